What follows belongs to an exercise in optimizing a design on an open flow for small area; a production flow would make more cautious choices.
Function was checked by simulation only, so behaviour that the tests miss may differ from the original.
Order is by start time. A run may have started before the one above it ended, and the first run may already hold edits.
Some runs may be left out. An edit can pass the tests and still lose a function that they never use.
Power figures rest on the tool's default switching activity, not on a simulated workload.

$ cat design.v
`timescale 1ns / 1ps
package WivDefines;
typedef struct packed {
    bit valid;
    bit [63:0] PC;
    bit [31:0] instruction;
} IF_ID_t;
typedef struct packed {
    bit        valid;
    bit [63:0] PC;
    bit [6:0]  opcode;
    bit [2:0]  funct3;
    bit [6:0]  funct7;
    bit [63:0] dat_a;
    bit [63:0] dat_b;
    bit [4:0]  rd;
    bit [11:0] csr;
    bit        we;
    bit        ld;
    bit        st;
    bit        jmp;
    bit        invalidate_icache;
    bit        invalidate_dcache;
    bit        csr_st;
    bit        amo;
    bit        trap;
} ID_EX_t;
typedef struct packed {
    bit        valid;
    bit [63:0] PC;
    bit [2:0]  funct3;
    bit [4:0]  funct5;
    bit [63:0] data;
    bit [63:0] addr;
    bit [4:0]  rd;
    bit [11:0] csr;
    bit [63:0] csr_data;
    bit        we;
    bit        ld;
    bit        st;
    bit        csr_st;
    bit        amo;
} EX_MEM_t;
typedef struct packed {
    bit        valid;
    bit [63:0] PC;
    bit [63:0] data;
    bit [4:0]  rd;
    bit        we;
} MEM_WB_t;
typedef enum bit [6:0] {
    LOAD      = 7'h3,
    LOAD_FP   = 7'h7,
    CUSTOM_0  = 7'hB,
    MISC_MEM  = 7'hF,
    OP_IMM    = 7'h13,
    AUIPC     = 7'h17,
    OP_IMM_32 = 7'h1B,
    RESERVED0 = 7'h1F,
    STORE     = 7'h23,
    STORE_FP  = 7'h27,
    CUSTOM_1  = 7'h2B,
    AMO       = 7'h2F,
    OP        = 7'h33,
    LUI       = 7'h37,
    OP_32     = 7'h3B,
    RESERVED1 = 7'h3F,
    MADD      = 7'h43,
    MSUB      = 7'h47,
    NMSUB     = 7'h4B,
    NMADD     = 7'h4F,
    OP_FP     = 7'h53,
    RESERVED2 = 7'h57,
    CUSTOM_2  = 7'h5B,
    RESERVED3 = 7'h5F,
    BRANCH    = 7'h63,
    JALR      = 7'h67,
    RESERVED4 = 7'h6B,
    JAL       = 7'h6F,
    SYSTEM    = 7'h73,
    RESERVED5 = 7'h77,
    CUSTOM_3  = 7'h7B,
    RESERVED6 = 7'h7F
} opcode_type_t;
typedef enum bit [1:0] {
    C0        = 2'h0,
    C1        = 2'h1,
    C2        = 2'h2
} cop_type_t;
typedef enum bit [2:0] {
    C_ADDI4SPN= 3'h0,
    C_FLD     = 3'h1,
    C_LW      = 3'h2,
    C_LD      = 3'h3,
    C_RESERVED= 3'h4,
    C_FSD     = 3'h5,
    C_SW      = 3'h6,
    C_SD      = 3'h7
} cfunct3_c0_type_t;
typedef enum bit [2:0] {
    C_ADDI    = 3'h0,
    C_ADDIW   = 3'h1,
    C_LI      = 3'h2,
    C_LUI     = 3'h3,
    C_ALU     = 3'h4,
    C_J       = 3'h5,
    C_BEQZ    = 3'h6,
    C_BNEZ    = 3'h7
} cfunct3_c1_type_t;
typedef enum bit [2:0] {
    C_SLLI    = 3'h0,
    C_FLDSP   = 3'h1,
    C_LWSP    = 3'h2,
    C_LDSP    = 3'h3,
    C_SPECIAL = 3'h4,
    C_FSDSP   = 3'h5,
    C_SWSP    = 3'h6,
    C_SDSP    = 3'h7
} cfunct3_c2_type_t;
typedef enum bit [2:0] {
    ADDI      = 3'h0,
    SLLI      = 3'h1,
    SLTI      = 3'h2,
    SLTIU     = 3'h3,
    XORI      = 3'h4,
    SRLI_SRAI = 3'h5,
    ORI       = 3'h6,
    ANDI      = 3'h7
} funct3_type_t;
typedef enum bit [2:0] {
    LB_SB     = 3'h0,
    LH_SH     = 3'h1,
    LW_SW     = 3'h2,
    LD_SD     = 3'h3,
    LBU       = 3'h4,
    LHU       = 3'h5,
    LWU       = 3'h6
} funct3_ld_type_t;
typedef enum bit [2:0] {
    FENCE     = 3'h0,
    FENCE_I   = 3'h1
} funct3_misc_mem_type_t;
typedef enum bit [2:0] {
    PRIV      = 3'h0,
    CSRRW     = 3'h1,
    CSRRS     = 3'h2,
    CSRRC     = 3'h3,
    CSRRWI    = 3'h5,
    CSRRSI    = 3'h6,
    CSRRCI    = 3'h7
} funct3_system_type_t;
typedef enum bit [11:0] {
    ECALL      = 12'h000,
    EBREAK     = 12'h001,
    MRET       = 12'h302,
    WFI        = 12'h105
} funct12_system_type_t;
typedef enum bit [4:0] {
    AMOADD     = 5'h00,
    AMOSWAP    = 5'h01,
    LR         = 5'h02,
    SC         = 5'h03,
    AMOXOR     = 5'h04,
    AMOOR      = 5'h08,
    AMOAND     = 5'h0C,
    AMOMIN     = 5'h10,
    AMOMAX     = 5'h14,
    AMOMINU    = 5'h18,
    AMOMAXU    = 5'h1C
} funct5_amo_type_t;
typedef enum bit [1:0] {
    PMP_MODE_OFF    = 2'h0,
    PMP_MODE_TOR    = 2'h1,
    PMP_MODE_NA4    = 2'h2,
    PMP_MODE_NAPOT  = 2'h3
} pmp_cfg_mode_t;
typedef struct packed {
    bit             lock;
    pmp_cfg_mode_t  mode;
    bit             exec;
    bit             write;
    bit             read;
} pmp_cfg_t;
typedef enum bit [1:0] {
    PMP_REQ_EXEC    = 2'h0,
    PMP_REQ_READ    = 2'h1,
    PMP_REQ_WRITE   = 2'h2
} pmp_req_type_t;
endpackage: WivDefines
`timescale 1ns / 1ps
import WivDefines::*;
module core_ex(
    input i_clk,
    input i_reset,
    input  WivDefines::ID_EX_t  i_ID_EX,
    output WivDefines::EX_MEM_t o_EX_MEM,
    input  i_stall,
    input  i_flush,
    output o_dependency
);
WivDefines::EX_MEM_t EX_MEM;
assign o_EX_MEM = EX_MEM;
wire [6:0] opcode = i_ID_EX.opcode;
wire is_compressed = opcode[1:0] != 2'b11;
wire [63:0] dat_a = i_ID_EX.dat_a;
wire [63:0] dat_b = i_ID_EX.dat_b;
wire op_32bit = opcode == OP_32 || opcode == OP_IMM_32;
assign o_dependency = 1'b0;
always @(posedge i_clk) begin
    if(i_reset) begin
        EX_MEM.valid <= 1'b0;
        EX_MEM.PC <= 64'h0;
        EX_MEM.funct3 <= 3'h0;
        EX_MEM.funct5 <= 5'h0;
        EX_MEM.data <= 64'h0;
        EX_MEM.addr <= 64'h0;
        EX_MEM.rd <= 5'h0;
        EX_MEM.we <= 1'b0;
        EX_MEM.ld <= 1'b0;
        EX_MEM.st <= 1'b0;
        EX_MEM.csr <= 12'h0;
        EX_MEM.csr_data <= 64'h0;
        EX_MEM.csr_st <= 1'b0;
        EX_MEM.amo <= 1'b0;
    end
    else if(i_flush) begin
        EX_MEM.valid <= 1'b0;
        EX_MEM.PC <= 64'h0;
        EX_MEM.funct3 <= 3'h0;
        EX_MEM.funct5 <= 5'h0;
        EX_MEM.data <= 64'h0;
        EX_MEM.addr <= 64'h0;
        EX_MEM.rd <= 5'h0;
        EX_MEM.we <= 1'b0;
        EX_MEM.ld <= 1'b0;
        EX_MEM.st <= 1'b0;
        EX_MEM.csr <= 12'h0;
        EX_MEM.csr_data <= 64'h0;
        EX_MEM.csr_st <= 1'b0;
        EX_MEM.amo <= 1'b0;
    end
    else begin
        if(!i_stall) begin
            EX_MEM.valid <= i_ID_EX.valid && !i_stall;
            EX_MEM.rd <= 5'h0;
            EX_MEM.we <= 1'b0;
            EX_MEM.funct3 <= 3'h0;
            EX_MEM.funct5 <= 5'h0;
            EX_MEM.data <= 64'h0;
            EX_MEM.addr <= 64'h0;
            EX_MEM.ld <= 1'b0;
            EX_MEM.st <= 1'b0;
            EX_MEM.csr <= 12'h0;
            EX_MEM.csr_data <= 64'h0;
            EX_MEM.csr_st <= 1'b0;
            EX_MEM.amo <= 1'b0;
            if(i_ID_EX.valid) begin
                if(opcode == OP_IMM || opcode == OP || opcode == OP_IMM_32 || opcode == OP_32) begin
                    case(i_ID_EX.funct3)
                        ADDI: begin
                            if(!op_32bit)
                                if(opcode == OP && i_ID_EX.funct7[5:5])
                                    EX_MEM.data <= dat_a - dat_b;
                                else
                                    EX_MEM.data <= dat_a + dat_b;
                            else  
                                if(opcode == OP_32 && i_ID_EX.funct7[5:5])
                                    EX_MEM.data <= 64'($signed(dat_a[31:0] - dat_b[31:0]));
                                else
                                    EX_MEM.data <= 64'($signed(dat_a[31:0] + dat_b[31:0]));
                        end
                        SLTI:   EX_MEM.data <= ($signed(dat_a) < $signed(dat_b)) ? 64'h1 : 64'h0;
                        SLTIU:  EX_MEM.data <= (dat_a < dat_b) ? 64'h1 : 64'h0;
                        ANDI:   EX_MEM.data <= dat_a & dat_b;
                        ORI:    EX_MEM.data <= dat_a | dat_b;
                        XORI:   EX_MEM.data <= dat_a ^ dat_b;
                        SLLI: begin
                            if(!op_32bit)
                                EX_MEM.data <= dat_a << dat_b[5:0];
                            else begin
                                EX_MEM.data <= 64'($signed(32'(dat_a[31:0] << dat_b[4:0])));
                            end
                        end
                        SRLI_SRAI: begin
                            if(!op_32bit)  
                                if(i_ID_EX.funct7[5:5])
                                    EX_MEM.data <= $signed(dat_a) >>> dat_b[5:0];
                                else
                                    EX_MEM.data <= dat_a >> dat_b[5:0];
                            else
                                if(i_ID_EX.funct7[5:5])  
                                    EX_MEM.data <= 64'($signed($signed(dat_a[31:0]) >>> dat_b[4:0]));
                                else
                                    EX_MEM.data <= 64'($signed(dat_a[31:0] >> dat_b[4:0]));
                        end
                        default: begin
                            EX_MEM.valid <= 1'b0;
                        end
                    endcase
                end else if(opcode == SYSTEM) begin
                    EX_MEM.data <= dat_b;
                    case(i_ID_EX.funct3)
                        CSRRW, CSRRWI: begin
                            EX_MEM.csr_data <= dat_a;
                        end
                        CSRRC, CSRRCI: begin
                            EX_MEM.csr_data <= dat_b & ~dat_a;
                        end
                        CSRRS, CSRRSI: begin
                            EX_MEM.csr_data <= dat_b | dat_a;
                        end
                        default: begin
                            EX_MEM.csr_data <= dat_a + dat_b;
                        end
                    endcase
                end else if(is_compressed) begin
                    EX_MEM.data <= dat_a;
                    case(opcode[1:0])
                        C0: begin
                            if(i_ID_EX.funct3 == C_ADDI4SPN)
                                EX_MEM.data <= dat_a + dat_b;
                            else
                                EX_MEM.data <= dat_a;
                        end
                        C1: begin
                            if(i_ID_EX.funct3 == C_ADDIW)
                                EX_MEM.data <= 64'($signed(dat_a[31:0] + dat_b[31:0]));
                            else if(i_ID_EX.funct3 == C_ALU) begin
                                if(i_ID_EX.funct7[1:0] != 2'b11) begin
                                    case(i_ID_EX.funct7[1:0])
                                        2'b00: EX_MEM.data <= dat_a >> dat_b[5:0];
                                        2'b01: EX_MEM.data <= $signed(dat_a) >>> dat_b[5:0];
                                        2'b10: EX_MEM.data <= dat_a & 64'($signed(dat_b[5:0]));
                                        default: EX_MEM.data <= 64'h0;
                                    endcase
                                end else begin
                                    case(i_ID_EX.funct7[4:2])
                                        3'b000: EX_MEM.data <= dat_a - dat_b;
                                        3'b001: EX_MEM.data <= dat_a ^ dat_b;
                                        3'b010: EX_MEM.data <= dat_a | dat_b;
                                        3'b011: EX_MEM.data <= dat_a & dat_b;
                                        3'b100: EX_MEM.data <= 64'($signed(dat_a[31:0] - dat_b[31:0]));
                                        3'b101: EX_MEM.data <= 64'($signed(dat_a[31:0] + dat_b[31:0]));
                                        default: EX_MEM.data <= 64'h0;
                                    endcase
                                end
                            end
                            else
                                EX_MEM.data <= dat_a + dat_b;
                        end
                        C2: begin
                            case(i_ID_EX.funct3)
                                C_SLLI: begin
                                    EX_MEM.data <= dat_a << dat_b[5:0];
                                end
                                default: begin
                                    EX_MEM.data <= dat_a;
                                end
                            endcase
                        end
                        default: begin end
                    endcase
                end else if(opcode != STORE && opcode != LOAD && opcode != JALR && opcode != JAL && opcode != AMO) begin
                    EX_MEM.data <= dat_a + dat_b;
                end else begin
                    EX_MEM.data <= dat_a;
                end
                EX_MEM.funct3 <= i_ID_EX.funct3;
                EX_MEM.funct5 <= i_ID_EX.funct7[6:2];
                if(is_compressed && (i_ID_EX.ld || i_ID_EX.st)) begin
                    case(i_ID_EX.funct3)
                        C_SWSP,
                        C_LWSP: EX_MEM.funct3 <= LW_SW;
                        C_SDSP,
                        C_LDSP: EX_MEM.funct3 <= LD_SD;
                        default: begin end
                    endcase
                end
                EX_MEM.addr <= i_ID_EX.dat_b;
                EX_MEM.rd <= i_ID_EX.rd;
                EX_MEM.we <= i_ID_EX.we;
                EX_MEM.ld <= i_ID_EX.ld;
                EX_MEM.st <= i_ID_EX.st;
                EX_MEM.csr <= i_ID_EX.csr;
                EX_MEM.csr_st <= i_ID_EX.csr_st;
                EX_MEM.amo <= i_ID_EX.amo;
                EX_MEM.PC <= i_ID_EX.PC;
            end
        end
    end
end
endmodule
module wiv_ex(
    input         clk,
    input         rst,
    input         stall,
    input         flush,
    input         id_valid,
    input  [63:0] id_pc,
    input  [6:0]  id_opcode,
    input  [2:0]  id_funct3,
    input  [6:0]  id_funct7,
    input  [63:0] id_dat_a,
    input  [63:0] id_dat_b,
    input  [4:0]  id_rd,
    input  [11:0] id_csr,
    input         id_we,
    input         id_ld,
    input         id_st,
    input         id_csr_st,
    input         id_amo,
    output        ex_valid,
    output [63:0] ex_pc,
    output [2:0]  ex_funct3,
    output [4:0]  ex_funct5,
    output [63:0] ex_data,
    output [63:0] ex_addr,
    output [4:0]  ex_rd,
    output [11:0] ex_csr,
    output [63:0] ex_csr_data,
    output        ex_we,
    output        ex_ld,
    output        ex_st,
    output        ex_csr_st,
    output        ex_amo
);
WivDefines::ID_EX_t  id;
WivDefines::EX_MEM_t ex;
always_comb begin
    id = '0;
    id.valid    = id_valid;
    id.PC       = id_pc;
    id.opcode   = id_opcode;
    id.funct3   = id_funct3;
    id.funct7   = id_funct7;
    id.dat_a    = id_dat_a;
    id.dat_b    = id_dat_b;
    id.rd       = id_rd;
    id.csr      = id_csr;
    id.we       = id_we;
    id.ld       = id_ld;
    id.st       = id_st;
    id.csr_st   = id_csr_st;
    id.amo      = id_amo;
end
core_ex u_ex(
    .i_clk(clk),
    .i_reset(rst),
    .i_ID_EX(id),
    .o_EX_MEM(ex),
    .i_stall(stall),
    .i_flush(flush),
    .o_dependency()
);
assign ex_valid    = ex.valid;
assign ex_pc       = ex.PC;
assign ex_funct3   = ex.funct3;
assign ex_funct5   = ex.funct5;
assign ex_data     = ex.data;
assign ex_addr     = ex.addr;
assign ex_rd       = ex.rd;
assign ex_csr      = ex.csr;
assign ex_csr_data = ex.csr_data;
assign ex_we       = ex.we;
assign ex_ld       = ex.ld;
assign ex_st       = ex.st;
assign ex_csr_st   = ex.csr_st;
assign ex_amo      = ex.amo;
endmodule
$ cat run.sh
#!/bin/bash
# synth_recipe.tcl (not shown) runs the flow's synth.tcl, then flattens the netlist and writes it again
# the make line also repeats each setting of config.mk as NAME=value (left out here)
make -C /OpenROAD-flow-scripts/flow DESIGN_CONFIG=/design/flow/config.mk WORK_HOME=/design/flow/orfs CLKGATE_MAP_FILE= SYNTH_SCRIPT=/design/flow/synth_recipe.tcl finish
$ cat config.mk
export PLATFORM = sky130hd
export DESIGN_NAME = wiv_ex
export DESIGN_NICKNAME = wiv_ex
export VERILOG_FILES = /design/flow/design.v
export SDC_FILE = /design/flow/constraint.sdc
export NUM_CORES = 4
export LEC_CHECK = 0
export ABC_AREA = 1
export CAP_MARGIN = 20
export CORE_MARGIN = 2
export CORE_UTILIZATION = 25
export PLACE_DENSITY = 0.45
export SLEW_MARGIN = 20
$ cat constraint.sdc
create_clock -name core_clock -period 7.0 [get_ports {clk}]
set_input_delay 1.4000 -clock core_clock [delete_from_list [all_inputs] [get_ports {clk}]]
set_output_delay 1.4000 -clock core_clock [all_outputs]
set_load 0.01 [all_outputs]
==> results of run 1 <==
==> metrics by stage <==
stage	util [%]	std cells	instance area, µm²	setup WS, ps	total power [mW]
floorplan	-	8916	46800	2500	4.04
global placement	30.6	11820	56800	458	6.65
detailed placement	30.6	11820	56800	534	6.61
CTS	31.4	11895	58200	1240	8.95
global route	31.4	11900	58200	816	9.42
finish	31.4	11921	58300	800	9.27
==> final cells by class <==
| cell class | instances | area [µm²] | area share, % |
|---|---|---|---|
| multi-input combinational | 7230 | 35500 | 61.0 |
| antenna | 26 | 65.1 | 0.112 |
| inverter | 787 | 2990 | 5.12 |
| clock inverter | 13 | 186 | 0.320 |
| sequential | 287 | 5750 | 9.86 |
| clock buffer | 62 | 1210 | 2.08 |
| tap | 2480 | 3100 | 5.32 |
| timing repair buffer | 1036 | 9460 | 16.2 |
==> synthesized netlist by cell type, types with 48 or more instances <==
| cell type | number |
|---|---|
| o211ai_1 | 161 |
| buf_1 | 106 |
| o21ai_0 | 552 |
| o22ai_1 | 58 |
| nor2_1 | 649 |
| o21ai_1 | 205 |
| buf_2 | 150 |
| ha_1 | 260 |
| nor3_1 | 52 |
| o221ai_1 | 64 |
| inv_1 | 741 |
| nand2_1 | 3066 |
| a21oi_1 | 903 |
| clkbuf_1 | 313 |
| dfxtp_1 | 287 |
| nand3_1 | 822 |
| xor2_1 | 48 |
| nand4_1 | 57 |
==> path summary, 6_finish.rpt <==
path,from,endpoint,slack (ps),cells past startpoint
min,u_ex.EX_MEM[90],u_ex.EX_MEM[90],460,2
max,id_dat_a[18],u_ex.EX_MEM[198],800,19
min reg2reg,u_ex.EX_MEM[90],u_ex.EX_MEM[90],460,2
max reg2reg,u_ex.EX_MEM[174],u_ex.EX_MEM[174],5950,3
==> per-layer routing <==
| metal | part of all wire [%] | up-vias | GRT usage (%) |
|---|---|---|---|
| li1 | - | 30411 | - |
| met1 | 40 | 35489 | 61.3 |
| met2 | 38 | 5645 | 64.7 |
| met3 | 15 | 1070 | 22.1 |
| met4 | 7.9 | 28 | 31.8 |
| met5 | 0.039 | - | 0 |
==> worst reg2reg max path, cell delays in order, from the launching register on <==
cell and delay [ps]:
dfxtp_1 560, nand2_1 90, a21boi_0 150, a21oi_1 170
==> power breakdown <==
part | switching [mW] | internal, mW | total (mW)
clock network | 1.03 | 1.29 | 2.32
registers | 0.0323 | 1.67 | 1.70
logic | 3.95 | 1.30 | 5.25
==> cell families after synthesis <==
logic type	count (synthesis)	share of synthesized area, %
AND/OR/NAND/NOR	4713	40.9
AO/OA/AOI/OAI	2189	26.4
buffers and inverters	1399	12.1
flip-flops	287	12.3
adder cells (fa/ha/maj)	262	7.04
XOR/XNOR	51	0.970
multiplexers	15	0.321
==> results by group, run 1 <==
Yosys
  – Post-synth top area share: 24.6%
  – Syn. warnings: 2
  – Netlist cell types: 67
  – Sequential share of the synthesized area: 12.3%
  – Number of synthesized register bits: 287
  – Main synth FF type: dfxtp_1
  – Post-synth EDFFs: 0
  – Post-Syn Nets: 9,414
  – Post-synth ARST share: 0%
  – Synth area leader: nand2_1
  – Top cells by area, synth: nand2_1 25%, dfxtp_1 12%, a21oi_1 9.7%
  – Mapped Area: 46,800 µm²
  – Syn Inst Count: 8,916
  – Syn avg cell area: 5.25 µm²

STA
  – Clk_skew: 0 ps
  – Pins Over Slew Limit: 0
  – RSZ-0062 raised after global routing: false
  – Min Tclk post-route: 6200 ps
  – Tcrit/Tclk final: 88.6%
  – Setup tns final: 0 ps
  – Final setup viols: 0
  – Hold_ws: 460 ps
  – Relative slew slack: 17.1%
  – Worst-margin pin slew: 1230 ps
  – Final Hold Vio Count: 0
  – Highest Clock Rate: 0.161 GHz

Floorplan
  – Total core area: 186,000 µm²
  – Die area: 191,000 µm²
  – Chip width: 437 µm
  – Starting Density: 25.2%
  – Die height: 437 µm
  – # IOs: 523
  – Row cnt: 158

Global route
  – GRT Overall Usage: 48.4%
  – First-pass GRT wire length: 623,000 µm
  – Initial antenna violation count: 64
  – Vias in the first global route: 65,692
  – Largest net degree at the start of global routing: 138
  – Overflow after GRT: 0

Layout
  – Layout fillers: 21,753
  – Largest register FFs: 287
  – Layout cells sized above 1: 7.49%
  – Register name with the most flops: u_ex.EX_MEM
  – Nets@finish: 9,881
  – Layout area overhead: 24.6%
  – Commonest non-fill, non-tap cell in the layout: nand2_1
  – Most frequent cells in the layout: 3,065 x nand2_1, 903 x a21oi_1, 820 x nand3_1

Hold path
  – HP Class: reg -> reg

CTS
  – TritonCTS clock tree: built
  – Hold buffers post-CTS: 0
  – Setup Buffers After CTS: 0
  – Worst-path clk slew: 70 ps
  – Clk sink count: 287
  – Clk buf depth: 3
  – Post-CTS sizing: 0
  – H-tree Lvls: 2
  – Number of buffers created by CTS: 41
  – Root Driver: clkbuf_16
  – Clock Latency Late Sink: 670 ps

Place
  – RePlAce Congestion: 1.10
  – Dpl hpwl: 385,000 µm
  – PortBufs: 522

Route
  – Vias: 72,643
  – Routed WL: 485,000 µm
  – # DRC: 0
  – DRT iter0 DRCs: 13,139
  – 1st-pass router iterations: 8
  – Routed vias/inst: 6.09
  – Wire per inst: 40.7 µm
  – Post-route ant nets: 0

Worst setup path
  – Crit path largest cell delay: 1000 ps
  – WP buf/inv: 5
  – Cell mode on critical path: nand2_1
  – CP Capture Type: register
  – Max FO, Critical Path: 19
  – CP required: 7590 ps
  – Top cell family by delay on the critical path: buffers and inverters
  – CP cell instances: clkdlybuf4s50_1 > inv_1 > ha_1 > a21oi_1 > nand2_1 > nand2_1 > nand2_1 > a21oi_2 > nand2_1 > nand2_1 > nand2_1 > inv_2 > o21ai_4 > inv_2 > a21oi_1 > o21ai_1 > nand2_1 > buf_12 > a21oi_1
  – CP max-delay cell: clkdlybuf4s50_1
  – Arrival @ worst endpoint: 6790 ps
  – WS Path Type: in -> reg
  – Startpoint Class: input pin

Power
  – Lkg Pwr: 26.4 nW
  – VDD IR max: 159 µV
  – Total power per unit cell area: 159 nW/µm²

Status
  – Status: no timing/DRC/antenna violations

Job
  – MaxCap Viol Count: 0
==> inputs of run 2 (changes only) <==
==> design.v (replaced) <==
package WivDefines;
localparam bit [2:0] CL_SUM   = 3'd0;   
localparam bit [2:0] CL_SH    = 3'd1;   
localparam bit [2:0] CL_CMP   = 3'd2;   
localparam bit [2:0] CL_LOGIC = 3'd3;   
localparam bit [2:0] CL_B     = 3'd4;   
localparam bit [2:0] CL_A     = 3'd5;   
localparam bit [2:0] CL_ANDSX = 3'd6;   
endpackage : WivDefines
module ex_add64(
    input  [63:0] a,
    input  [63:0] b,
    input         cin,
    output [63:0] s,
    output        co
);
    wire [63:0] p = a ^ b;
    wire [63:0] g0 = a & b;
    wire [63:0] G [0:6];
    wire [63:0] P [0:6];
    assign G[0] = {g0[63:1], g0[0] | (p[0] & cin)};
    assign P[0] = p;
    genvar l, i;
    generate
        for (l = 1; l <= 6; l = l + 1) begin : up
            for (i = 0; i < 64; i = i + 1) begin : b_
                if ((i % (1 << l)) == (1 << l) - 1) begin : n
                    assign G[l][i] = G[l-1][i] | (P[l-1][i] & G[l-1][i - (1 << (l-1))]);
                    assign P[l][i] = P[l-1][i] & P[l-1][i - (1 << (l-1))];
                end else begin : c
                    assign G[l][i] = G[l-1][i];
                    assign P[l][i] = P[l-1][i];
                end
            end
        end
    endgenerate
    wire [63:0] D [1:6];
    assign D[6] = G[6];
    generate
        for (l = 5; l >= 1; l = l - 1) begin : dn
            for (i = 0; i < 64; i = i + 1) begin : b_
                if ((i % (1 << l)) == (1 << (l-1)) - 1 && i >= (1 << l)) begin : n
                    assign D[l][i] = D[l+1][i] | (P[l-1][i] & D[l+1][i - (1 << (l-1))]);
                end else begin : c
                    assign D[l][i] = D[l+1][i];
                end
            end
        end
    endgenerate
    wire [64:0] c = {D[1], cin};
    assign s = p ^ c[63:0];
    assign co = c[64];
endmodule
module ex_shift64(
    input  [63:0] a,
    input  [5:0]  amt,
    input         left,
    input         word,
    input         arith,
    output [63:0] y
);
    wire fill = arith & (word ? a[31] : a[63]);
    wire [63:0] x;
    genvar i, l;
    generate
        for (i = 0; i < 64; i = i + 1) begin : inp
            if (i < 32) begin : lo
                assign x[i] = left ? a[63-i] : a[i];
            end else begin : hi
                assign x[i] = left ? a[63-i] : (word ? fill : a[i]);
            end
        end
    endgenerate
    wire [63:0] z [0:6];
    assign z[0] = x;
    generate
        for (l = 0; l < 6; l = l + 1) begin : lv
            for (i = 0; i < 64; i = i + 1) begin : b_
                if (i + (1 << l) < 64) begin : n
                    assign z[l+1][i] = amt[l] ? z[l][i + (1 << l)] : z[l][i];
                end else begin : f
                    assign z[l+1][i] = amt[l] ? fill : z[l][i];
                end
            end
        end
    endgenerate
    generate
        for (i = 0; i < 64; i = i + 1) begin : outp
            assign y[i] = left ? z[6][63-i] : z[6][i];
        end
    endgenerate
endmodule
module core_ex(
    input             clk,
    input             rst,
    input             stall,
    input             flush,
    input             id_valid,
    input      [63:0] id_pc,
    input      [6:0]  id_opcode,
    input      [2:0]  id_funct3,
    input      [6:0]  id_funct7,
    input      [63:0] id_dat_a,
    input      [63:0] id_dat_b,
    input      [4:0]  id_rd,
    input      [11:0] id_csr,
    input             id_we,
    input             id_ld,
    input             id_st,
    input             id_csr_st,
    input             id_amo,
    output reg        ex_valid,
    output reg [63:0] ex_pc,
    output reg [2:0]  ex_funct3,
    output reg [4:0]  ex_funct5,
    output     [63:0] ex_data,
    output reg [63:0] ex_addr,
    output reg [4:0]  ex_rd,
    output reg [11:0] ex_csr,
    output     [63:0] ex_csr_data,
    output reg        ex_we,
    output reg        ex_ld,
    output reg        ex_st,
    output reg        ex_csr_st,
    output reg        ex_amo
);
    wire [6:0] opc = id_opcode;
    wire [2:0] f3  = id_funct3;
    wire [6:0] f7  = id_funct7;
    wire is_alu = opc == 7'h13 || opc == 7'h33 || opc == 7'h1B || opc == 7'h3B;
    wire is_w   = opc == 7'h1B || opc == 7'h3B;
    wire is_reg = opc == 7'h33 || opc == 7'h3B;
    wire is_sys = opc == 7'h73;
    wire is_pass = opc == 7'h23 || opc == 7'h03 || opc == 7'h67 || opc == 7'h6F || opc == 7'h2F;
    reg [2:0] d_cl;
    reg [2:0] d_m;    
    always_comb begin
        d_cl = WivDefines::CL_SUM;
        d_m  = 3'b000;
        if (is_alu) begin
            case (f3)
                3'd0: begin d_cl = WivDefines::CL_SUM;   d_m = {1'b0, is_w, is_reg & f7[5]}; end
                3'd1: begin d_cl = WivDefines::CL_SH;    d_m = {1'b0, is_w, 1'b1}; end
                3'd2: begin d_cl = WivDefines::CL_CMP;   d_m = 3'b001; end
                3'd3: begin d_cl = WivDefines::CL_CMP;   d_m = 3'b000; end
                3'd4: begin d_cl = WivDefines::CL_LOGIC; d_m = 3'b001; end
                3'd5: begin d_cl = WivDefines::CL_SH;    d_m = {f7[5], is_w, 1'b0}; end
                3'd6: begin d_cl = WivDefines::CL_LOGIC; d_m = 3'b011; end
                default: begin d_cl = WivDefines::CL_LOGIC; d_m = 3'b010; end
            endcase
        end else if (is_sys) begin
            d_cl = WivDefines::CL_B;
        end else if (opc[1:0] == 2'b00) begin
            d_cl = (f3 == 3'd0) ? WivDefines::CL_SUM : WivDefines::CL_A;
        end else if (opc[1:0] == 2'b01) begin
            if (f3 == 3'd1) begin
                d_cl = WivDefines::CL_SUM; d_m = 3'b010;
            end else if (f3 == 3'd4) begin
                case (f7[1:0])
                    2'b00: begin d_cl = WivDefines::CL_SH; d_m = 3'b000; end
                    2'b01: begin d_cl = WivDefines::CL_SH; d_m = 3'b100; end
                    2'b10: begin d_cl = WivDefines::CL_ANDSX; end
                    default: begin
                        case (f7[4:2])
                            3'd0: begin d_cl = WivDefines::CL_SUM;   d_m = 3'b001; end
                            3'd1: begin d_cl = WivDefines::CL_LOGIC; d_m = 3'b001; end
                            3'd2: begin d_cl = WivDefines::CL_LOGIC; d_m = 3'b011; end
                            3'd3: begin d_cl = WivDefines::CL_LOGIC; d_m = 3'b010; end
                            3'd4: begin d_cl = WivDefines::CL_SUM;   d_m = 3'b011; end
                            3'd5: begin d_cl = WivDefines::CL_SUM;   d_m = 3'b010; end
                            default: begin d_cl = WivDefines::CL_LOGIC; d_m = 3'b000; end
                        endcase
                    end
                endcase
            end
        end else if (opc[1:0] == 2'b10) begin
            if (f3 == 3'd0) begin d_cl = WivDefines::CL_SH; d_m = 3'b001; end
            else d_cl = WivDefines::CL_A;
        end else if (is_pass) begin
            d_cl = WivDefines::CL_A;
        end
    end
    wire [2:0] d_f3 = (opc[1:0] != 2'b11 && (id_ld || id_st) && f3[1]) ? {1'b0, f3[1:0]} : f3;
    wire clr  = rst | flush;
    wire take = !clr && !stall && id_valid;
    wire keep = !clr && stall;
    reg [63:0] a_q;
    reg [2:0]  cl_q;
    reg [2:0]  m_q;
    always @(posedge clk) begin
        if (clr) begin
            ex_pc <= 64'h0;
        end else if (!stall && id_valid) begin
            ex_pc <= id_pc;
        end
        if (!keep) begin
            cl_q <= d_cl;
            m_q  <= d_m;
        end
        if (!keep) begin
            if (take) begin
                ex_valid  <= 1'b1;
                a_q       <= id_dat_a;
                ex_addr   <= id_dat_b;
                ex_funct3 <= d_f3;
                ex_funct5 <= f7[6:2];
                ex_rd     <= id_rd;
                ex_csr    <= id_csr;
                ex_we     <= id_we;
                ex_ld     <= id_ld;
                ex_st     <= id_st;
                ex_csr_st <= id_csr_st;
                ex_amo    <= id_amo;
            end else begin
                ex_valid  <= 1'b0;
                a_q       <= 64'h0;
                ex_addr   <= 64'h0;
                ex_funct3 <= 3'h0;
                ex_funct5 <= 5'h0;
                ex_rd     <= 5'h0;
                ex_csr    <= 12'h0;
                ex_we     <= 1'b0;
                ex_ld     <= 1'b0;
                ex_st     <= 1'b0;
                ex_csr_st <= 1'b0;
                ex_amo    <= 1'b0;
            end
        end
    end
    wire [63:0] a = a_q;
    wire [63:0] b = ex_addr;
    wire c_sum   = cl_q == WivDefines::CL_SUM;
    wire c_sh    = cl_q == WivDefines::CL_SH;
    wire c_cmp   = cl_q == WivDefines::CL_CMP;
    wire c_logic = cl_q == WivDefines::CL_LOGIC;
    wire c_b     = cl_q == WivDefines::CL_B;
    wire c_a     = cl_q == WivDefines::CL_A;
    wire c_andsx = cl_q == WivDefines::CL_ANDSX;
    wire sub  = (c_sum & m_q[0]) | c_cmp;
    wire word = (c_sum | c_sh) & m_q[1];
    wire [63:0] sum;
    wire        co;
    ex_add64 u_add(.a(a), .b(b ^ {64{sub}}), .cin(sub), .s(sum), .co(co));
    wire [63:0] sh;
    ex_shift64 u_sh(.a(a), .amt({b[5] & ~word, b[4:0]}), .left(m_q[0]), .word(word),
                    .arith(m_q[2]), .y(sh));
    wire [63:0] ar  = c_sum ? sum : (c_sh ? sh : 64'h0);
    wire [63:0] arw = word ? {{32{ar[31]}}, ar[31:0]} : ar;
    wire lt = c_cmp & ((a[63] ^ b[63]) ? (m_q[0] & a[63]) | (~m_q[0] & b[63]) : ~co);
    wire lx = c_logic & m_q[0];
    wire la = c_logic & m_q[1];
    wire [63:0] sxb = {{58{b[5]}}, b[5:0]};
    assign ex_data = arw
                   | ({64{lx}} & (a ^ b))
                   | ({64{la}} & a & b)
                   | ({64{c_andsx}} & a & sxb)
                   | ({64{c_a}} & a)
                   | ({64{c_b}} & b)
                   | {63'h0, lt};
    wire [2:0] cf = ex_funct3;
    assign ex_csr_data = {64{c_b}} & (
                           ({64{cf[1:0] == 2'b01}} & a)
                         | ({64{cf[1:0] == 2'b11}} & b & ~a)
                         | ({64{cf[1:0] == 2'b10}} & (b | a))
                         | ({64{cf[1:0] == 2'b00}} & sum));
endmodule
module wiv_ex(
    input         clk,
    input         rst,
    input         stall,
    input         flush,
    input         id_valid,
    input  [63:0] id_pc,
    input  [6:0]  id_opcode,
    input  [2:0]  id_funct3,
    input  [6:0]  id_funct7,
    input  [63:0] id_dat_a,
    input  [63:0] id_dat_b,
    input  [4:0]  id_rd,
    input  [11:0] id_csr,
    input         id_we,
    input         id_ld,
    input         id_st,
    input         id_csr_st,
    input         id_amo,
    output        ex_valid,
    output [63:0] ex_pc,
    output [2:0]  ex_funct3,
    output [4:0]  ex_funct5,
    output [63:0] ex_data,
    output [63:0] ex_addr,
    output [4:0]  ex_rd,
    output [11:0] ex_csr,
    output [63:0] ex_csr_data,
    output        ex_we,
    output        ex_ld,
    output        ex_st,
    output        ex_csr_st,
    output        ex_amo
);
core_ex u_ex(
    .clk(clk),
    .rst(rst),
    .stall(stall),
    .flush(flush),
    .id_valid(id_valid),
    .id_pc(id_pc),
    .id_opcode(id_opcode),
    .id_funct3(id_funct3),
    .id_funct7(id_funct7),
    .id_dat_a(id_dat_a),
    .id_dat_b(id_dat_b),
    .id_rd(id_rd),
    .id_csr(id_csr),
    .id_we(id_we),
    .id_ld(id_ld),
    .id_st(id_st),
    .id_csr_st(id_csr_st),
    .id_amo(id_amo),
    .ex_valid(ex_valid),
    .ex_pc(ex_pc),
    .ex_funct3(ex_funct3),
    .ex_funct5(ex_funct5),
    .ex_data(ex_data),
    .ex_addr(ex_addr),
    .ex_rd(ex_rd),
    .ex_csr(ex_csr),
    .ex_csr_data(ex_csr_data),
    .ex_we(ex_we),
    .ex_ld(ex_ld),
    .ex_st(ex_st),
    .ex_csr_st(ex_csr_st),
    .ex_amo(ex_amo)
);
endmodule
==> run 2 against run 1 <==
Area after synthesis down 50%. Non-clock buffer count down 408. Power down 42%. Register-to-register slack better by 400 ps. Sequential share of layout area up 10 points. Highest routed layer unchanged.
==> results by group, run 2 <==
STA
  – Min Tclk post-route: 6820 ps
  – Final setup viols: 0
  – Final setup margin: 177 ps
  – Pins Over Slew Limit: 0
  – Setup tns final: 0 ps
  – Tcrit/Tclk final: 97.5%
  – Relative slew slack: 26.7%
  – Clk_skew: 0 ps
  – Worst-margin pin slew: 1100 ps
  – Highest Clock Rate: 0.147 GHz
  – Final Hold Vio Count: 0

Layout
  – Layout cells sized above 1: 6.80%
  – Layout area overhead: 34.6%
  – Nets@finish: 4,327
  – Commonest non-fill, non-tap cell in the layout: nand2_1
  – Multi-input gate area: 14,700 µm²
  – Most frequent cells in the layout: 716 x nand2_1, 630 x nand3_1, 477 x clkdlybuf4s50_1
  – Final Core Density: 34.0%
  – Layout fillers: 10,161
  – FF+latch area: 6240 µm²

Yosys
  – Netlist cell types: 53
  – Synth Area in XOR/XNOR: 3.54%
  – Main synth FF type: edfxtp_1
  – Mapped Area: 23,200 µm²
  – Simple-Gate Fraction of Synth Area: 34.1%
  – Top cells by area, synth: edfxtp_1 21%, nand3_1 14%, nand2_1 12%
  – Sequential share of the synthesized area: 26.8%
  – Syn Inst Count: 3,510
  – Post-synthesis compound-gate area fraction: 15.1%
  – Syn. warnings: 3
  – Synth area leader: edfxtp_1
  – Post-Syn Nets: 3,904
  – Leading cell types by count after synthesis: 725 x nand2_1, 630 x nand3_1, 392 x inv_1, 376 x nor2_1, 189 x a21oi_1
  – Post-synth ARST share: 0%
  – Number of synthesized register bits: 229
  – Post-synth top area share: 21.3%
  – Count leader, synth: nand2_1
  – Main combinational cell family by area after synthesis: simple AND/OR/NAND/NOR gates
  – Post-synth EDFFs: 165
  – Post-Synth Adder-Cell Area: 9.54%
  – Syn avg cell area: 6.62 µm²
  – Post-synthesis mux area share: 0.129%

Power
  – VDD IR max: 153 µV
  – Lkg Pwr: 14.4 nW
  – Tot Pwr: 5.42 mW
  – Total power per unit cell area: 173 nW/µm²

Route
  – Vias: 26,951
  – Wire per inst: 23.9 µm
  – # DRC: 0
  – Post-route ant nets: 0
  – Routed WL: 124,000 µm
  – Routed vias/inst: 5.18
  – DRT iter0 DRCs: 2,484
  – 1st-pass router iterations: 8

Global route
  – Largest net degree at the start of global routing: 164
  – First-pass GRT wire length: 178,000 µm
  – Initial antenna violation count: 5
  – GRT Overall Usage: 25.2%
  – Overflow after GRT: 0
  – Vias in the first global route: 25,670

Place
  – PortBufs: 522
  – Pre-CTS setup slack: 356 ps
  – RePlAce Congestion: 0.986
  – Dpl hpwl: 95,500 µm

Floorplan
  – Chip width: 309 µm
  – Row cnt: 111
  – Starting Density: 25.3%
  – # IOs: 523
  – Die height: 309 µm
  – Total core area: 91,900 µm²
  – Die area: 95,400 µm²

Status
  – Status: no timing/DRC/antenna violations

CTS
  – Clock Latency Late Sink: 590 ps
  – Worst-path clk slew: 60 ps
  – TritonCTS clock tree: built
  – Number of buffers created by CTS: 30
  – Clk sink count: 229
  – Clk buf depth: 3
  – Root Driver: clkbuf_16
  – H-tree Lvls: 1

Worst setup path
  – CP required: 5600 ps
  – Max FO, Critical Path: 8
  – Arrival @ worst endpoint: 5420 ps
  – R2R Setup Slk: 6350 ps
  – WS Path Type: reg -> out
  – Startpoint Class: register
  – CP Capture Type: output pin

Job
  – MaxCap Viol Count: 0

Hold path
  – HP Class: reg -> reg
## run 2: cell type report
class / count / area share, %
diodes: 2 / 0.0160
flip-flops and latches: 229 / 19.9
repair buffers: 628 / 20.0
clock inverters: 6 / 0.160
clock buffers: 50 / 2.94
inverters: 401 / 4.83
well taps: 1243 / 4.97
multi-input cells: 2643 / 47.1
## run 2: through the flow
| stage | area, µm² | hold slack (ps) | std cells |
|---|---|---|---|
| finish | 31300 | 511 | 5202 |
| global route | 31300 | 534 | 5200 |
| floorplan | 23200 | 549 | 3510 |
| CTS | 30900 | 518 | 5188 |
| detailed placement | 29900 | 500 | 5131 |
| global placement | 29900 | 491 | 5131 |
## run 2: logic make-up (layout without fill, tap and decap cells)
logic type,after synthesis,after routing
AO/OA/AOI/OAI,571,571
XOR/XNOR,94,94
adder cells (fa/ha/maj),158,158
buffers and inverters,638,1085
flip-flops,229,229
multiplexers,3,3
other,0,2
AND/OR/NAND/NOR,1817,1817
## run 2: critical path, cell delays in order, from the launching register on
cell and delay, ps:
edfxtp_1 420, nor2_2 150, nand2_1 110, o21ai_4 180, buf_12 170, xor2_1 200, ha_1 300, a21o_1 230
a221oi_2 270, nand2_2 110, nand3_1 100, nand2_2 90, buf_12 150, buf_4 140, a21oi_2 130, nor2_1 50
nor2_1 140, buf_4 130, buf_4 100, fa_1 430, o22ai_1 180, inv_1 60, a31oi_1 340, clkdlybuf4s50_1 630
## run 2: layer usage
layer / up-vias / part of all wire (%) / wire length [µm] / track usage (%)
li1: 12683 / - / - / -
met1: 12925 / 41 / 51400 / 32.5
met2: 1174 / 46 / 57500 / 41.2
met3: 159 / 8.8 / 11000 / 5.91
met4: 10 / 3.6 / 4440 / 8.42
met5: - / 0.050 / 62 / 0
## run 2: final timing paths
| path | depth (start not counted) | startpoint | to |
|---|---|---|---|
| max reg2reg | 2 | u_ex.ex_pc[29] | u_ex.ex_pc[29] |
| max | 23 | u_ex.cl_q[1] | ex_csr_data[28] |
| min reg2reg | 2 | u_ex.ex_pc[56] | u_ex.ex_pc[56] |
| min | 2 | u_ex.ex_pc[56] | u_ex.ex_pc[56] |
## run 2: repair_timing
| action | 4_1_cts | 5_1_grt |
|---|---|---|
| pin swaps | 3 | 10 |
| hold buffers | 0 | 0 |
| setup endpoints to repair | 51 | 60 |
| resized for setup | 14 | 70 |
| setup buffers | 1 | 12 |
## run 2: where the power goes
part	switching [mW]	total, mW	internal [mW]
sequential	0.0989	1.62	1.52
combinational	1.39	2.25	0.858
clock	0.658	1.55	0.893
total	2.15	5.42	3.27
==> inputs of run 3 (changes only) <==
--- a/design.v
+++ b/design.v
@@ -13,8 +13,10 @@
     input         cin,
     output [63:0] s,
-    output        co
+    output        co,
+    output [63:0] p,
+    output [63:0] g0
 );
-    wire [63:0] p = a ^ b;
-    wire [63:0] g0 = a & b;
+    assign p  = a ^ b;
+    assign g0 = a & b;
     wire [63:0] G [0:6];
     wire [63:0] P [0:6];
@@ -60,35 +62,106 @@
     output [63:0] y
 );
-    wire fill = arith & (word ? a[31] : a[63]);
+    wire fill  = arith & (word ? a[31] : a[63]);
+    wire right = ~left;
+    wire wfill = ~left & word & fill;
+    wire rfull = ~left & ~word;
     wire [63:0] x;
-    genvar i, l;
+    genvar i, k;
     generate
         for (i = 0; i < 64; i = i + 1) begin : inp
             if (i < 32) begin : lo
-                assign x[i] = left ? a[63-i] : a[i];
+                assign x[i] = (left & a[63-i]) | (right & a[i]);
             end else begin : hi
-                assign x[i] = left ? a[63-i] : (word ? fill : a[i]);
+                assign x[i] = (left & a[63-i]) | (rfull & a[i]) | wfill;
             end
         end
     endgenerate
-    wire [63:0] z [0:6];
-    assign z[0] = x;
+    wire [3:0] d0 = 4'b1 << amt[1:0];
+    wire [3:0] d1 = 4'b1 << amt[3:2];
+    wire [3:0] d2 = 4'b1 << amt[5:4];
+    wire [3:0] n0 = ~d0, n1 = ~d1, n2 = ~d2;
+    wire [63:0] z1, z2, z3;
     generate
-        for (l = 0; l < 6; l = l + 1) begin : lv
-            for (i = 0; i < 64; i = i + 1) begin : b_
-                if (i + (1 << l) < 64) begin : n
-                    assign z[l+1][i] = amt[l] ? z[l][i + (1 << l)] : z[l][i];
-                end else begin : f
-                    assign z[l+1][i] = amt[l] ? fill : z[l][i];
-                end
+        for (i = 0; i < 64; i = i + 1) begin : st
+            wire [3:0] t1, t2, t3;
+            for (k = 0; k < 4; k = k + 1) begin : tk
+                assign t1[k] = n0[k] | ((i + k      < 64) ? x[(i + k) % 64]       : fill);
+                assign t2[k] = n1[k] | ((i + 4*k    < 64) ? z1[(i + 4*k) % 64]    : fill);
+                assign t3[k] = n2[k] | ((i + 16*k   < 64) ? z2[(i + 16*k) % 64]   : fill);
             end
+            assign z1[i] = &t1;
+            assign z2[i] = &t2;
+            assign z3[i] = &t3;
         end
     endgenerate
+    assign y = z3;
+endmodule
+module ex_sel #(parameter integer W = 1) (
+    input          k,
+    input          t,
+    input  [W-1:0] q,
+    input  [W-1:0] d,
+    output [W-1:0] y
+);
+    assign y = ({W{k}} & q) | ({W{t}} & d);
+endmodule
+module ex_res(
+    input  [63:0] sum,
+    input  [63:0] z,
+    input  [63:0] a,
+    input  [63:0] b,
+    input  [63:0] p,
+    input  [63:0] g,
+    input         s_sum,
+    input         s_shr,
+    input         s_shl,
+    input         word,
+    input         s_p,
+    input         s_g,
+    input         s_a,
+    input         s_b,
+    input         s_andsx,
+    input         lt,
+    output [63:0] y
+);
+    wire ar31 = (s_sum & sum[31]) | (s_shr & z[31]) | (s_shl & z[32]);
+    wire ext  = word & ar31;
+    wire h_sum = s_sum & ~word;
+    wire h_shr = s_shr & ~word;
+    wire h_shl = s_shl & ~word;
+    wire g_lo  = s_g | s_andsx;
+    wire a_hi  = s_a | (s_andsx & b[5]);
+    genvar i;
     generate
-        for (i = 0; i < 64; i = i + 1) begin : outp
-            assign y[i] = left ? z[6][63-i] : z[6][i];
+        for (i = 0; i < 64; i = i + 1) begin : bt
+            if (i < 6) begin : lo6
+                assign y[i] = (s_sum & sum[i]) | (s_shr & z[i]) | (s_shl & z[63-i])
+                            | (s_p & p[i]) | (g_lo & g[i]) | (s_a & a[i]) | (s_b & b[i])
+                            | ((i == 0) ? lt : 1'b0);
+            end else if (i < 32) begin : lo
+                assign y[i] = (s_sum & sum[i]) | (s_shr & z[i]) | (s_shl & z[63-i])
+                            | (s_p & p[i]) | (s_g & g[i]) | (a_hi & a[i]) | (s_b & b[i]);
+            end else begin : hi
+                assign y[i] = (h_sum & sum[i]) | (h_shr & z[i]) | (h_shl & z[63-i]) | ext
+                            | (s_p & p[i]) | (s_g & g[i]) | (a_hi & a[i]) | (s_b & b[i]);
+            end
         end
     endgenerate
 endmodule
+module ex_csr(
+    input  [63:0] a,
+    input  [63:0] b,
+    input  [63:0] p,
+    input  [63:0] g,
+    input  [63:0] sum,
+    input         s_a,
+    input         s_bna,
+    input         s_or,
+    input         s_sum,
+    output [63:0] y
+);
+    assign y = ({64{s_a}} & a) | ({64{s_bna}} & p & b) | ({64{s_or}} & (p | g))
+             | ({64{s_sum}} & sum);
+endmodule
 module core_ex(
     input             clk,
@@ -188,42 +261,22 @@
     reg [2:0]  cl_q;
     reg [2:0]  m_q;
+    reg        sub_q;    
+    wire [63:0] n_pc;
+    ex_sel #(.W(64)) u_npc(.k(!clr && (stall || !id_valid)), .t(take), .q(ex_pc), .d(id_pc), .y(n_pc));
+    localparam integer NR = 1 + 64 + 64 + 3 + 5 + 5 + 12 + 5;
+    wire [NR-1:0] r_q = {ex_valid, a_q, ex_addr, ex_funct3, ex_funct5, ex_rd, ex_csr,
+                         ex_we, ex_ld, ex_st, ex_csr_st, ex_amo};
+    wire [NR-1:0] r_in = {1'b1, id_dat_a, id_dat_b, d_f3, f7[6:2], id_rd, id_csr,
+                          id_we, id_ld, id_st, id_csr_st, id_amo};
+    wire [NR-1:0] n_r;
+    ex_sel #(.W(NR)) u_nr(.k(keep), .t(take), .q(r_q), .d(r_in), .y(n_r));
     always @(posedge clk) begin
-        if (clr) begin
-            ex_pc <= 64'h0;
-        end else if (!stall && id_valid) begin
-            ex_pc <= id_pc;
-        end
-        if (!keep) begin
-            cl_q <= d_cl;
-            m_q  <= d_m;
-        end
+        ex_pc <= n_pc;
+        {ex_valid, a_q, ex_addr, ex_funct3, ex_funct5, ex_rd, ex_csr,
+         ex_we, ex_ld, ex_st, ex_csr_st, ex_amo} <= n_r;
         if (!keep) begin
-            if (take) begin
-                ex_valid  <= 1'b1;
-                a_q       <= id_dat_a;
-                ex_addr   <= id_dat_b;
-                ex_funct3 <= d_f3;
-                ex_funct5 <= f7[6:2];
-                ex_rd     <= id_rd;
-                ex_csr    <= id_csr;
-                ex_we     <= id_we;
-                ex_ld     <= id_ld;
-                ex_st     <= id_st;
-                ex_csr_st <= id_csr_st;
-                ex_amo    <= id_amo;
-            end else begin
-                ex_valid  <= 1'b0;
-                a_q       <= 64'h0;
-                ex_addr   <= 64'h0;
-                ex_funct3 <= 3'h0;
-                ex_funct5 <= 5'h0;
-                ex_rd     <= 5'h0;
-                ex_csr    <= 12'h0;
-                ex_we     <= 1'b0;
-                ex_ld     <= 1'b0;
-                ex_st     <= 1'b0;
-                ex_csr_st <= 1'b0;
-                ex_amo    <= 1'b0;
-            end
+            cl_q  <= d_cl;
+            m_q   <= d_m;
+            sub_q <= (d_cl == WivDefines::CL_SUM && d_m[0]) || d_cl == WivDefines::CL_CMP;
         end
     end
@@ -237,31 +290,23 @@
     wire c_a     = cl_q == WivDefines::CL_A;
     wire c_andsx = cl_q == WivDefines::CL_ANDSX;
-    wire sub  = (c_sum & m_q[0]) | c_cmp;
+    wire sub  = sub_q;
     wire word = (c_sum | c_sh) & m_q[1];
-    wire [63:0] sum;
+    wire [63:0] sum, p, g;
     wire        co;
-    ex_add64 u_add(.a(a), .b(b ^ {64{sub}}), .cin(sub), .s(sum), .co(co));
+    ex_add64 u_add(.a(a), .b(b ^ {64{sub}}), .cin(sub), .s(sum), .co(co), .p(p), .g0(g));
     wire [63:0] sh;
     ex_shift64 u_sh(.a(a), .amt({b[5] & ~word, b[4:0]}), .left(m_q[0]), .word(word),
                     .arith(m_q[2]), .y(sh));
-    wire [63:0] ar  = c_sum ? sum : (c_sh ? sh : 64'h0);
-    wire [63:0] arw = word ? {{32{ar[31]}}, ar[31:0]} : ar;
     wire lt = c_cmp & ((a[63] ^ b[63]) ? (m_q[0] & a[63]) | (~m_q[0] & b[63]) : ~co);
-    wire lx = c_logic & m_q[0];
-    wire la = c_logic & m_q[1];
-    wire [63:0] sxb = {{58{b[5]}}, b[5:0]};
-    assign ex_data = arw
-                   | ({64{lx}} & (a ^ b))
-                   | ({64{la}} & a & b)
-                   | ({64{c_andsx}} & a & sxb)
-                   | ({64{c_a}} & a)
-                   | ({64{c_b}} & b)
-                   | {63'h0, lt};
+    ex_res u_res(
+        .sum(sum), .z(sh), .a(a), .b(b), .p(p), .g(g),
+        .s_sum(c_sum), .s_shr(c_sh & ~m_q[0]), .s_shl(c_sh & m_q[0]), .word(word),
+        .s_p(c_logic & m_q[0]), .s_g(c_logic & m_q[1]), .s_a(c_a), .s_b(c_b),
+        .s_andsx(c_andsx), .lt(lt), .y(ex_data));
     wire [2:0] cf = ex_funct3;
-    assign ex_csr_data = {64{c_b}} & (
-                           ({64{cf[1:0] == 2'b01}} & a)
-                         | ({64{cf[1:0] == 2'b11}} & b & ~a)
-                         | ({64{cf[1:0] == 2'b10}} & (b | a))
-                         | ({64{cf[1:0] == 2'b00}} & sum));
+    ex_csr u_csr(.a(a), .b(b), .p(p), .g(g), .sum(sum),
+                 .s_a(c_b & cf[1:0] == 2'b01), .s_bna(c_b & cf[1:0] == 2'b11),
+                 .s_or(c_b & cf[1:0] == 2'b10), .s_sum(c_b & cf[1:0] == 2'b00),
+                 .y(ex_csr_data));
 endmodule
 module wiv_ex(
==> flow/run.sh (new file) <==
#!/bin/bash
# Own layout flow: the standard flow (standard.sh) with two changes:
#  - synthesis (flow/synth.tcl, the standard script with the abc call wrapped) maps
#    the adder module with the standard ABC script and every other module with an
#    area-oriented one (flow/abc_small.script); registers are mapped before ABC,
#    exactly as in the standard synthesis;
#  - the port buffers that placement inserts are sky130_fd_sc_hd__buf_1.
set -euo pipefail
WORK=$(cd "$(dirname "$0")/.." && pwd)
export MY_ABC_AREA="$WORK/flow/abc_small.script"
export MY_ABC_FAST_MODULES="ex_add64"
export BUFFER_PORTS_ARGS="-buffer_cell sky130_fd_sc_hd__buf_1"
sed "s#SYNTH_SCRIPT=[^ ]*#SYNTH_SCRIPT=$WORK/flow/synth.tcl#" "$WORK/standard.sh" > "$WORK/own_standard.sh"
bash "$WORK/own_standard.sh" > "$WORK/own_flow.log" 2>&1
==> flow/abc_small.script (new file) <==
strash
dch
amap -F 4 -A 10
topo
==> flow/synth.tcl (new file) <==
proc synth {args} { yosys synth -nofsm -noshare {*}$args }
proc abc {args} {
  set i [lsearch -exact $args -script]
  if {$i >= 0 && [info exists ::env(MY_ABC_AREA)] && $::env(MY_ABC_AREA) ne ""} {
    set small $args
    lset small [expr {$i + 1}] $::env(MY_ABC_AREA)
    set fast [list]
    foreach m $::env(MY_ABC_FAST_MODULES) {
      lappend fast "=$m"
      if {[llength $fast] > 1} { lappend fast %u }
    }
    if {[llength $fast] > 0} {
      yosys abc {*}$args {*}$fast
      yosys abc {*}$small {*}$fast %n
    } else {
      yosys abc {*}$small
    }
  } else {
    yosys abc {*}$args
  }
}
source $::env(SCRIPTS_DIR)/synth.tcl
# left out here: clear keep_hierarchy, flatten, clean up, hide names made inside functions, write 1_2_yosys.v
==> standard.sh (new file) <==
#!/bin/bash
# synth_recipe.tcl (not shown) runs the flow's synth.tcl, then flattens the netlist and writes it again
# the make line also repeats each setting of config.mk as NAME=value (left out here)
make -C /OpenROAD-flow-scripts/flow DESIGN_CONFIG=/design/flow/config.mk WORK_HOME=/design/flow/orfs CLKGATE_MAP_FILE= SYNTH_SCRIPT=/design/flow/synth_recipe.tcl "${@:-finish}"
--- a/config.mk
+++ b/config.mk
@@ -9,5 +9,7 @@
 export CAP_MARGIN = 20
 export CORE_MARGIN = 2
-export CORE_UTILIZATION = 25
-export PLACE_DENSITY = 0.45
+export CORE_UTILIZATION = 50
+export PLACE_DENSITY = 0.65
 export SLEW_MARGIN = 20
+export SYNTH_HIERARCHICAL = 1
+export SYNTH_MINIMUM_KEEP_SIZE = 0
removed: run.sh
==> run 3 against run 2 <==
Setup slack better by 17 ps. Via count is 11% lower. Utilization is 29 points higher. Largest cell class unchanged.
==> results by group, run 3 <==
Status
  – Status: no timing/DRC/antenna violations

CTS
  – Clock Latency Late Sink: 550 ps
  – Clk buf depth: 3
  – Hold buffers post-CTS: 0
  – Clk sink count: 230
  – Number of buffers created by CTS: 25
  – TritonCTS clock tree: built
  – H-tree Lvls: 1
  – Root Driver: clkbuf_16
  – Worst-path clk slew: 60 ps

Global route
  – Largest net degree at the start of global routing: 149
  – Overflow after GRT: 0
  – First-pass GRT wire length: 130,000 µm
  – GRT Overall Usage: 44.7%
  – Initial antenna violation count: 7
  – Vias in the first global route: 21,778

Yosys
  – Main synth FF type: dfxtp_1
  – Mapped Area: 17,900 µm²
  – Netlist cell types: 51
  – Post-synth top area share: 25.0%
  – Post-Syn Nets: 2,530
  – Number of synthesized register bits: 230
  – Leading cell types by count after synthesis: 223 x a22o_1, 223 x dfxtp_1, 207 x clkinv_1, 194 x nor2_1, 165 x o22ai_1
  – Sequential share of the synthesized area: 26.2%
  – Syn avg cell area: 8.13 µm²
  – Synth area leader: dfxtp_1
  – Top cells by area, synth: dfxtp_1 25%, a22o_1 11%, a222oi_1 7.6%
  – Syn. warnings: 436
  – Post-synth ARST share: 0%
  – Post-synth EDFFs: 7
  – Syn Inst Count: 2,197

STA
  – Worst-margin pin slew: 1250 ps
  – Highest Clock Rate: 0.147 GHz
  – Tcrit/Tclk final: 97.2%
  – RSZ-0062 raised after global routing: false
  – Setup tns final: 0 ps
  – Pins Over Slew Limit: 0
  – Clk_skew: 0 ps
  – Relative slew slack: 16.5%
  – Final setup margin: 194 ps
  – Final setup viols: 0
  – Min Tclk post-route: 6810 ps
  – Final Hold Vio Count: 0
  – Hold_ws: 468 ps

Place
  – Dpl hpwl: 63,400 µm
  – RePlAce Congestion: 1.11
  – Pre-CTS setup slack: 484 ps
  – PortBufs: 522

Route
  – Post-route ant nets: 0
  – 1st-pass router iterations: 13
  – DRT iter0 DRCs: 4,298
  – # DRC: 0
  – Wire per inst: 26.7 µm
  – Vias: 23,854
  – Routed WL: 88,300 µm
  – Routed vias/inst: 7.20

Layout
  – Layout cells sized above 1: 5.97%
  – Final Core Density: 62.6%
  – Layout area overhead: 23.9%
  – Most frequent cells in the layout: 522 x buf_1, 223 x a22o_1, 223 x dfxtp_1
  – Nets@finish: 3,160
  – Commonest non-fill, non-tap cell in the layout: buf_1
  – Layout fillers: 3,183

Floorplan
  – Die height: 193 µm
  – Row cnt: 69
  – Die area: 37,300 µm²
  – # IOs: 523
  – Starting Density: 50.5%
  – Total core area: 35,400 µm²
  – Chip width: 193 µm

Power
  – Tot Pwr: 3.79 mW
  – VDD IR max: 224 µV
  – Total power per unit cell area: 171 nW/µm²
  – Lkg Pwr: 8.36 nW

Worst setup path
  – RR Startpoint: u_ex.a_q[31]
  – Startpoint Class: register
  – WS Path Type: reg -> out
  – CP Capture Type: output pin
  – CP required: 5600 ps
  – Max FO, Critical Path: 16
  – Crit. Startpoint: u_ex.cl_q[1]
  – Arrival @ worst endpoint: 5410 ps

Job
  – MaxCap Viol Count: 0

Hold path
  – Hold wc startpoint: u_ex.ex_csr[1]
  – HP Class: reg -> reg
[run 3: cell types whose count changed after synthesis, moves of 136 or more]
cell / previous run / this run
inv_1: 392 / 64
clkbuf_1: 144 / 0
nor2_1: 376 / 194
nand3_1: 630 / 90
a222oi_1: 0 / 136
edfxtp_1: 165 / 7
nand2_1: 725 / 146
clkinv_1: 6 / 207
a22o_1: 0 / 223
o22ai_1: 13 / 165
dfxtp_1: 64 / 223
[run 3: cell type report]
type / instances / area [µm²] / share of cell area (%)
antenna: 5 / 12.5 / 0.0565
clock buffer: 37 / 751 / 3.39
clock inverter: 9 / 110 / 0.497
inverter: 271 / 1020 / 4.62
multi-input combinational: 1697 / 12300 / 55.7
sequential: 230 / 4670 / 21.1
tap: 461 / 577 / 2.60
timing repair buffer: 602 / 2660 / 12.0
[run 3: cell families (layout without fill, tap and decap cells)]
logic type | after synthesis | in the layout | synth area share (%)
flip-flops | 230 | 230 | 26.2
AO/OA/AOI/OAI | 1048 | 1048 | 45.7
buffers and inverters | 271 | 919 | 5.69
AND/OR/NAND/NOR | 519 | 520 | 12.7
other | 1 | 6 | 0.0210
XOR/XNOR | 31 | 31 | 1.52
adder cells (fa/ha/maj) | 97 | 97 | 8.18
[run 3: power breakdown]
| group | total (mW) | switching, mW | internal (mW) |
|---|---|---|---|
| Sequential | 1.39 | 0.0430 | 1.35 |
| Combinational | 1.01 | 0.689 | 0.322 |
| Clock | 1.39 | 0.576 | 0.818 |
[run 3: timing repair]
item                                    in CTS  in global routing
endpoints found under the setup margin      32                 32
buffers inserted                             1                  8
resized for setup                            1                  0
pin swaps                                    1                  0
cloned                                       1                  0
[run 3: per-module statistics from Yosys, one instance, submodules excluded, a selection]
module,area [µm²],copies in the design,flops+latches
core_ex,5720,1,230
ex_add64,2830,1,0
ex_csr,1440,1,0
ex_res,2070,1,0
ex_shift64,3850,1,0
[run 3: per-layer routing]
metal	up-vias	track usage (%)	part of all wire, %
met4	4	24.9	5.9
li1	10327	-	-
met3	350	10.7	13
met5	-	0	0.024
met1	11198	57.1	37
met2	1975	69.5	44
[run 3: final timing paths]
check                   end  slack [ps]  cells past startpoint
min reg2reg  u_ex.ex_csr[1]         470                      1
max reg2reg    u_ex.a_q[31]        6100                      1
max             ex_data[39]         190                     18
min          u_ex.ex_csr[1]         470                      1
[run 3: critical path, stage by stage, from the launching register on]
cell       delay [ps]
edfxtp_1          500
nor3_1            280
buf_4             310
o221ai_1          140
buf_4             200
clkinv_1           60
nand3_1           100
buf_4             260
o221ai_1          230
o22a_1            230
o221ai_1          230
nand2_1           130
o21ai_0           150
a221oi_1          580
o22ai_1           130
nor3_1            720
a222oi_1          200
o2111ai_1         190
buf_1             190
[run 3: through the flow]
| step | instance area [µm²] | std cells |
|---|---|---|
| final | 22100 | 3312 |
| after CTS | 22000 | 3299 |
| after global routing | 22100 | 3312 |
| after detailed placement | 21200 | 3251 |
| after global placement | 21100 | 3249 |
| after floorplan | 17900 | 2197 |
==> inputs of run 4 (changes only) <==
--- a/flow/run.sh
+++ b/flow/run.sh
@@ -5,5 +5,6 @@
 #    area-oriented one (flow/abc_small.script); registers are mapped before ABC,
 #    exactly as in the standard synthesis;
-#  - the port buffers that placement inserts are sky130_fd_sc_hd__buf_1.
+#  - the port buffers that placement inserts are sky130_fd_sc_hd__buf_1;
+#  - clock tree synthesis uses clkbuf_4 (clkbuf_8 at the root) and no dummy loads.
 set -euo pipefail
 WORK=$(cd "$(dirname "$0")/.." && pwd)
@@ -11,4 +12,5 @@
 export MY_ABC_FAST_MODULES="ex_add64"
 export BUFFER_PORTS_ARGS="-buffer_cell sky130_fd_sc_hd__buf_1"
+export CTS_ARGS="-sink_clustering_enable -repair_clock_nets -buf_list sky130_fd_sc_hd__clkbuf_4 -root_buf sky130_fd_sc_hd__clkbuf_8 -dont_use_dummy_load"
 sed "s#SYNTH_SCRIPT=[^ ]*#SYNTH_SCRIPT=$WORK/flow/synth.tcl#" "$WORK/standard.sh" > "$WORK/own_standard.sh"
 bash "$WORK/own_standard.sh" > "$WORK/own_flow.log" 2>&1
==> run 4 against run 3 <==
Non-clock buffer count shrank 1. Power shrank 12%. Clock skew is the same. Register-to-register slack is essentially flat. Global-route usage shrank 0.064 points. Synthesized cell count is the same. Clock power shrank 33%. Cell count grew 0.30%. Combinational power is essentially flat. Largest power group unchanged.
==> results by group, run 4 <==
Status
  – Status: no timing/DRC/antenna violations

Global route
  – Overflow after GRT: 0
  – GRT Overall Usage: 44.7%
  – Initial antenna violation count: 4
  – Largest net degree at the start of global routing: 149
  – Vias in the first global route: 21,970
  – First-pass GRT wire length: 129,000 µm

Layout
  – Layout cells sized above 1: 6.54%
  – Nets@finish: 3,193
  – Layout area overhead: 21.8%
  – Commonest non-fill, non-tap cell in the layout: buf_1
  – Most frequent cells in the layout: 522 x buf_1, 223 x a22o_1, 223 x dfxtp_1
  – Layout fillers: 3,231
  – Design Area, Final: 21,800 µm²
  – Final Instance Count excl. Fillers: 3,322

Floorplan
  – Die height: 193 µm
  – Die area: 37,300 µm²
  – # IOs: 523
  – Total core area: 35,400 µm²
  – Chip width: 193 µm
  – Starting Density: 50.5%
  – Row cnt: 69

Place
  – PortBufs: 522
  – Dpl hpwl: 63,400 µm
  – RePlAce Congestion: 1.11
  – Placed insts: 3,251
  – Area post-placement: 21,200 µm²

Worst setup path
  – CP Capture Type: output pin
  – Arrival @ worst endpoint: 5390 ps
  – CP max-delay cell: a222oi_1
  – R2R Setup Slk: 6090 ps
  – WS Path Type: reg -> out
  – Startpoint Class: register
  – Crit path largest cell delay: 670 ps
  – WP buf/inv: 3
  – CP required: 5600 ps
  – Max FO, Critical Path: 8
  – Cell mode on critical path: nand2_1
  – RR Startpoint: u_ex.a_q[31]
  – Top cell family by delay on the critical path: simple AND/OR/NAND/NOR gates
  – RR Endpoint: u_ex.a_q[31]
  – R2R cell count: 1
  – CP cell instances: nor2_1 > a21oi_1 > inv_1 > fa_1 > inv_1 > fa_1 > nand3_1 > nand3_2 > nand2_1 > nand2_2 > nand2_1 > nand2_2 > nand2_2 > nand2_4 > nand2_2 > nand2_4 > nand2_1 > nand2_1 > nand3_1 > nand2_1 > fa_1 > a222oi_1 > o2111ai_1 > buf_1

CTS
  – Clock Latency Late Sink: 580 ps
  – Clk sink count: 230
  – H-tree Lvls: 2
  – Worst-path clk slew: 50 ps
  – Number of buffers created by CTS: 59
  – Hold buffers post-CTS: 0
  – TritonCTS clock tree: built
  – Root Driver: clkbuf_8
  – Clk buf depth: 3

Hold path
  – Min-Delay Endpoint: u_ex.ex_rd[3]
  – Hold wc startpoint: u_ex.ex_rd[3]
  – Worst hold path depth: 1
  – HP Class: reg -> reg

Job
  – MaxCap Viol Count: 0

Yosys
  – Top cells by area, synth: dfxtp_1 25%, a22o_1 11%, a222oi_1 7.6%
  – Post-synth EDFFs: 7
  – Main synth FF type: dfxtp_1
  – Synth area leader: dfxtp_1
  – Syn Inst Count: 2,197
  – Sequential share of the synthesized area: 26.2%
  – Syn. warnings: 436
  – Syn avg cell area: 8.13 µm²
  – Netlist cell types: 51
  – Post-Syn Nets: 2,530
  – Leading cell types by count after synthesis: 223 x a22o_1, 223 x dfxtp_1, 207 x clkinv_1, 194 x nor2_1, 165 x o22ai_1
  – Mapped Area: 17,900 µm²
  – Number of synthesized register bits: 230
  – Post-synth top area share: 25.0%
  – Post-synth ARST share: 0%

STA
  – Tcrit/Tclk final: 96.9%
  – Worst-margin pin slew: 1230 ps
  – Min Tclk post-route: 6790 ps
  – Highest Clock Rate: 0.147 GHz
  – Final Hold Vio Count: 0
  – Clk_skew: 0 ps
  – Relative slew slack: 17.7%
  – Pins Over Slew Limit: 0
  – Final setup viols: 0

Power
  – VDD IR max: 148 µV
  – Total power per unit cell area: 153 nW/µm²
  – Tot Pwr: 3.33 mW
  – Lkg Pwr: 8.22 nW

Route
  – # DRC: 0
  – DRT iter0 DRCs: 4,373
  – Post-route ant nets: 0
  – 1st-pass router iterations: 12
  – Wire per inst: 26.5 µm
  – Routed WL: 87,900 µm
  – Routed vias/inst: 7.16
  – Vias: 23,795
-- run 4: cell counts after synthesis --
No cell type changed its count.
-- run 4: power breakdown --
part	leakage [nW]	switching (mW)	internal, mW
sequential	1.89	0.0429	1.35
clock	0.284	0.517	0.416
combinational	6.05	0.688	0.323
-- run 4: per-layer routing --
metal / vias to the layer above / track usage (%) / routed length [µm]
met2: 1899 / 69.8 / 39400
met4: 2 / 24.8 / 4790
li1: 10383 / - / -
met1: 11171 / 57.2 / 32900
met5: - / 0 / 13
met3: 340 / 9.81 / 10900
-- run 4: final cells by class --
cell class,count,area (µm²),area share (%)
multi-input cells,1697,12300,56.7
flip-flops and latches,230,4670,21.5
repair buffers,601,2660,12.2
inverters,271,1020,4.70
well taps,461,577,2.65
clock buffers,59,474,2.18
diodes,3,7.51,0.0345
-- run 4: kinds of logic after synthesis --
kind of cell | after synthesis | synth area share [%]
AOI/OAI and AO/OA | 1048 | 45.7
xor gates and xnor gates | 31 | 1.52
adders and majority gates | 97 | 8.18
buffers and inverters | 271 | 5.69
DFF | 230 | 26.2
other | 1 | 0.0210
and+or+nand+nor | 519 | 12.7
-- run 4: worst max path at each step --
stage / start / slack [ps] / depth (start not counted) / to
3_3_place_gp: u_ex.sub_q / 660 / 19 / ex_data[32]
6_report: u_ex.sub_q / 210 / 24 / ex_data[54]
2_1_floorplan: u_ex.sub_q / 8 / 20 / ex_data[32]
4_1_cts: u_ex.sub_q / 70 / 20 / ex_data[54]
5_1_grt: u_ex.sub_q / -8 / 24 / ex_data[54]
3_5_place_dp: u_ex.sub_q / 480 / 19 / ex_data[38]
-- run 4: through the flow --
| stage | hold slack [ps] | util, % | TNS, ps | setup slack [ps] |
|---|---|---|---|---|
| after CTS | 474 | 61.4 | 0 | 71.2 |
| after global placement | 453 | 59.7 | 0 | 664 |
| after detailed placement | 452 | 59.8 | 0 | 484 |
| final | 472 | 61.5 | 0 | 214 |
| after floorplan | 511 | - | 0 | 7.88 |
| after global routing | 489 | 61.5 | -8.21 | -8.21 |
-- run 4: what timing repair did --
action	4_1_cts	5_1_grt
endpoints found under the hold margin	0	0
cloned	1	0
resized for setup	1	1
setup buffers	5	3
pin swaps	0	2
setup endpoints to repair	32	34
-- run 4: Yosys stat by module, one instance, submodules excluded, a selection --
module      times used  cells  area [µm²]  flops+latches
ex_csr               1    256        1440              0
ex_add64             1    353        2830              0
ex_res               1    263        2070              0
core_ex              1    456        5720            230
ex_shift64           1    646        3850              0
==> inputs of run 5 (changes only) <==
--- a/design.v
+++ b/design.v
@@ -119,9 +119,10 @@
     input         s_p,
     input         s_g,
-    input         s_a,
-    input         s_b,
+    input         s_bna,
+    input         s_sys,
     input         s_andsx,
     input         lt,
-    output [63:0] y
+    output [63:0] y,
+    output [63:0] csr
 );
     wire ar31 = (s_sum & sum[31]) | (s_shr & z[31]) | (s_shl & z[32]);
@@ -131,36 +132,25 @@
     wire h_shl = s_shl & ~word;
     wire g_lo  = s_g | s_andsx;
-    wire a_hi  = s_a | (s_andsx & b[5]);
+    wire x_shr = s_shr | (s_andsx & b[5]);
+    wire xh_shr = x_shr & ~word;
+    wire [63:0] r;
     genvar i;
     generate
         for (i = 0; i < 64; i = i + 1) begin : bt
             if (i < 6) begin : lo6
-                assign y[i] = (s_sum & sum[i]) | (s_shr & z[i]) | (s_shl & z[63-i])
-                            | (s_p & p[i]) | (g_lo & g[i]) | (s_a & a[i]) | (s_b & b[i])
+                assign r[i] = (s_sum & sum[i]) | (s_shr & z[i]) | (s_shl & z[63-i])
+                            | (s_p & p[i]) | (g_lo & g[i]) | (s_bna & p[i] & b[i])
                             | ((i == 0) ? lt : 1'b0);
             end else if (i < 32) begin : lo
-                assign y[i] = (s_sum & sum[i]) | (s_shr & z[i]) | (s_shl & z[63-i])
-                            | (s_p & p[i]) | (s_g & g[i]) | (a_hi & a[i]) | (s_b & b[i]);
+                assign r[i] = (s_sum & sum[i]) | (x_shr & z[i]) | (s_shl & z[63-i])
+                            | (s_p & p[i]) | (s_g & g[i]) | (s_bna & p[i] & b[i]);
             end else begin : hi
-                assign y[i] = (h_sum & sum[i]) | (h_shr & z[i]) | (h_shl & z[63-i]) | ext
-                            | (s_p & p[i]) | (s_g & g[i]) | (a_hi & a[i]) | (s_b & b[i]);
+                assign r[i] = (h_sum & sum[i]) | (xh_shr & z[i]) | (h_shl & z[63-i]) | ext
+                            | (s_p & p[i]) | (s_g & g[i]) | (s_bna & p[i] & b[i]);
             end
         end
     endgenerate
-endmodule
-module ex_csr(
-    input  [63:0] a,
-    input  [63:0] b,
-    input  [63:0] p,
-    input  [63:0] g,
-    input  [63:0] sum,
-    input         s_a,
-    input         s_bna,
-    input         s_or,
-    input         s_sum,
-    output [63:0] y
-);
-    assign y = ({64{s_a}} & a) | ({64{s_bna}} & p & b) | ({64{s_or}} & (p | g))
-             | ({64{s_sum}} & sum);
+    assign y   = s_sys ? b : r;
+    assign csr = {64{s_sys}} & r;
 endmodule
 module core_ex(
@@ -261,5 +251,5 @@
     reg [2:0]  cl_q;
     reg [2:0]  m_q;
-    reg        sub_q;    
+    reg [1:0]  sub_q;    
     wire [63:0] n_pc;
     ex_sel #(.W(64)) u_npc(.k(!clr && (stall || !id_valid)), .t(take), .q(ex_pc), .d(id_pc), .y(n_pc));
@@ -271,13 +261,13 @@
     wire [NR-1:0] n_r;
     ex_sel #(.W(NR)) u_nr(.k(keep), .t(take), .q(r_q), .d(r_in), .y(n_r));
+    wire       d_sub = (d_cl == WivDefines::CL_SUM && d_m[0]) || d_cl == WivDefines::CL_CMP;
+    wire [7:0] n_c;
+    ex_sel #(.W(8)) u_nc(.k(keep), .t(!keep), .q({cl_q, m_q, sub_q}), .d({d_cl, d_m, {2{d_sub}}}),
+                         .y(n_c));
     always @(posedge clk) begin
         ex_pc <= n_pc;
         {ex_valid, a_q, ex_addr, ex_funct3, ex_funct5, ex_rd, ex_csr,
          ex_we, ex_ld, ex_st, ex_csr_st, ex_amo} <= n_r;
-        if (!keep) begin
-            cl_q  <= d_cl;
-            m_q   <= d_m;
-            sub_q <= (d_cl == WivDefines::CL_SUM && d_m[0]) || d_cl == WivDefines::CL_CMP;
-        end
+        {cl_q, m_q, sub_q} <= n_c;
     end
     wire [63:0] a = a_q;
@@ -290,23 +280,22 @@
     wire c_a     = cl_q == WivDefines::CL_A;
     wire c_andsx = cl_q == WivDefines::CL_ANDSX;
-    wire sub  = sub_q;
+    wire sub  = sub_q[0];
     wire word = (c_sum | c_sh) & m_q[1];
     wire [63:0] sum, p, g;
     wire        co;
-    ex_add64 u_add(.a(a), .b(b ^ {64{sub}}), .cin(sub), .s(sum), .co(co), .p(p), .g0(g));
+    ex_add64 u_add(.a(a), .b(b ^ {{32{sub_q[1]}}, {32{sub_q[0]}}}), .cin(sub), .s(sum), .co(co), .p(p), .g0(g));
     wire [63:0] sh;
-    ex_shift64 u_sh(.a(a), .amt({b[5] & ~word, b[4:0]}), .left(m_q[0]), .word(word),
-                    .arith(m_q[2]), .y(sh));
+    ex_shift64 u_sh(.a(a), .amt({b[5] & ~word, b[4:0]} & {6{c_sh}}), .left(c_sh & m_q[0]),
+                    .word(word), .arith(m_q[2]), .y(sh));
     wire lt = c_cmp & ((a[63] ^ b[63]) ? (m_q[0] & a[63]) | (~m_q[0] & b[63]) : ~co);
+    wire [1:0] cf = ex_funct3[1:0];
     ex_res u_res(
         .sum(sum), .z(sh), .a(a), .b(b), .p(p), .g(g),
-        .s_sum(c_sum), .s_shr(c_sh & ~m_q[0]), .s_shl(c_sh & m_q[0]), .word(word),
-        .s_p(c_logic & m_q[0]), .s_g(c_logic & m_q[1]), .s_a(c_a), .s_b(c_b),
-        .s_andsx(c_andsx), .lt(lt), .y(ex_data));
-    wire [2:0] cf = ex_funct3;
-    ex_csr u_csr(.a(a), .b(b), .p(p), .g(g), .sum(sum),
-                 .s_a(c_b & cf[1:0] == 2'b01), .s_bna(c_b & cf[1:0] == 2'b11),
-                 .s_or(c_b & cf[1:0] == 2'b10), .s_sum(c_b & cf[1:0] == 2'b00),
-                 .y(ex_csr_data));
+        .s_sum(c_sum | (c_b & cf == 2'b00)),
+        .s_shr((c_sh & ~m_q[0]) | c_a | (c_b & cf == 2'b01)), .s_shl(c_sh & m_q[0]),
+        .word(word),
+        .s_p((c_logic & m_q[0]) | (c_b & cf == 2'b10)), .s_g((c_logic & m_q[1]) | (c_b & cf == 2'b10)),
+        .s_bna(c_b & cf == 2'b11), .s_sys(c_b),
+        .s_andsx(c_andsx), .lt(lt), .y(ex_data), .csr(ex_csr_data));
 endmodule
 module wiv_ex(
--- a/flow/run.sh
+++ b/flow/run.sh
@@ -1,4 +1,4 @@
 #!/bin/bash
-# Own layout flow: the standard flow (standard.sh) with two changes:
+# Own layout flow: the standard flow (standard.sh) with these changes:
 #  - synthesis (flow/synth.tcl, the standard script with the abc call wrapped) maps
 #    the adder module with the standard ABC script and every other module with an
--- a/config.mk
+++ b/config.mk
@@ -11,4 +11,5 @@
 export CORE_UTILIZATION = 50
 export PLACE_DENSITY = 0.65
+export SETUP_SLACK_MARGIN = 0.1
 export SLEW_MARGIN = 20
 export SYNTH_HIERARCHICAL = 1
==> run 5 against run 4 <==
Register-to-register slack got worse by 520 ps. Sequential power about the same. Count of clock-buffer cells in the layout increased by 2.
==> results by group, run 5 <==
STA
  – Pins Over Slew Limit: 0
  – Min Tclk post-route: 6820 ps
  – Final setup viols: 0
  – Setup tns final: 0 ps
  – Worst-margin pin slew: 1160 ps
  – Clk_skew: 0 ps
  – Highest Clock Rate: 0.147 GHz
  – Final Hold Vio Count: 0
  – Relative slew slack: 22.2%
  – RSZ-0062 raised after global routing: true
  – Final setup margin: 177 ps
  – Tcrit/Tclk final: 97.5%

Yosys
  – Main synth FF type: dfxtp_1
  – Netlist cell types: 52
  – Post-synth top area share: 26.9%
  – Count leader, synth: nor2_1
  – Post-synth EDFFs: 0
  – Synth area leader: dfxtp_1
  – Syn. warnings: 436
  – Syn avg cell area: 7.76 µm²
  – Mapped Area: 17,200 µm²
  – Syn Inst Count: 2,218
  – Leading cell types by count after synthesis: 261 x nor2_1, 232 x a22o_1, 231 x dfxtp_1, 196 x nand2_1, 195 x clkinv_1
  – Number of synthesized register bits: 231
  – Post-Syn Nets: 2,551
  – Post-synth ARST share: 0%
  – Top cells by area, synth: dfxtp_1 27%, a22o_1 12%, o22ai_1 6.5%
  – Sequential share of the synthesized area: 26.9%

CTS
  – Clk buf depth: 3
  – Root Driver: clkbuf_8
  – Worst-path clk slew: 50 ps
  – TritonCTS clock tree: built
  – Clock Latency Late Sink: 640 ps
  – H-tree Lvls: 2
  – Clk sink count: 231
  – Number of buffers created by CTS: 61

Floorplan
  – Chip width: 190 µm
  – Row cnt: 67
  – # IOs: 523
  – Die height: 190 µm
  – Total core area: 33,700 µm²
  – Starting Density: 51.1%
  – Die area: 35,900 µm²

Place
  – PortBufs: 522
  – RePlAce Congestion: 1.12
  – Pre-CTS setup slack: 388 ps
  – Dpl hpwl: 64,600 µm
  – Placed insts: 3,286

Power
  – Total power per unit cell area: 145 nW/µm²
  – Tot Pwr: 3.13 mW
  – VDD IR max: 127 µV
  – Lkg Pwr: 8.54 nW

Job
  – MaxCap Viol Count: 0

Worst setup path
  – Startpoint Class: register
  – CP Capture Type: output pin
  – WS Path Type: reg -> out
  – Arrival @ worst endpoint: 5420 ps
  – Max FO, Critical Path: 27
  – CP required: 5600 ps

Layout
  – Nets@finish: 3,241
  – Most frequent cells in the layout: 522 x buf_1, 255 x nor2_1, 232 x a22o_1
  – Layout area overhead: 25.3%
  – Final Instance Count excl. Fillers: 3,369
  – Layout cells sized above 1: 8.77%
  – Commonest non-fill, non-tap cell in the layout: buf_1
  – Final Core Density: 64.0%

Status
  – Status: no timing/DRC/antenna violations

Route
  – Vias: 23,454
  – Wire per inst: 26.3 µm
  – Routed WL: 88,700 µm
  – DRT iter0 DRCs: 3,726
  – 1st-pass router iterations: 13
  – # DRC: 0
  – Post-route ant nets: 0
  – Routed vias/inst: 6.96

Global route
  – First-pass GRT wire length: 128,000 µm
  – Largest net degree at the start of global routing: 98
  – Initial antenna violation count: 14
  – Overflow after GRT: 0
  – GRT Overall Usage: 46.1%
  – Vias in the first global route: 21,901

Hold path
  – HP Class: reg -> reg
-- run 5: changes by cell type in the layout (fill, tap and decap cells not counted), moves of 14 or more --
cell	previous run	this run
a31oi_1	5	19
a32oi_1	66	1
nor2_1	188	255
clkinv_1	206	187
o21ai_0	96	127
buf_4	70	91
a222oi_1	136	65
a221o_1	0	17
o2111ai_1	33	3
nand2_1	146	195
a21oi_1	90	134
o211ai_1	27	3
nand3_1	90	34
-- run 5: through the flow --
step                instance area [µm²]  hold slack [ps]
floorplan                         17300              441
global placement                  20600              454
detailed placement                20700              453
CTS                               21200              472
global route                      21600              486
finish                            21600              472
-- run 5: per-layer routing --
| metal | part of all wire (%) | global-route usage (%) |
|---|---|---|
| met3 | 14 | 12.5 |
| met4 | 5.8 | 25.8 |
| met2 | 44 | 70.9 |
| met5 | 0 | 0 |
| met1 | 37 | 58.5 |
-- run 5: worst paths after layout --
kind                   from  cells after the start  slack (ps)             end
min          u_ex.ex_csr[6]                      1         470  u_ex.ex_csr[6]
max           u_ex.sub_q[0]                     23         180     ex_data[49]
max reg2reg   u_ex.sub_q[1]                      3        5570   u_ex.sub_q[1]
min reg2reg  u_ex.ex_csr[6]                      1         470  u_ex.ex_csr[6]
-- run 5: final cells by class --
type,instances,area [µm²]
clock buffers,61,489
well taps,448,561
multi-input cells,1729,12000
repair buffers,626,2880
inverters,259,988
diodes,15,37.5
fillers,2919,12100
flip-flops and latches,231,4630
-- run 5: per-module statistics from Yosys (local to each module, per instance), excerpt --
module / times used / cells / flip-flops and latches
ex_add64: 1 / 353 / 0
ex_res: 1 / 523 / 0
core_ex: 1 / 465 / 231
ex_shift64: 1 / 646 / 0
-- run 5: cell families after synthesis --
logic type      count (synthesis)  synth area share (%)
other cells                     1                0.0218
xor+xnor                       31                  1.58
simple gates                  591                  14.5
compound gates               1008                  42.9
flops                         231                  26.9
fa+ha+maj                      97                  8.49
buf+inv                       259                  5.64
-- run 5: timing repair --
item	4_1_cts	5_1_grt
setup endpoints to repair	68	122
gates cloned	0	2
pin swaps	1	2
buffers inserted	0	5
resized for setup	12	50
hold buffers	0	0
-- run 5: power by group --
| part | switching (mW) | internal [mW] |
|---|---|---|
| logic | 0.517 | 0.257 |
| registers | 0.0389 | 1.34 |
| clock network | 0.546 | 0.428 |
| total | 1.10 | 2.03 |
-- run 5: critical path, cell delays in order (launching register included) --
cell and delay (ps):
dfxtp_4 370, buf_12 130, buf_4 160, clkbuf_16 220
a21oi_1 280, ha_1 300, nand2_1 100, inv_1 50
a21oi_1 190, nand2_1 170, a31oi_4 260, o21bai_2 130
nand3_1 80, nand3_1 90, fa_1 380, xor2_1 210
a22o_1 270, o21ai_2 220, buf_6 240, nand2_1 100
a221o_1 270, a31oi_1 260, o21ai_0 130, buf_1 160
==> inputs of run 6 (changes only) <==
--- a/design.v
+++ b/design.v
@@ -252,4 +252,7 @@
     reg [2:0]  m_q;
     reg [1:0]  sub_q;    
+    reg        shf_q;    
+    reg        shl_q;    
+    reg        word_q;   
     wire [63:0] n_pc;
     ex_sel #(.W(64)) u_npc(.k(!clr && (stall || !id_valid)), .t(take), .q(ex_pc), .d(id_pc), .y(n_pc));
@@ -262,12 +265,14 @@
     ex_sel #(.W(NR)) u_nr(.k(keep), .t(take), .q(r_q), .d(r_in), .y(n_r));
     wire       d_sub = (d_cl == WivDefines::CL_SUM && d_m[0]) || d_cl == WivDefines::CL_CMP;
-    wire [7:0] n_c;
-    ex_sel #(.W(8)) u_nc(.k(keep), .t(!keep), .q({cl_q, m_q, sub_q}), .d({d_cl, d_m, {2{d_sub}}}),
-                         .y(n_c));
+    wire       d_shf  = d_cl == WivDefines::CL_SH;
+    wire       d_word = (d_cl == WivDefines::CL_SUM || d_cl == WivDefines::CL_SH) && d_m[1];
+    wire [10:0] n_c;
+    ex_sel #(.W(11)) u_nc(.k(keep), .t(!keep), .q({cl_q, m_q, sub_q, shf_q, shl_q, word_q}),
+                          .d({d_cl, d_m, {2{d_sub}}, d_shf, d_shf & d_m[0], d_word}), .y(n_c));
     always @(posedge clk) begin
         ex_pc <= n_pc;
         {ex_valid, a_q, ex_addr, ex_funct3, ex_funct5, ex_rd, ex_csr,
          ex_we, ex_ld, ex_st, ex_csr_st, ex_amo} <= n_r;
-        {cl_q, m_q, sub_q} <= n_c;
+        {cl_q, m_q, sub_q, shf_q, shl_q, word_q} <= n_c;
     end
     wire [63:0] a = a_q;
@@ -281,10 +286,10 @@
     wire c_andsx = cl_q == WivDefines::CL_ANDSX;
     wire sub  = sub_q[0];
-    wire word = (c_sum | c_sh) & m_q[1];
+    wire word = word_q;
     wire [63:0] sum, p, g;
     wire        co;
     ex_add64 u_add(.a(a), .b(b ^ {{32{sub_q[1]}}, {32{sub_q[0]}}}), .cin(sub), .s(sum), .co(co), .p(p), .g0(g));
     wire [63:0] sh;
-    ex_shift64 u_sh(.a(a), .amt({b[5] & ~word, b[4:0]} & {6{c_sh}}), .left(c_sh & m_q[0]),
+    ex_shift64 u_sh(.a(a), .amt({b[5] & ~word, b[4:0]} & {6{shf_q}}), .left(shl_q),
                     .word(word), .arith(m_q[2]), .y(sh));
     wire lt = c_cmp & ((a[63] ^ b[63]) ? (m_q[0] & a[63]) | (~m_q[0] & b[63]) : ~co);
@@ -293,5 +298,5 @@
         .sum(sum), .z(sh), .a(a), .b(b), .p(p), .g(g),
         .s_sum(c_sum | (c_b & cf == 2'b00)),
-        .s_shr((c_sh & ~m_q[0]) | c_a | (c_b & cf == 2'b01)), .s_shl(c_sh & m_q[0]),
+        .s_shr((shf_q & ~shl_q) | c_a | (c_b & cf == 2'b01)), .s_shl(shl_q),
         .word(word),
         .s_p((c_logic & m_q[0]) | (c_b & cf == 2'b10)), .s_g((c_logic & m_q[1]) | (c_b & cf == 2'b10)),
--- a/flow/run.sh
+++ b/flow/run.sh
@@ -6,5 +6,5 @@
 #    exactly as in the standard synthesis;
 #  - the port buffers that placement inserts are sky130_fd_sc_hd__buf_1;
-#  - clock tree synthesis uses clkbuf_4 (clkbuf_8 at the root) and no dummy loads.
+#  - clock tree synthesis uses clkbuf_2 (clkbuf_8 at the root) and no dummy loads.
 set -euo pipefail
 WORK=$(cd "$(dirname "$0")/.." && pwd)
@@ -12,5 +12,5 @@
 export MY_ABC_FAST_MODULES="ex_add64"
 export BUFFER_PORTS_ARGS="-buffer_cell sky130_fd_sc_hd__buf_1"
-export CTS_ARGS="-sink_clustering_enable -repair_clock_nets -buf_list sky130_fd_sc_hd__clkbuf_4 -root_buf sky130_fd_sc_hd__clkbuf_8 -dont_use_dummy_load"
+export CTS_ARGS="-sink_clustering_enable -repair_clock_nets -buf_list sky130_fd_sc_hd__clkbuf_2 -root_buf sky130_fd_sc_hd__clkbuf_8 -dont_use_dummy_load"
 sed "s#SYNTH_SCRIPT=[^ ]*#SYNTH_SCRIPT=$WORK/flow/synth.tcl#" "$WORK/standard.sh" > "$WORK/own_standard.sh"
 bash "$WORK/own_standard.sh" > "$WORK/own_flow.log" 2>&1
--- a/config.mk
+++ b/config.mk
@@ -7,10 +7,10 @@
 export LEC_CHECK = 0
 export ABC_AREA = 1
-export CAP_MARGIN = 20
+export CAP_MARGIN = 10
 export CORE_MARGIN = 2
 export CORE_UTILIZATION = 50
 export PLACE_DENSITY = 0.65
 export SETUP_SLACK_MARGIN = 0.1
-export SLEW_MARGIN = 20
+export SLEW_MARGIN = 10
 export SYNTH_HIERARCHICAL = 1
 export SYNTH_MINIMUM_KEEP_SIZE = 0
==> run 6 against run 5 <==
Still clean on timing, DRC and antenna. Sequential share of layout area rose by 0.63 points. Critical path depth rose by 4. Design area fell by 1.6%. Die area rose by 0.59%. Flip-flop and latch count rose by 3. Critical path type unchanged. Critical endpoint is now ex_data[63]. Largest cell class unchanged.
==> results by group, run 6 <==
Status
  – Status: no timing/DRC/antenna violations

Yosys
  – Syn avg cell area: 7.77 µm²
  – Synth Area in XOR/XNOR: 1.57%
  – Simple-Gate Fraction of Synth Area: 14.3%
  – Number of synthesized register bits: 234
  – Post-Synth Adder-Cell Area: 8.43%
  – Leading cell types by count after synthesis: 265 x nor2_1, 235 x a22o_1, 234 x dfxtp_1, 202 x clkinv_1, 196 x nand2_1
  – Count leader, synth: nor2_1
  – Synth area leader: dfxtp_1
  – Post-synth EDFFs: 0
  – Main synth FF type: dfxtp_1
  – Post-synthesis mux area share: 0%
  – Post-Syn Nets: 2,562
  – Syn Inst Count: 2,229
  – Sequential share of the synthesized area: 27.0%
  – Netlist cell types: 54
  – Mapped Area: 17,300 µm²
  – Main combinational cell family by area after synthesis: compound AO/OA/AOI/OAI gates
  – Syn. warnings: 436
  – Top cells by area, synth: dfxtp_1 27%, a22o_1 12%, o22ai_1 6.5%
  – Post-synthesis compound-gate area fraction: 42.9%
  – Post-synth ARST share: 0%
  – Post-synth top area share: 27.0%

Route
  – Vias: 23,513
  – # DRC: 0
  – Routed vias/inst: 6.98
  – Routed WL: 90,600 µm
  – 1st-pass router iterations: 12
  – DRT iter0 DRCs: 3,695
  – Post-route ant nets: 0
  – Wire per inst: 26.9 µm

Worst setup path
  – Startpoint Class: register
  – R2R Setup Slk: 5470 ps
  – Crit path largest cell delay: 420 ps
  – CP max-delay cell: dfxtp_4
  – CP Capture Type: output pin
  – CP required: 5600 ps
  – Arrival @ worst endpoint: 5420 ps
  – Max FO, Critical Path: 28
  – WS Path Type: reg -> out

Power
  – Lkg Pwr: 8.40 nW
  – Sequential power share: 45.1%
  – Comb pwr share: 28.7%
  – Total power per unit cell area: 147 nW/µm²
  – Sw Pwr: 1.19 mW
  – Clock power frac: 26.2%
  – Switching Share: 38.3%
  – Internal Power: 1.92 mW
  – VDD IR max: 154 µV

STA
  – Relative slew slack: 23.3%
  – Highest Clock Rate: 0.147 GHz
  – Final setup viols: 0
  – Min Tclk post-route: 6820 ps
  – Pins Over Slew Limit: 0
  – Final Hold Vio Count: 0
  – Worst-margin pin slew: 1150 ps
  – Clk_skew: 0 ps
  – Setup tns final: 0 ps
  – Tcrit/Tclk final: 97.4%
  – RSZ-0062 raised after global routing: false
  – Final setup margin: 182 ps

CTS
  – TritonCTS clock tree: built
  – Clock Latency Late Sink: 600 ps
  – Clk buf depth: 3
  – Root Driver: clkbuf_8
  – Worst-path clk slew: 100 ps
  – H-tree Lvls: 2
  – Clk sink count: 234
  – Hold buffers post-CTS: 0
  – Number of buffers created by CTS: 59

Floorplan
  – Starting Density: 50.4%
  – Row cnt: 68
  – Chip width: 190 µm
  – Die height: 190 µm
  – Die area: 36,200 µm²
  – # IOs: 523
  – Total core area: 34,400 µm²

Global route
  – First-pass GRT wire length: 129,000 µm
  – Largest net degree at the start of global routing: 102
  – Initial antenna violation count: 16
  – Overflow after GRT: 0
  – Vias in the first global route: 21,548
  – GRT Overall Usage: 46.9%

Hold path
  – HP Class: reg -> reg

Layout
  – Layout area overhead: 22.5%
  – Commonest non-fill, non-tap cell in the layout: buf_1
  – Layout fillers: 3,139
  – Most frequent cells in the layout: 522 x buf_1, 261 x nor2_1, 235 x a22o_1
  – Nets@finish: 3,237
  – Layout cells sized above 1: 7.24%

Place
  – Dpl hpwl: 66,600 µm
  – RePlAce Congestion: 1.08
  – PortBufs: 522
  – Pre-CTS setup slack: 529 ps

Job
  – MaxCap Viol Count: 0
[run 6: changes by cell type after synthesis, moves of 3 or more]
cell / delta
o21ai_0: -3
a22o_1: +3
a21oi_1: -5
nor2_1: +4
clkinv_1: +7
dfxtp_1: +3
nor3_1: -3
[run 6: path summary, 6_finish.rpt]
check | end | depth (start not counted) | startpoint
worst max register to register | u_ex.shl_q | 3 | u_ex.shl_q
worst max-delay path | ex_data[63] | 27 | u_ex.sub_q[0]
worst min-delay path | u_ex.ex_funct5[0] | 1 | u_ex.ex_funct5[0]
worst min register to register | u_ex.ex_funct5[0] | 1 | u_ex.ex_funct5[0]
[run 6: logic make-up (layout without fill, tap and decap cells)]
logic type | count (synthesis) | in the layout
flip-flops | 234 | 234
other | 1 | 15
AO/OA/AOI/OAI | 1010 | 1010
XOR/XNOR | 31 | 31
AND/OR/NAND/NOR | 590 | 590
buffers and inverters | 266 | 939
adder cells (fa/ha/maj) | 97 | 97
[run 6: modules after synthesis, one instance, submodules excluded, a selection]
module,times used,cells,area [µm²]
ex_shift64,1,646,3850
ex_res,1,523,2820
ex_add64,1,354,2810
core_ex,1,472,5790
[run 6: timing repair]
action / CTS / global route
setup buffers: 0 / 7
gates cloned: 0 / 2
resized for setup: 4 / 22
pin swaps: 0 / 3
setup endpoints to repair: 45 / 71
[run 6: power groups by stage]
stage | Combinational [mW] | Sequential (mW) | Clock, mW
final | 0.893 | 1.40 | 0.815
after global routing | 0.937 | 1.41 | 0.869
after CTS | 0.844 | 1.40 | 0.814
after detailed placement | 0.838 | 1.43 | 0
after global placement | 0.823 | 1.43 | 0
after floorplan | 0.472 | 1.44 | 0
[run 6: per-layer routing]
layer / share of wire, % / vias to the layer above / track usage (%)
met5: 0.071 / - / 0
li1: - / 10088 / -
met2: 43 / 1986 / 70.0
met3: 14 / 408 / 15.7
met4: 6.0 / 10 / 25.6
met1: 37 / 11021 / 59.5
[run 6: per-stage QoR]
stage / total power [mW] / instances / utilization, % / cell area (µm²) / hold slack (ps)
2_1_floorplan: 1.91 / 2229 / - / 17400 / 441
3_3_place_gp: 2.25 / 3289 / 60.0 / 20600 / 454
3_5_place_dp: 2.27 / 3289 / 60.0 / 20600 / 452
4_1_cts: 3.06 / 3348 / 61.0 / 21000 / 481
5_1_grt: 3.21 / 3367 / 61.7 / 21200 / 496
6_report: 3.11 / 3371 / 61.7 / 21200 / 481
[run 6: critical path: cells and delay by family (launching register included)]
kind | cells | cell delay [ps]
AOI/OAI and AO/OA | 6 | 1360
xor gates and xnor gates | 1 | 170
adders and majority gates | 2 | 700
buffers and inverters | 4 | 660
DFF | 1 | 420
and+or+nand+nor | 14 | 1470
[run 6: area by class of cell]
class / instances / area, µm² / area share [%]
antenna: 14 / 35.0 / 0.165
inverter: 266 / 1010 / 4.75
multi-input combinational: 1729 / 11800 / 55.7
clock buffer: 59 / 339 / 1.60
tap: 455 / 569 / 2.68
timing repair buffer: 614 / 2750 / 13.0
sequential: 234 / 4690 / 22.1
==> inputs of run 7 (changes only) <==
--- a/config.mk
+++ b/config.mk
@@ -11,5 +11,5 @@
 export CORE_UTILIZATION = 50
 export PLACE_DENSITY = 0.65
-export SETUP_SLACK_MARGIN = 0.1
+export SETUP_SLACK_MARGIN = 0.25
 export SLEW_MARGIN = 10
 export SYNTH_HIERARCHICAL = 1
==> run 7 against run 6 <==
Register-to-register slack improved by 200 ps. Die area did not move. Cell count up 0.15%. Largest cell class unchanged. Highest routed layer unchanged. Count of clock-buffer cells in the layout increased by 2. Non-clock buffer count grew 8.
==> results by group, run 7 <==
Route
  – Post-route ant nets: 0
  – Vias: 23,636
  – Wire per inst: 27.2 µm
  – DRT iter0 DRCs: 4,054
  – Routed WL: 91,800 µm
  – Routed vias/inst: 7.00
  – # DRC: 0
  – 1st-pass router iterations: 11

Yosys
  – Top cells by area, synth: dfxtp_1 27%, a22o_1 12%, o22ai_1 6.5%
  – Main synth FF type: dfxtp_1
  – Syn avg cell area: 7.77 µm²
  – Post-synthesis compound-gate area fraction: 42.9%
  – Post-synth top area share: 27.0%
  – Synth area leader: dfxtp_1
  – Main combinational cell family by area after synthesis: compound AO/OA/AOI/OAI gates
  – Count leader, synth: nor2_1
  – Leading cell types by count after synthesis: 265 x nor2_1, 235 x a22o_1, 234 x dfxtp_1, 202 x clkinv_1, 196 x nand2_1
  – Post-Synth Adder-Cell Area: 8.43%
  – Sequential share of the synthesized area: 27.0%
  – Post-Syn Nets: 2,562
  – Syn Inst Count: 2,229
  – Simple-Gate Fraction of Synth Area: 14.3%
  – Mapped Area: 17,300 µm²
  – Syn. warnings: 436
  – Synth Area in XOR/XNOR: 1.57%
  – Netlist cell types: 54
  – Post-synth EDFFs: 0
  – Post-synth ARST share: 0%
  – Number of synthesized register bits: 234
  – Post-synthesis mux area share: 0%

STA
  – Final setup viols: 0
  – Tcrit/Tclk final: 95.8%
  – Setup tns final: 0 ps
  – Clk_skew: 0 ps
  – RSZ-0062 raised after global routing: true
  – Worst-margin pin slew: 1220 ps
  – Final Hold Vio Count: 0
  – Min Tclk post-route: 6700 ps
  – Highest Clock Rate: 0.149 GHz
  – Pins Over Slew Limit: 0
  – Relative slew slack: 18.4%

Global route
  – Largest net degree at the start of global routing: 84
  – Vias in the first global route: 21,915
  – Initial antenna violation count: 11
  – First-pass GRT wire length: 131,000 µm
  – GRT Overall Usage: 47.5%
  – Overflow after GRT: 0

Power
  – Sw Pwr: 1.20 mW
  – Clock power frac: 26.1%
  – VDD IR max: 148 µV
  – Lkg Pwr: 8.51 nW
  – Sequential power share: 44.8%
  – Total power per unit cell area: 146 nW/µm²
  – Internal Power: 1.93 mW
  – Comb pwr share: 29.1%
  – Switching Share: 38.3%

Place
  – RePlAce Congestion: 1.06
  – Dpl hpwl: 67,100 µm
  – Placed insts: 3,294
  – PortBufs: 522

Hold path
  – Hold wc startpoint: u_ex.ex_csr[8]
  – HP Class: reg -> reg

Layout
  – Most frequent cells in the layout: 518 x buf_1, 261 x nor2_1, 235 x a22o_1
  – Nets@finish: 3,247
  – Layout cells sized above 1: 8.24%
  – Layout area overhead: 23.5%
  – Layout fillers: 3,059
  – Final Instance Count excl. Fillers: 3,376
  – Commonest non-fill, non-tap cell in the layout: buf_1

CTS
  – TritonCTS clock tree: built
  – Hold buffers post-CTS: 0
  – Clk sink count: 234
  – Clk buf depth: 3
  – H-tree Lvls: 2
  – Worst-path clk slew: 90 ps
  – Number of buffers created by CTS: 61
  – Root Driver: clkbuf_8
  – Clock Latency Late Sink: 610 ps

Floorplan
  – Die height: 190 µm
  – Total core area: 34,400 µm²
  – # IOs: 523
  – Row cnt: 68
  – Die area: 36,200 µm²
  – Starting Density: 50.4%
  – Chip width: 190 µm

Worst setup path
  – CP max-delay cell: a2111oi_1
  – Crit. Startpoint: u_ex.sub_q[0]
  – Startpoint Class: register
  – CP required: 5600 ps
  – Arrival @ worst endpoint: 5300 ps
  – CP cell instances: buf_12 > nor2_1 > a21oi_2 > ha_1 > nand2_1 > inv_1 > a21oi_2 > nand2_4 > nand2_2 > nand2_4 > a31oi_4 > o21bai_2 > nand3_1 > nand3_1 > fa_2 > xor2_1 > a22o_1 > a2111oi_1 > buf_4 > o21ai_0 > buf_1
  – Crit path largest cell delay: 910 ps
  – Max FO, Critical Path: 14
  – RR Startpoint: u_ex.shl_q
  – WS Path Type: reg -> out
  – CP Capture Type: output pin

Status
  – Status: no timing/DRC/antenna violations

Job
  – MaxCap Viol Count: 0
[run 7: cell counts after synthesis]
Identical to the previous run, type by type.
[run 7: routing by layer]
metal  up-vias  routed length, µm  GRT usage [%]
li1      10107                  -              -
met1     11096              33900           60.2
met2      1980              39400           70.9
met3       445              12600           14.2
met4         8               5770           28.7
met5         -                 48              0
[run 7: cell type report]
| class | instances | area, µm² | area share (%) |
|---|---|---|---|
| inverter | 266 | 1010 | 4.71 |
| timing repair buffer | 622 | 2840 | 13.3 |
| sequential | 234 | 4700 | 22.0 |
| multi-input combinational | 1729 | 11900 | 55.6 |
| clock buffer | 61 | 349 | 1.63 |
| tap | 455 | 569 | 2.66 |
| antenna | 9 | 22.5 | 0.105 |
[run 7: final timing paths]
path,endpoint,slack (ps),cells past startpoint
setup reg to reg,u_ex.shl_q,5670,2
setup / recovery,ex_data[31],300,21
hold reg to reg,u_ex.ex_csr[8],480,1
hold / removal,u_ex.ex_csr[8],480,1
[run 7: power groups by stage]
stage,Combinational [mW],Clock (mW),Sequential (mW)
floorplan,0.471,0,1.44
global placement,0.830,0,1.43
detailed placement,0.844,0,1.43
CTS,0.853,0.819,1.40
global route,0.950,0.877,1.40
finish,0.909,0.818,1.40
[run 7: what timing repair did]
action | CTS | global route
buffers inserted | 0 | 8
pin swaps | 1 | 5
gates cloned | 1 | 3
endpoints found under the setup margin | 37 | 74
hold endpoints to repair | 0 | 0
resized for setup | 12 | 44
[run 7: cell families (layout without fill, tap and decap cells)]
family,count (synthesis),in the layout
AO/OA/AOI/OAI,1010,1010
AND/OR/NAND/NOR,590,590
buffers and inverters,266,949
flip-flops,234,234
adder cells (fa/ha/maj),97,97
XOR/XNOR,31,31
other,1,10
[run 7: per-module statistics from Yosys (local to each module, per instance), excerpt]
module	area, µm²	cells	flops+latches
ex_shift64	3850	646	0
ex_res	2820	523	0
ex_add64	2810	354	0
core_ex	5790	472	234
[run 7: through the flow]
stage               cell area [µm²]  hold slack, ps  power, mW  worst slack [ps]  utilization [%]
floorplan                     17400             441       1.91               314                -
global placement              20600             454       2.26               567             60.0
detailed placement            20600             453       2.27               578             60.0
CTS                           21100             481       3.07               268             61.3
global route                  21400             496       3.23               206             62.2
finish                        21400             483       3.13               296             62.2
[run 7: worst max-delay path: cells and delay by family (launching register included)]
kind,cells,cell delay [ps]
buf+inv,4,690
flops,1,460
xor+xnor,1,200
simple gates,7,730
compound gates,7,1960
fa+ha+maj,2,640
==> inputs of run 8 (changes only) <==
--- a/config.mk
+++ b/config.mk
@@ -9,7 +9,7 @@
 export CAP_MARGIN = 10
 export CORE_MARGIN = 2
-export CORE_UTILIZATION = 50
-export PLACE_DENSITY = 0.65
-export SETUP_SLACK_MARGIN = 0.25
+export CORE_UTILIZATION = 60
+export PLACE_DENSITY = 0.75
+export SETUP_SLACK_MARGIN = 0.1
 export SLEW_MARGIN = 10
 export SYNTH_HIERARCHICAL = 1
==> run 8 against run 7 <==
Register-to-register slack improved by 20 ps. Maximum frequency down 1.7%. Largest power group unchanged. Routed wire length down 6.3%. Critical path type unchanged.
==> results by group, run 8 <==
Power
  – Lkg Pwr: 8.25 nW
  – VDD IR max: 142 µV
  – Total power per unit cell area: 148 nW/µm²
  – Tot Pwr: 3.10 mW

Yosys
  – Number of synthesized register bits: 234
  – Leading cell types by count after synthesis: 265 x nor2_1, 235 x a22o_1, 234 x dfxtp_1, 202 x clkinv_1, 196 x nand2_1
  – Post-synth top area share: 27.0%
  – Mapped Area: 17,300 µm²
  – Syn Inst Count: 2,229
  – Count leader, synth: nor2_1
  – Top cells by area, synth: dfxtp_1 27%, a22o_1 12%, o22ai_1 6.5%
  – Post-synth ARST share: 0%
  – Synth area leader: dfxtp_1
  – Main synth FF type: dfxtp_1
  – Syn. warnings: 436
  – Netlist cell types: 54
  – Syn avg cell area: 7.77 µm²
  – Sequential share of the synthesized area: 27.0%
  – Post-Syn Nets: 2,562
  – Post-synth EDFFs: 0

Worst setup path
  – Max FO, Critical Path: 32
  – Arrival @ worst endpoint: 5420 ps
  – CP required: 5600 ps
  – Startpoint Class: register
  – CP Capture Type: output pin
  – WS Path Type: reg -> out
  – CP max-delay cell: a211oi_1
  – R2R cell count: 2
  – CP cell instances: o221ai_1 > clkinv_1 > nand3_1 > buf_4 > o221ai_1 > o22ai_1 > a221oi_1 > nor2_1 > a211oi_1 > nor2_1 > nor3_1 > clkinv_1 > o21ai_0 > a21oi_1 > o21ai_0 > buf_1
  – Crit path largest cell delay: 980 ps

Route
  – Routed vias/inst: 7.25
  – # DRC: 0
  – Post-route ant nets: 0
  – Wire per inst: 26.2 µm
  – Vias: 23,789
  – 1st-pass router iterations: 14
  – Routed WL: 85,900 µm
  – DRT iter0 DRCs: 4,474

Global route
  – GRT Overall Usage: 53.1%
  – First-pass GRT wire length: 126,000 µm
  – Initial antenna violation count: 17
  – Overflow after GRT: 0
  – Vias in the first global route: 21,776
  – Largest net degree at the start of global routing: 96

Floorplan
  – # IOs: 523
  – Starting Density: 60.7%
  – Total core area: 28,500 µm²
  – Chip width: 174 µm
  – Die height: 174 µm
  – Die area: 30,300 µm²
  – Row cnt: 62

Hold path
  – HP Class: reg -> reg
  – Worst hold path depth: 1

CTS
  – H-tree Lvls: 2
  – Worst-path clk slew: 120 ps
  – Clk buf depth: 3
  – Number of buffers created by CTS: 57
  – Hold buffers post-CTS: 0
  – Clk sink count: 234
  – Root Driver: clkbuf_8
  – Clock Latency Late Sink: 540 ps
  – TritonCTS clock tree: built

Place
  – RePlAce Congestion: 1.09
  – PortBufs: 522
  – Pre-CTS setup slack: 582 ps
  – Dpl hpwl: 62,600 µm

Layout
  – Commonest non-fill, non-tap cell in the layout: buf_1
  – Layout fillers: 2,153
  – Multi-input gate area: 11,800 µm²
  – Most frequent cells in the layout: 522 x buf_1, 262 x nor2_1, 235 x a22o_1
  – Layout area overhead: 20.4%
  – Layout cells sized above 1: 6.18%
  – Nets@finish: 3,215
  – FF+latch area: 4690 µm²

STA
  – Relative slew slack: 2.42%
  – Tcrit/Tclk final: 97.4%
  – Final setup margin: 180 ps
  – Highest Clock Rate: 0.147 GHz
  – Min Tclk post-route: 6820 ps
  – Final setup viols: 0
  – Clk_skew: 0 ps
  – Setup tns final: 0 ps
  – Pins Over Slew Limit: 0
  – RSZ-0062 raised after global routing: false
  – Final Hold Vio Count: 0
  – Worst-margin pin slew: 1460 ps

Status
  – Status: no timing/DRC/antenna violations

Job
  – MaxCap Viol Count: 0
## run 8: cell type report
| class | instances | share of cell area (%) |
|---|---|---|
| clock buffers | 57 | 1.58 |
| multi-input cells | 1729 | 56.3 |
| diodes | 16 | 0.192 |
| inverters | 266 | 4.85 |
| repair buffers | 594 | 12.2 |
| well taps | 384 | 2.30 |
| flip-flops and latches | 234 | 22.5 |
## run 8: power breakdown
part           internal [mW]  switching, mW  total, mW
combinational          0.281          0.597      0.878
clock                  0.261          0.552      0.813
sequential              1.36         0.0428       1.40
total                   1.90           1.19       3.10
## run 8: cell families (layout without fill, tap and decap cells)
kind of cell             after synthesis  in the layout  share of synthesized area (%)
AO/OA/AOI/OAI                       1010           1010                           42.9
XOR/XNOR                              31             31                           1.57
adder cells (fa/ha/maj)               97             97                           8.43
buffers and inverters                266            917                           5.76
flip-flops                           234            234                           27.0
other                                  1             17                         0.0216
AND/OR/NAND/NOR                      590            590                           14.3
## run 8: metal layers
layer / global-route usage (%) / up-vias / part of all wire, %
li1: - / 10051 / -
met4: 33.5 / 8 / 7.5
met2: 77.4 / 2273 / 41
met3: 21.2 / 568 / 16
met5: 0 / - / 0.062
met1: 65.2 / 10889 / 35
## run 8: path summary, 6_finish.rpt
| kind | start | end | slack, ps |
|---|---|---|---|
| max | u_ex.a_q[31] | ex_data[17] | 180 |
| min | u_ex.ex_pc[48] | u_ex.ex_pc[48] | 480 |
| max reg2reg | u_ex.shl_q | u_ex.shl_q | 5690 |
| min reg2reg | u_ex.ex_pc[48] | u_ex.ex_pc[48] | 480 |
## run 8: repair_timing
action | in CTS | in global routing
buffers inserted | 0 | 0
resized for setup | 1 | 17
setup endpoints to repair | 2 | 67
pin swaps | 0 | 0
## run 8: modules after synthesis, one instance, submodules excluded, a selection
module | area (µm²) | cells inside | flops+latches | copies in the design
core_ex | 5790 | 472 | 234 | 1
ex_add64 | 2810 | 354 | 0 | 1
ex_res | 2820 | 523 | 0 | 1
ex_shift64 | 3850 | 646 | 0 | 1
## run 8: critical path, delay by kind of cell (launching register included)
family | cells | cell delay, ps
flip-flops | 1 | 580
AO/OA/AOI/OAI | 8 | 2680
AND/OR/NAND/NOR | 4 | 860
buffers and inverters | 4 | 710
## run 8: through the flow
step / instance area, µm² / std cells / utilization [%] / hold WS [ps]
after CTS: 20700 / 3264 / 72.7 / 478
after global placement: 20400 / 3207 / 71.5 / 452
final: 20900 / 3280 / 73.1 / 484
after detailed placement: 20400 / 3207 / 71.5 / 453
after floorplan: 17400 / 2229 / - / 441
after global routing: 20800 / 3275 / 73.0 / 501

static timing again, ports no longer ideal:
How much do the figures lean on ideal ports? The routed layouts below were timed once more, with nothing changed but the port constraints. Step 1, drivers: a clkbuf_16 drives clk and a buf_2 each remaining input, both assumed. Step 2 also shifts input and output timing later by t, the mid clock arrival at the registers, as if the neighbouring blocks saw the same clock. a / b / c = ideal / step 1 / step 2; a / b = the first two.
run	t, ns	setup slack, ns	worst hold slack (ns)	worst register clock-pin slew, ns	worst data-port slew with drivers (ns)
run 1	0.784	0.800 / 0.862 / 0.078	0.460 / 0.460 / 0.460	0.08 / 0.08	0.16
run 2	0.659	0.177 / 0.111 / 0.770	0.511 / 0.511 / 0.511	0.07 / 0.07	0.10
run 3	0.613	0.194 / 0.138 / 0.751	0.468 / 0.468 / 0.468	0.06 / 0.06	0.11
run 4	0.641	0.214 / 0.163 / 0.805	0.472 / 0.472 / 0.472	0.07 / 0.07	0.10
run 5	0.651	0.177 / 0.124 / 0.775	0.472 / 0.472 / 0.472	0.07 / 0.07	0.12
run 6	0.656	0.182 / 0.130 / 0.787	0.481 / 0.481 / 0.481	0.12 / 0.12	0.14
run 7	0.641	0.296 / 0.241 / 0.882	0.483 / 0.483 / 0.483	0.11 / 0.11	0.13
run 8	0.624	0.180 / 0.126 / 0.750	0.484 / 0.484 / 0.484	0.12 / 0.12	0.14
After both steps setup and hold are still met in every run listed. The setup slack of run 1, which loses most, moves by +0.062 ns with the drivers and by -0.722 ns with both steps.
